This is an optimization exercise on Yosys and OpenROAD, whose aim is small area and a short achievable clock period, not a production implementation.
RTL that was checked went through simulation tests only; none was proved equivalent to the original.
Order is by start time. A run may have started before the one above it ended, and the first run may already hold edits.
Some runs may be left out. An edit can pass the tests and still lose a function that they never use.
Function not checked in runs 3 to 5, 10 and 11: the RTL went through the layout flow alone.
Power is estimated from default activity; no workload was simulated.

## flow/run.sh

```bash
#!/bin/bash
# synth_recipe.tcl (not shown) runs the flow's synth.tcl, then flattens the netlist and writes it again
# the make line also repeats each setting of config.mk as NAME=value (left out here)
make -C /OpenROAD-flow-scripts/flow DESIGN_CONFIG=/design/flow/config.mk WORK_HOME=/design/flow/orfs CLKGATE_MAP_FILE= SYNTH_SCRIPT=/design/flow/synth_recipe.tcl finish
```

## flow/config.mk

```make
export PLATFORM = sky130hd
export DESIGN_NAME = MemorySystem
export DESIGN_NICKNAME = MemorySystem
export VERILOG_FILES = /design/flow/design.v
export SDC_FILE = /design/flow/constraint.sdc
export NUM_CORES = 4
export LEC_CHECK = 0
export CAP_MARGIN = 20
export CORE_MARGIN = 2
export CORE_UTILIZATION = 40
export PLACE_DENSITY = 0.6
export SLEW_MARGIN = 20
```

## flow/constraint.sdc

```tcl
create_clock -name core_clock -period 10.0 [get_ports {clk}]
set_input_delay 2.0000 -clock core_clock [delete_from_list [all_inputs] [get_ports {clk}]]
set_output_delay 2.0000 -clock core_clock [all_outputs]
set_load 0.01 [all_outputs]
```

## flow/design.v

```verilog
module RAM (ReadData, WriteData, Reset,readAddress,writeAddress, Clk, writeEn,readEn);
  output [7 : 0] ReadData;
  input [7 : 0] WriteData;
  input [5 : 0] readAddress,writeAddress;
  input Clk  ,writeEn , readEn , Reset;
  reg [7 : 0] Memory [0 : 63];
  integer i;
  assign ReadData =(readEn)? Memory[readAddress]:8'b00000000;
  always @(posedge Clk)
   if (Reset) begin
	for(i=0;i<64;i=i+1)
      Memory [i] <= 8'b00000000;		
    end else  if (writeEn)
      Memory [writeAddress] <= WriteData;
endmodule
module Cache (
	input [5:0] address,
	input [7:0] WriteData, MemoryToCache,
	input WriteEn,
	input reset,
	input clk,
	output hit, RAMWE,
	output [7:0] ReadData, 
	output [7:0] CacheToMemory,
	output [5:0] AddressToMemory
) ;
	reg [12:0] Way1 [7:0] ;
	reg [7:0] LRU ;				 
	reg [12:0] Way0 [7:0] ;
	wire hit1 ;
	wire hit0 ;
	assign hit1 = ( (Way1[address[2:0]][11]) && (address[5:3] == Way1[address[2:0]][10:8]) ) ;
	assign hit0 = ( (Way0[address[2:0]][11]) && (address[5:3] == Way0[address[2:0]][10:8]) ) ;
	assign hit = hit1 || hit0 ;
	assign ReadData = (hit1)? Way1[address[2:0]][7:0] : Way0[address[2:0]][7:0] ;
	assign RAMWE = (hit)? 1'b0 : ((LRU[address[2:0]]) && (Way1[address[2:0]][12])) 
							 || (!(LRU[address[2:0]]) && (Way0[address[2:0]][12])) ;
	assign CacheToMemory = (LRU[address[2:0]])? Way1[address[2:0]][7:0] : Way0[address[2:0]][7:0] ;
	assign AddressToMemory = (LRU[address[2:0]])? {Way1[address[2:0]][10:8], address[2:0]}
							 : {Way0[address[2:0]][10:8], address[2:0]} ;
	integer i ;
	always @(posedge clk)
		begin
			if(reset)
			begin
				LRU <= 8'd0 ;
				for (i = 0 ; i < 8 ; i = i + 1)
					begin
						Way1[i] <= 13'd0 ;
						Way0[i] <= 12'd0 ;	
					end
			end
			else
			begin
				if(WriteEn)								 
				begin
					if(hit)	
					begin
						if(hit0)
							begin
								Way0[address[2:0]][12] <= 1'b1 ;
								Way0[address[2:0]][7:0] <= WriteData ;	
							end
						else
							begin
								Way1[address[2:0]][12] <= 1'b1 ;
								Way1[address[2:0]][7:0] <= WriteData ;
							end
					end
					else if(!hit)						 
						if (LRU[address[2:0]])
							begin
								Way1[address[2:0]][11] <= 1'b1 ;
								Way1[address[2:0]][10:8] <= address[5:3] ; 
								Way1[address[2:0]][12] <= 1'b1 ;
								Way1[address[2:0]][7:0] <= WriteData ;
							end
						else
							begin
								Way0[address[2:0]][11] <= 1'b1 ;
								Way0[address[2:0]][10:8] <= address[5:3] ;
								Way0[address[2:0]][12] <= 1'b1 ;
								Way0[address[2:0]][7:0] <= WriteData ;
							end
				end
				else if(!hit)							 
					if (LRU[address[2:0]])
						begin
							Way1[address[2:0]][7:0] <= MemoryToCache ;
							Way1[address[2:0]][10:8] <= address[5:3] ;
							Way1[address[2:0]][11] <= 1'b1 ;	
							Way1[address[2:0]][12] <= 1'b0 ;
						end
					else
						begin
							Way0[address[2:0]][7:0] <= MemoryToCache ;
							Way0[address[2:0]][10:8] <= address[5:3] ;
							Way0[address[2:0]][11] <= 1'b1 ;	
							Way0[address[2:0]][12] <= 1'b0 ;	
						end
				if (hit)								 
					LRU[address[2:0]] <= hit0 ;
				else
					LRU[address[2:0]] <= !(LRU[address[2:0]]) ;
			end	
		end 
endmodule 
module MemorySystem	(
	input clk,
	input reset,
	input RWB,
	input [5:0] address,
	input [7:0] data,
	output hit,
	output [7:0] MemSysOut 
);
	wire [7:0] MemoryToCache, ReadDataCache, CacheToMemory ;
	wire [5:0] AddressToMemory ;
	wire RAMWE ;
	Cache cache1 (address,data,MemoryToCache,RWB,reset,clk,hit,RAMWE,ReadDataCache,CacheToMemory,AddressToMemory) ;
	RAM ram1 (MemoryToCache,CacheToMemory,reset,address,AddressToMemory,clk,RAMWE,(!hit)) ;
	assign MemSysOut = (RWB) ? 8'd0 : ((hit) ? ReadDataCache : MemoryToCache) ;
endmodule 
```

==> flow_summary.json, run 1 <==
{
  "status": "timing/DRC/antenna clean",
  "gp_congestion": 0.957,
  "timing.final.crit_share_pct": 82.0,
  "cp.arrival_ps": 6200,
  "dieWidth_um": 297,
  "cp-end-kind": "output pin",
  "syn-num-nets": 2757,
  "die-area_um2": 88200,
  "synthToLayoutAreaGrowth_pct": 10.3,
  "async_flop_share_pct": 0,
  "drv_slew": 0,
  "ant_nets": 0,
  "drc_errors": 0,
  "grt_pass1_vias": 24115,
  "cts_tree": "done",
  "yosysUniqueCellTypes": 84,
  "p_comb_share_pct": 12.3,
  "ys_warn_count": 2,
  "antenna_cells": 0,
  "wl_um": 114000,
  "power_per_cell_area_nw_per_um2": 193,
  "worstRegToRegCells": 9,
  "wl_per_cell_um": 29.8,
  "layout-drive-gt1-share_pct": 14.6,
  "top_layer_used": "met5",
  "stdcell_area_um2": 37900,
  "p_int_w": 0.00534,
  "placed_area_um2": 35300,
  "tightest_slew_ps": 1150,
  "place_ws_ps": 1930,
  "critPathLaunchType": "input port",
  "fin_tns_setup_ps": 0,
  "worstPathRequired_ps": 8000,
  "hold_buffers": 0,
  "syn_area_um2": 34300,
  "htree_levels": 3,
  "ir_worst_vdd_mv": 0.108,
  "global_route.usage.total_pct": 25.3,
  "ys_ff_latch": 728,
  "cap_viol_max_count": 0,
  "slowest_delay_ps": 730,
  "finalSetupViolations": 0,
  "clkTransAtPathRegs_ps": 60,
  "fin_nets": 2639,
  "p_seq_share_pct": 48.0,
  "min_path_type": "flop to flop",
  "route.met2.wl_um": 52100,
  "clock_latency_ps": 640,
  "cts_buffers": 77,
  "core-area_um2": 85100,
  "synth.avg_cell_area_um2": 12.5,
  "hold_viol": 0,
  "pwr-share-clk_pct": 39.6,
  "drtIter0Drc": 3789,
  "worst_slack_ps": 1800,
  "viasPerCell": 6.51,
  "crit_chain": "buf_8 > buf_4 > mux2_2 > a221oi_1 > o221ai_1 > o21ai_0 > o2bb2ai_1 > o311ai_0 > o31ai_1 > clkdlybuf4s50_1",
  "crit_type": "input port to output pin",
  "synth-edff-count": 704,
  "portBuffers": 25,
  "cp_max_fo": 85,
  "grt_setup_unrepaired": "no",
  "grt_pass1_wl_um": 167000,
  "wl_met3_um": 13300,
  "syn_inst": 2736,
  "synth_flop_cell": "edfxtp_1",
  "cts_setup_buffers": 0,
  "grt_overflow": 0,
  "drt-met1-wl_um": 43900,
  "antenna_found_initial": 1,
  "first_pass_iters": 8,
  "vias": 24889,
  "rows": 107,
  "slew_headroom_pct": 23.1,
  "ioPinCount": 26,
  "p_leak_nw": 12.3,
  "root_buffer": "clkbuf_16",
  "start_util_pct": 40.3,
  "min_path_cells": 2,
  "grt_start_max_net_pins": 86,
  "fillers": 7711,
  "p_total_w": 0.00729,
  "clock_path_buffers": 3,
  "swShare_pct": 26.7,
  "hpwl_um": 69600,
  "ys_seq_area_share_pct": 63.0,
  "fp.dieH_um": 297,
  "p_switching_w": 0.00195,
  "critPathSlowestCell": "buf_4",
  "fin_crit_ps": 8200,
  "post-route-util_pct": 44.5,
  "cts_resized": 0,
  "fmax_mhz": 122,
  "clock_skew_ps": 28.6,
  "cts_num_sinks": 728
}
critical path: cells and delay by family:
| kind | cells | cell delay (ps) |
|---|---|---|
| muxes | 1 | 430 |
| buffers and inverters | 3 | 1860 |
| AOI/OAI and AO/OA | 6 | 1740 |
logic make-up after synthesis:
| family | count (synthesis) | share of synthesized area, % |
|---|---|---|
| buffers and inverters | 336 | 4.50 |
| and+or+nand+nor | 953 | 13.4 |
| DFF | 728 | 63.0 |
| xor gates and xnor gates | 7 | 0.179 |
| AOI/OAI and AO/OA | 477 | 10.6 |
| muxes | 231 | 8.28 |
| adders and majority gates | 4 | 0.146 |
worst paths after layout:
check / endpoint / slack [ps] / startpoint
setup / recovery: MemSysOut[0] / 1800 / address[2]
hold reg to reg: cache1.Way0[0][11] / 460 / cache1.Way0[0][11]
hold / removal: cache1.Way0[0][11] / 460 / cache1.Way0[0][11]
setup reg to reg: ram1.Memory[10][4] / 5360 / cache1.Way0[7][9]
routing by layer:
metal  GRT usage [%]  vias to the layer above
met3            5.63                      294
met2            39.2                     1727
met5               0                        -
met4            10.1                        2
met1            34.5                    12552
li1                -                    10314
power groups by stage:
stage	clock network, W	registers [W]	logic [W]
CTS	0.00291	0.00350	0.000874
detailed placement	0	0.00357	0.000872
global placement	0	0.00356	0.000864
global route	0.00302	0.00351	0.000928
finish	0.00289	0.00350	0.000898
floorplan	0	0.00355	0.000554
cell type report:
type | instances | area (um^2) | share of cell area, %
clock buffer | 104 | 2190 | 5.79
clock inverter | 36 | 314 | 0.830
inverter | 26 | 97.6 | 0.258
multi-input combinational | 1672 | 11200 | 29.6
sequential | 728 | 21600 | 57.1
tap | 1144 | 1430 | 3.78
timing repair buffer | 113 | 976 | 2.58
Yosys cell counts (22+ instances only):
cell | count | share of area [%]
a21oi_1 | 50 | 0.73
a221o_1 | 32 | 0.93
a221oi_1 | 60 | 1.5
a22oi_1 | 58 | 1.3
buf_2 | 130 | 1.9
clkbuf_1 | 137 | 1.5
dfxtp_1 | 24 | 1.4
edfxtp_1 | 704 | 62
mux2_2 | 101 | 3.3
mux2i_1 | 97 | 2.8
mux4_2 | 32 | 2.1
nand2_1 | 93 | 1.0
nand2b_1 | 23 | 0.42
nand3_1 | 22 | 0.32
nor2_1 | 213 | 2.3
nor2b_1 | 22 | 0.40
nor3_1 | 533 | 7.8
o21ai_0 | 43 | 0.63
o21bai_1 | 65 | 1.4
o22ai_1 | 22 | 0.40
o2bb2ai_1 | 22 | 0.56
through the flow:
stage               std cells  hold slack [ps]
floorplan                2736              431
global placement         3683              441
detailed placement       3683              451
CTS                      3823              461
global route             3823              485
finish                   3823              462
state kept, by name, summed over array words and instances, names as in the netlist:
name         flops
cache1.LRU       8
ram1.Memory    512
cache1.Way0    104
cache1.Way1    104
placed cells by master (no fill, tap or decap), drive strengths merged, types with 7 or more instances in the layout:
master and count:
a211oi 7, a21o 18, a21oi 51, a221o 32
a221oi 60, a22oi 58, a31oi 8, buf 92
clkbuf 105, clkdlybuf4s50 20, clkinv 31, dfxtp 24
edfxtp 704, inv 24, mux2 102, mux2i 97
mux4 32, nand2 101, nand2b 23, nand3 22
nor2 215, nor2b 22, nor3 534, o211ai 12
o21ai 52, o21bai 65, o221ai 16, o22ai 22
o2bb2ai 22
==> run 2: changes to the inputs <==
==> flow/design.v (replaced) <==
module RAM (
	input        clk,
	input        reset,
	input        we,
	input  [5:0] address,
	input  [7:0] wdata,
	output [7:0] rdata
);
	reg [7:0] mem [0:63];
	wire [7:0] wd = reset ? 8'd0 : wdata;
	genvar g;
	generate
		for (g = 0; g < 64; g = g + 1) begin : byte_g
			always @(posedge clk)
				if (reset || (we && address == g))
					mem[g] <= wd;
		end
	endgenerate
	assign rdata = mem[address];
endmodule
module Cache (
	input        clk,
	input        reset,
	input  [5:0] address,
	output       hit
);
	reg [2:0] mru [0:7];
	reg [2:0] lru [0:7];
	reg [7:0] valid;
	wire [2:0] set = address[2:0];
	wire [2:0] tag = address[5:3];
	wire hit_m = valid[set] && (mru[set] == tag);
	wire hit_l = valid[set] && (lru[set] == tag);
	assign hit = hit_m || hit_l;
	genvar g;
	generate
		for (g = 0; g < 8; g = g + 1) begin : set_g
			wire sel = !reset && (set == g);
			always @(posedge clk) begin
				if (reset)
					valid[g] <= 1'b0;
				else if (sel)
					valid[g] <= 1'b1;
				if (sel)
					mru[g] <= tag;
				if (sel && !hit_m)
					lru[g] <= valid[g] ? mru[g] : tag;
			end
		end
	endgenerate
endmodule
module MemorySystem	(
	input clk,
	input reset,
	input RWB,
	input [5:0] address,
	input [7:0] data,
	output hit,
	output [7:0] MemSysOut
);
	wire [7:0] rdata ;
	Cache cache1 (.clk(clk), .reset(reset), .address(address), .hit(hit)) ;
	RAM ram1 (.clk(clk), .reset(reset), .we(RWB), .address(address), .wdata(data), .rdata(rdata)) ;
	assign MemSysOut = RWB ? 8'd0 : rdata ;
endmodule
==> flow_summary.json, run 2 <==
{
  "status": "timing/DRC/antenna clean",
  "cap_viol_max_count": 0,
  "ys_warn_count": 5,
  "fin_nets": 1484,
  "syn_area_um2": 22600,
  "synth_largest_area_cell": "edfxtp_1",
  "largest_reg_flops": 512,
  "synth_flop_cell": "edfxtp_1",
  "synth_top_family_by_area": "simple AND/OR/NAND/NOR gates",
  "hold_buffers": 0,
  "grt_setup_unrepaired": "no",
  "tightest_slew_ps": 1190,
  "synth_commonest_cells": "560 x edfxtp_1, 140 x nand2_1, 111 x a22oi_1, 60 x and3_1, 53 x a32oi_1",
  "vias": 14914,
  "ys_seq_area_share_pct": 75.0,
  "drv_slew": 0,
  "drtIter0Drc": 2627,
  "ioPinCount": 26,
  "die-area_um2": 58500,
  "grt_overflow": 0,
  "largest_register": "ram1.mem",
  "synthSimpleGateAreaFrac_pct": 11.1,
  "whs_ps": 560,
  "final_cell_mix": "560 x edfxtp_1, 140 x nand2_1, 111 x a22oi_1, 60 x and3_1, 56 x clkbuf_16",
  "cp.arrival_ps": 6930,
  "clock_skew_ps": 8.31,
  "hold_viol": 0,
  "yosysUniqueCellTypes": 62,
  "slowest_delay_ps": 1160,
  "yosysTopAreaCellShare_pct": 74.3,
  "synth-compound-area-share_pct": 10.2,
  "reg.largest.list": "ram1.mem (512), cache1.lru (24), cache1.mru (24)",
  "placed_area_um2": 23900,
  "fp.dieH_um": 242,
  "cts_buffers": 56,
  "critPathSlowestCell": "nor3_2",
  "grt_pass1_vias": 14211,
  "p_total_w": 0.00546,
  "cts_resized": 0,
  "antenna_found_initial": 1,
  "synth.avg_cell_area_um2": 16.1,
  "start_util_pct": 40.3,
  "synthAdderAreaFrac_pct": 0,
  "stdcell_area_um2": 25900,
  "antenna_cells": 0,
  "cts_setup_buffers": 0,
  "ant_nets": 0,
  "synthMuxAreaShare_pct": 1.49,
  "synth_xor_area_share_pct": 0.155,
  "fillers": 4919,
  "wl_per_cell_um": 36.4,
  "cts_num_sinks": 568,
  "ir_worst_vdd_mv": 0.150,
  "synthToLayoutAreaGrowth_pct": 14.2,
  "htree_levels": 2,
  "slew_headroom_pct": 20.4,
  "power_per_cell_area_nw_per_um2": 211,
  "worstPathRequired_ps": 8000,
  "viasPerCell": 6.57,
  "clkTransAtPathRegs_ps": 60,
  "syn-num-nets": 1426,
  "fin_tns_setup_ps": 0,
  "dieWidth_um": 242,
  "mostFrequentLayoutCell": "edfxtp_1",
  "yosys-top-cells-area": "edfxtp_1 74%, a22oi_1 3.7%, nand2_1 2.3%, a32oi_1 2.1%, nor3_2 1.7%",
  "wl_um": 82600,
  "cts_tree": "done",
  "cp_top_family": "simple AND/OR/NAND/NOR gates",
  "root_buffer": "clkbuf_16",
  "clock_latency_ps": 620,
  "ys_ff_latch": 568,
  "timing.final.crit_share_pct": 89.3,
  "fin_crit_ps": 8930,
  "multi_input_area_um2": 5320,
  "post-synth-top-count-cell": "edfxtp_1",
  "finalSetupViolations": 0,
  "portBuffers": 25,
  "synth-edff-count": 560,
  "gp_congestion": 1.02,
  "min_path_type": "flop to flop",
  "first_pass_iters": 5,
  "crit_chain": "buf_2 > nand2_1 > nor3_2 > a22oi_1 > nand4_1 > nor4_1 > a31oi_1 > clkdlybuf4s50_1",
  "seqCellArea_um2": 17000,
  "drc_errors": 0,
  "fmax_mhz": 112,
  "critPathLaunchType": "input port",
  "p_leak_nw": 8.74,
  "post-route-util_pct": 46.1,
  "rows": 87,
  "syn_inst": 1409,
  "async_flop_share_pct": 0,
  "cp_num_buf_inv": 2,
  "core-area_um2": 56200,
  "grt_start_max_net_pins": 73,
  "cp-end-kind": "output pin",
  "crit_type": "input port to output pin",
  "hpwl_um": 52800,
  "layout-drive-gt1-share_pct": 15.8,
  "global_route.usage.total_pct": 27.8,
  "cp_max_fo": 43,
  "grt_pass1_wl_um": 114000,
  "clock_path_buffers": 3
}
[run 2: changes by cell type in the layout (fill, tap and decap cells not counted), sizes merged, moves of 40 or more]
cell | previous run | this run
a22oi | 58 | 111
a32oi | 6 | 53
and3 | 3 | 60
clkbuf | 105 | 63
edfxtp | 704 | 560
mux2 | 102 | 18
mux2i | 97 | 9
nand2 | 101 | 141
nor2 | 215 | 35
nor3 | 534 | 63
o21ai | 52 | 9
o21bai | 65 | 7
[run 2: report_power, final]
group / internal, W / switching [W] / leakage [nW]
Combinational: 0.0000671 / 0.000248 / 2.35
Sequential: 0.00282 / 0.0000667 / 5.44
Clock: 0.00131 / 0.000942 / 0.952
[run 2: cell families after synthesis]
family          after synthesis
simple gates                425
flops                       568
buf+inv                      89
xor+xnor                      4
compound gates              294
mux                          29
[run 2: worst paths after layout]
check | from | endpoint | slack [ps] | depth (start not counted)
max | address[2] | MemSysOut[6] | 1070 | 8
max reg2reg | cache1.mru[4][2] | cache1.lru[6][0] | 7470 | 5
min reg2reg | cache1.mru[6][1] | cache1.lru[6][1] | 560 | 2
min | cache1.mru[6][1] | cache1.lru[6][1] | 560 | 2
[run 2: final cells by class]
type                       instances  area share, %
inverter                           8          0.116
sequential                       568           65.6
multi-input combinational        752           20.6
tap                              756           3.66
clock inverter                    42           1.91
clock buffer                      63           5.64
timing repair buffer              81           2.50
[run 2: per-stage QoR]
| stage | setup slack, ps | instances |
|---|---|---|
| 5_1_grt | 1150 | 2270 |
| 3_5_place_dp | 1560 | 2164 |
| 2_1_floorplan | 4300 | 1409 |
| 6_report | 1070 | 2270 |
| 3_3_place_gp | 1100 | 2163 |
| 4_1_cts | 1550 | 2269 |
[run 2: layer usage]
layer	wire (um)	share of wire, %	vias up	GRT usage [%]
li1	-	-	5893	-
met1	30000	36	7515	36.9
met2	36100	44	1255	41.3
met3	11000	13	251	7.64
met4	5490	6.6	0	15.8
met5	0	0	-	0
[run 2: worst register-to-register path, cell delays in order (launching register included)]
cell and delay (ps):
edfxtp_1 400, mux2_2 310, o32ai_1 340, a21boi_0 150
o2111a_1 440, nor3_1 520
==> run 3: changes to the inputs <==
--- a/flow/design.v
+++ b/flow/design.v
@@ -7,16 +7,59 @@
 	output [7:0] rdata
 );
 	reg [7:0] mem [0:63];
-	wire [7:0] wd = reset ? 8'd0 : wdata;
-	genvar g;
+	wire [7:0] lo = 8'd1 << address[2:0];
+	wire [7:0] hi = 8'd1 << address[5:3];
+	wire [7:0] wd  = reset ? 8'd0 : wdata;
+	wire [7:0] wlo = lo | {8{reset}};
+	wire [7:0] whi = (hi & {8{we}}) | {8{reset}};
+	genvar t, s, b;
 	generate
-		for (g = 0; g < 64; g = g + 1) begin : byte_g
-			always @(posedge clk)
-				if (reset || (we && address == g))
-					mem[g] <= wd;
+		for (t = 0; t < 8; t = t + 1) begin : row_g
+			for (s = 0; s < 8; s = s + 1) begin : col_g
+				always @(posedge clk)
+					if (wlo[s] && whi[t])
+						mem[t*8+s] <= wd;
+			end
 		end
 	endgenerate
-	assign rdata = mem[address];
+	wire [7:0] row [0:7];
+	generate
+		for (t = 0; t < 8; t = t + 1) begin : rrow_g
+			for (b = 0; b < 8; b = b + 1) begin : rbit_g
+				AndOr8 col_mux (
+					.sel(lo),
+					.d({mem[t*8+7][b], mem[t*8+6][b], mem[t*8+5][b], mem[t*8+4][b],
+					    mem[t*8+3][b], mem[t*8+2][b], mem[t*8+1][b], mem[t*8+0][b]}),
+					.y(row[t][b])
+				);
+			end
+		end
+		for (b = 0; b < 8; b = b + 1) begin : rout_g
+			AndOr8 row_mux (
+				.sel(hi),
+				.d({row[7][b], row[6][b], row[5][b], row[4][b],
+				    row[3][b], row[2][b], row[1][b], row[0][b]}),
+				.y(rdata[b])
+			);
+		end
+	endgenerate
+endmodule
+module AndOr8 (
+	input  [7:0] sel,
+	input  [7:0] d,
+	output       y
+);
+	wire n0, n1;
+	Aoi222 g0 (.a(sel[2:0]), .b(d[2:0]), .y(n0));
+	Aoi222 g1 (.a(sel[5:3]), .b(d[5:3]), .y(n1));
+	assign y = ~(n0 & n1) | (sel[6] & d[6]) | (sel[7] & d[7]);
+endmodule
+module Aoi222 (
+	input  [2:0] a,
+	input  [2:0] b,
+	output       y
+);
+	assign y = ~|(a & b);
 endmodule
 module Cache (
 	input        clk,
--- a/flow/config.mk
+++ b/flow/config.mk
@@ -9,4 +9,6 @@
 export CORE_MARGIN = 2
 export CORE_UTILIZATION = 40
 export PLACE_DENSITY = 0.6
+export SETUP_SLACK_MARGIN = 3.5
 export SLEW_MARGIN = 20
+export SYNTH_HIERARCHICAL = 1
==> flow_summary.json, run 3 <==
{
  "hold_buffers": 0,
  "cts_num_sinks": 568,
  "syn_area_um2": 21200,
  "min_path_type": "flop to flop",
  "hpwl_um": 31400,
  "use_met3_pct": 4.47,
  "grt_util_met2_pct": 33.6,
  "holdPathEnd": "cache1.valid[0]",
  "clock_skew_ps": 31.3,
  "p_total_w": 0.00540,
  "synth_flop_cell": "edfxtp_1",
  "cts_tree": "done",
  "cp-end-kind": "output pin",
  "synth-edff-count": 560,
  "yosys-top-cells-area": "edfxtp_1 79%, a222oi_1 6.8%, a22oi_1 2.6%, nand3_1 1.8%, mux2_2 1.3%",
  "p_seq_share_pct": 53.2,
  "grt_setup_unrepaired": "yes",
  "fin_tns_setup_ps": 0,
  "clock_latency_ps": 620,
  "ioPinCount": 26,
  "stdcell_area_um2": 25200,
  "antenna_found_initial": 1,
  "largest_register": "ram1.mem",
  "timing.final.crit_share_pct": 67.3,
  "fin_crit_ps": 6730,
  "status": "timing/DRC/antenna clean",
  "syn_inst": 1145,
  "fp.dieH_um": 234,
  "ir_worst_vdd_mv": 0.143,
  "drv_slew": 0,
  "async_flop_share_pct": 0,
  "post-synth-top-count-cell": "edfxtp_1",
  "tightest_slew_ps": 1070,
  "synth_largest_area_cell": "edfxtp_1",
  "ys_ff_latch": 568,
  "r2r-end": "cache1.lru[7][0]",
  "slew_headroom_pct": 28.4,
  "global_route.usage.total_pct": 21.2,
  "worstRegToRegCells": 6,
  "cts_buffers": 58,
  "grt_overflow": 0,
  "synth.avg_cell_area_um2": 18.5,
  "core-area_um2": 52400,
  "p_switching_w": 0.00123,
  "met1_usage_pct": 29.3,
  "p_leak_nw": 8.32,
  "ys_warn_count": 12,
  "seqCellArea_um2": 17000,
  "clkTransAtPathRegs_ps": 60,
  "wl_per_cell_um": 28.6,
  "yosysUniqueCellTypes": 49,
  "pwr-share-clk_pct": 39.4,
  "antenna_cells": 0,
  "fmax_mhz": 149,
  "layout-drive-gt1-share_pct": 19.4,
  "finalSetupViolations": 0,
  "start_util_pct": 40.3,
  "grt_start_max_net_pins": 65,
  "swShare_pct": 22.7,
  "min_path_cells": 2,
  "top_usage_layer": "met2",
  "rows": 84,
  "grt_pass1_vias": 12449,
  "reg.largest.list": "ram1.mem (512), cache1.lru (24), cache1.mru (24)",
  "timing.rr.start": "cache1.mru[1][1]",
  "crit_type": "input port to output pin",
  "mostFrequentLayoutCell": "edfxtp_1",
  "cp_max_fo": 12,
  "die-area_um2": 54800,
  "fin_nets": 1315,
  "synthToLayoutAreaGrowth_pct": 19.3,
  "synth_commonest_cells": "560 x edfxtp_1, 144 x a222oi_1, 76 x nand3_1, 73 x a22oi_1, 47 x o21ai_0",
  "critPathLaunchType": "input port",
  "cap_viol_max_count": 0,
  "worstPathRequired_ps": 8000,
  "multi_input_area_um2": 4120,
  "gp_congestion": 0.826,
  "largest_reg_flops": 512,
  "portBuffers": 25,
  "dieWidth_um": 234,
  "placed_area_um2": 22600,
  "ant_nets": 0,
  "final_cell_mix": "560 x edfxtp_1, 144 x a222oi_1, 76 x nand3_1, 72 x a22oi_1, 72 x buf_4",
  "syn-num-nets": 1162,
  "p_comb_share_pct": 7.3,
  "drtIter0Drc": 2342,
  "vias": 12731,
  "drc_errors": 0,
  "ff2ff_setup_slack_ps": 7740,
  "htree_levels": 2,
  "first_pass_iters": 7,
  "grt_pass1_wl_um": 84200,
  "startpoint": "address[1]",
  "hp-start": "cache1.valid[0]",
  "root_buffer": "clkbuf_16",
  "cp.arrival_ps": 4730,
  "wl_um": 58000,
  "yosysTopAreaCellShare_pct": 79.5,
  "viasPerCell": 6.27,
  "hold_viol": 0,
  "clock_path_buffers": 3,
  "p_int_w": 0.00418,
  "fillers": 4328,
  "power_per_cell_area_nw_per_um2": 214,
  "ys_seq_area_share_pct": 80.2
}
-- run 3: cell count changes after synthesis, moves of 17 or more --
cell	previous run	this run
a222oi_1	0	144
nand2_1	140	13
and3_1	60	3
a32oi_1	53	0
nand3_1	32	76
nor3_2	39	0
a22oi_1	111	73
o21ai_0	9	47
nand4_1	32	0
a221oi_1	21	0
clkbuf_1	32	11
a2111oi_0	17	0
-- run 3: power by group through the flow --
stage / sequential [W] / combinational, W / clock (W)
4_1_cts: 0.00288 / 0.000388 / 0.00215
2_1_floorplan: 0.00291 / 0.000195 / 0
6_report: 0.00288 / 0.000396 / 0.00213
3_3_place_gp: 0.00292 / 0.000352 / 0
5_1_grt: 0.00289 / 0.000417 / 0.00225
3_5_place_dp: 0.00293 / 0.000355 / 0
-- run 3: worst max-delay path: stages --
cell and delay (ps):
bufbuf_16 230, nand3b_1 220, bufinv_16 240, buf_12 150, buf_4 130, a222oi_1 360, nand3_1 190, a222oi_1 540
nand3_1 240, nor2b_2 230, buf_2 170
-- run 3: routing by layer --
layer | routed length (um) | up-vias
met4 | 1780 | 2
met1 | 23000 | 6451
met3 | 6020 | 113
met5 | 13 | -
met2 | 27200 | 789
li1 | - | 5376
-- run 3: cell families after synthesis --
logic type      after synthesis  share of synthesized area (%)
simple gates                174                           4.54
buf+inv                      48                           1.08
xor+xnor                      6                          0.248
compound gates              315                           12.0
flops                       568                           80.2
mux                          34                           1.87
-- run 3: final cells by class --
class | count | area share, %
flip-flops and latches | 568 | 67.2
multi-input cells | 531 | 16.3
clock buffers | 65 | 5.85
repair buffers | 117 | 4.78
well taps | 688 | 3.41
clock inverters | 40 | 1.60
inverters | 14 | 0.515
repair inverters | 8 | 0.278
-- run 3: how the worst max path moves through the flow --
| stage | cells after the start | slack [ps] | to |
|---|---|---|---|
| 2_1_floorplan | 9 | 3640 | MemSysOut[0] |
| 3_3_place_gp | 9 | 1750 | MemSysOut[7] |
| 3_5_place_dp | 10 | 1730 | MemSysOut[3] |
| 4_1_cts | 11 | 3390 | MemSysOut[6] |
| 5_1_grt | 12 | 3290 | MemSysOut[2] |
| 6_report | 11 | 3270 | MemSysOut[0] |
-- run 3: modules after synthesis (local to each module, per instance) --
| module | area, um^2 | times used | cells inside | flops+latches |
|---|---|---|---|---|
| MemorySystem | 50.0 | 1 | 8 | 0 |
| Cache | 2690 | 1 | 212 | 56 |
| Aoi222 | 10.0 | 144 | 1 | 0 |
| RAM | 16100 | 1 | 637 | 512 |
| AndOr8 | 12.5 | 72 | 2 | 0 |
-- run 3: what timing repair did --
action,CTS,global route
endpoints found under the setup margin,9,9
cloned,16,0
pin swaps,59,29
buffers inserted,23,4
resized for setup,112,17
-- run 3: stage by stage --
stage / hold slack (ps) / cells / setup slack [ps] / utilization (%)
2_1_floorplan: 475 / 1145 / 3640 / -
3_3_place_gp: 501 / 1883 / 1750 / 43.1
3_5_place_dp: 511 / 1883 / 1730 / 43.1
4_1_cts: 521 / 2027 / 3390 / 48.0
5_1_grt: 562 / 2031 / 3290 / 48.1
6_report: 517 / 2031 / 3270 / 48.1
==> run 4: changes to the inputs <==
--- a/flow/config.mk
+++ b/flow/config.mk
@@ -9,6 +9,6 @@
 export CORE_MARGIN = 2
 export CORE_UTILIZATION = 40
 export PLACE_DENSITY = 0.6
-export SETUP_SLACK_MARGIN = 3.5
+export SETUP_SLACK_MARGIN = 4.5
 export SLEW_MARGIN = 20
 export SYNTH_HIERARCHICAL = 1
==> flow_summary.json, run 4 <==
{
  "root_buffer": "clkbuf_16",
  "synth_largest_area_cell": "edfxtp_1",
  "syn_inst": 1145,
  "drtIter0Drc": 2189,
  "cts_buffers": 58,
  "place_ws_ps": 1690,
  "core-area_um2": 52400,
  "hpwl_um": 31300,
  "grt_overflow": 0,
  "status": "timing/DRC/antenna clean",
  "crit_type": "input port to output pin",
  "worstPathRequired_ps": 8000,
  "p_total_w": 0.00536,
  "post-synth-top-count-cell": "edfxtp_1",
  "largest_register": "ram1.mem",
  "min_path_type": "flop to flop",
  "grt_pass1_vias": 12693,
  "wl_per_cell_um": 28.5,
  "synthToLayoutAreaGrowth_pct": 20.5,
  "fp.dieH_um": 234,
  "wl_um": 58000,
  "clock_path_buffers": 3,
  "synth_flop_cell": "edfxtp_1",
  "drv_slew": 0,
  "ir_worst_vdd_mv": 0.157,
  "mostFrequentLayoutCell": "edfxtp_1",
  "cp_max_fo": 6,
  "synth.avg_cell_area_um2": 18.5,
  "fmax_mhz": 146,
  "ys_warn_count": 12,
  "dieWidth_um": 234,
  "fin_nets": 1323,
  "die-area_um2": 54800,
  "slew_headroom_pct": 25.8,
  "cts_num_sinks": 568,
  "gp_congestion": 0.876,
  "min_path_cells": 2,
  "syn_area_um2": 21200,
  "cts_tree": "done",
  "p_leak_nw": 8.37,
  "antenna_cells": 0,
  "finalSetupViolations": 0,
  "ant_nets": 0,
  "largest_reg_flops": 512,
  "rows": 84,
  "synth_commonest_cells": "560 x edfxtp_1, 144 x a222oi_1, 76 x nand3_1, 73 x a22oi_1, 47 x o21ai_0",
  "ys_ff_latch": 568,
  "first_pass_iters": 10,
  "worst_slack_ps": 3150,
  "post-route-util_pct": 48.6,
  "antenna_found_initial": 0,
  "cap_viol_max_count": 0,
  "timing.final.crit_share_pct": 68.5,
  "clock_skew_ps": 10.1,
  "viasPerCell": 6.29,
  "critPathLaunchType": "input port",
  "hold_buffers": 0,
  "hold_viol": 0,
  "drc_errors": 0,
  "grt_setup_unrepaired": "yes",
  "clock_latency_ps": 610,
  "startpoint": "address[1]",
  "yosysUniqueCellTypes": 49,
  "worstRegToRegCells": 7,
  "async_flop_share_pct": 0,
  "portBuffers": 25,
  "hp-start": "cache1.valid[0]",
  "synth-edff-count": 560,
  "clkTransAtPathRegs_ps": 60,
  "htree_levels": 2,
  "cp.arrival_ps": 4850,
  "start_util_pct": 40.3,
  "placed_area_um2": 22700,
  "tightest_slew_ps": 1110,
  "yosysTopAreaCellShare_pct": 79.5,
  "ioPinCount": 26,
  "final_cell_mix": "560 x edfxtp_1, 144 x a222oi_1, 76 x nand3_1, 75 x buf_4, 73 x a22oi_1",
  "timing.rr.start": "cache1.mru[7][0]",
  "vias": 12791,
  "grt_start_max_net_pins": 65,
  "stdcell_area_um2": 25500,
  "cp-end-kind": "output pin",
  "ys_seq_area_share_pct": 80.2,
  "power_per_cell_area_nw_per_um2": 210,
  "yosys-top-cells-area": "edfxtp_1 79%, a222oi_1 6.8%, a22oi_1 2.6%, nand3_1 1.8%, mux2_2 1.3%",
  "fin_tns_setup_ps": 0,
  "grt_pass1_wl_um": 85100,
  "reg.largest.list": "ram1.mem (512), cache1.lru (24), cache1.mru (24)",
  "layout-drive-gt1-share_pct": 20.8,
  "global_route.usage.total_pct": 21.3,
  "fin_crit_ps": 6850,
  "syn-num-nets": 1162
}
[run 4: area by class of cell]
cell class / instances / area (um^2)
flip-flops and latches: 568 / 17000
clock inverters: 29 / 302
multi-input cells: 529 / 4210
repair inverters: 2 / 16.3
inverters: 14 / 92.6
fillers: 4283 / 26900
repair buffers: 133 / 1540
clock buffers: 72 / 1500
well taps: 688 / 861
[run 4: logic make-up (layout without fill, tap and decap cells)]
logic type	Yosys count	count (layout)	share of synthesized area, %
XOR/XNOR	6	6	0.248
flip-flops	568	568	80.2
AND/OR/NAND/NOR	174	174	4.54
AO/OA/AOI/OAI	315	315	12.0
buffers and inverters	48	250	1.08
multiplexers	34	34	1.87
[run 4: worst paths after layout]
kind,endpoint,slack [ps]
max reg2reg,cache1.lru[3][2],7600
min reg2reg,cache1.valid[0],520
min,cache1.valid[0],520
max,MemSysOut[3],3150
[run 4: Yosys stat by module, one instance, submodules excluded]
module / flip-flops and latches / cells inside / times used
RAM: 512 / 637 / 1
Cache: 56 / 212 / 1
MemorySystem: 0 / 8 / 1
AndOr8: 0 / 2 / 72
Aoi222: 0 / 1 / 144
[run 4: worst max-delay path, stage by stage]
cell and delay [ps]:
buf_8 100, buf_12 130, or3b_4 250, clkinvlp_4 120, buf_6 140, buf_12 130
a222oi_1 620, nand3_1 140, a222oi_1 660, nand3_1 190, nor2b_4 170, buf_6 160
[run 4: what timing repair did]
item,CTS,global route
pin swaps,67,23
cloned,16,0
setup endpoints to repair,9,9
buffers inserted,27,4
gates resized for setup,140,17
[run 4: where the power goes]
part / switching, W / internal (W) / total [W]
clock: 0.000902 / 0.00117 / 0.00207
combinational: 0.000266 / 0.000143 / 0.000409
sequential: 0.0000535 / 0.00283 / 0.00288
[run 4: through the flow]
stage          hold slack (ps)  std cells
6_report                   523       2035
5_1_grt                    588       2035
4_1_cts                    528       2031
3_5_place_dp               526       1887
3_3_place_gp               505       1887
2_1_floorplan              475       1145
[run 4: metal layers]
metal,share of wire (%),wire (um),vias up,global-route usage [%]
li1,-,-,5374,-
met1,40,23400,6613,29.3
met2,47,27400,680,33.5
met3,9.2,5350,124,4.58
met4,3.2,1870,0,7.71
met5,0,0,-,0
==> run 5: changes to the inputs <==
==> flow/design.v (replaced) <==
module RAM (
	input        clk,
	input        reset,
	input        we,
	input  [7:0] col_oh,
	input  [7:0] row_oh,
	input  [7:0] wdata,
	output [7:0] rdata
);
	reg [7:0] mem [0:63];
	wire [7:0] wd  = reset ? 8'd0 : wdata;
	wire [7:0] wcol_n = ~(col_oh | {8{reset}});
	wire [7:0] wrow_n = ~((row_oh & {8{we}}) | {8{reset}});
	wire [7:0] rrow = row_oh & {8{!we}};
	genvar t, s, b;
	generate
		for (t = 0; t < 8; t = t + 1) begin : row_g
			for (s = 0; s < 8; s = s + 1) begin : col_g
				wire en;
				Nor2 en_g (.a(wcol_n[s]), .b(wrow_n[t]), .y(en));
				always @(posedge clk)
					if (en)
						mem[t*8+s] <= wd;
			end
		end
	endgenerate
	wire [7:0] row [0:7];
	generate
		for (t = 0; t < 8; t = t + 1) begin : rrow_g
			for (b = 0; b < 8; b = b + 1) begin : rbit_g
				AndOr8 col_mux (
					.sel(col_oh),
					.d({mem[t*8+7][b], mem[t*8+6][b], mem[t*8+5][b], mem[t*8+4][b],
					    mem[t*8+3][b], mem[t*8+2][b], mem[t*8+1][b], mem[t*8+0][b]}),
					.y(row[t][b])
				);
			end
		end
		for (b = 0; b < 8; b = b + 1) begin : rout_g
			AndOr8 row_mux (
				.sel(rrow),
				.d({row[7][b], row[6][b], row[5][b], row[4][b],
				    row[3][b], row[2][b], row[1][b], row[0][b]}),
				.y(rdata[b])
			);
		end
	endgenerate
endmodule
module AndOr8 (
	input  [7:0] sel,
	input  [7:0] d,
	output       y
);
	wire n0, n1;
	Aoi222 g0 (.a(sel[2:0]), .b(d[2:0]), .y(n0));
	Aoi222 g1 (.a(sel[5:3]), .b(d[5:3]), .y(n1));
	assign y = ~(n0 & n1) | (sel[6] & d[6]) | (sel[7] & d[7]);
endmodule
module Aoi222 (
	input  [2:0] a,
	input  [2:0] b,
	output       y
);
	assign y = ~|(a & b);
endmodule
module Nor2 (
	input  a,
	input  b,
	output y
);
	assign y = ~(a | b);
endmodule
module Cache (
	input        clk,
	input        reset,
	input  [7:0] set_oh,
	input  [2:0] tag,
	output       hit
);
	reg [2:0] mru [0:7];
	reg [2:0] lru [0:7];
	reg [7:0] valid;
	wire [2:0] mru_s, lru_s;
	wire       valid_s;
	genvar b, g;
	generate
		for (b = 0; b < 3; b = b + 1) begin : sel_g
			AndOr8 mru_mux (
				.sel(set_oh),
				.d({mru[7][b], mru[6][b], mru[5][b], mru[4][b],
				    mru[3][b], mru[2][b], mru[1][b], mru[0][b]}),
				.y(mru_s[b])
			);
			AndOr8 lru_mux (
				.sel(set_oh),
				.d({lru[7][b], lru[6][b], lru[5][b], lru[4][b],
				    lru[3][b], lru[2][b], lru[1][b], lru[0][b]}),
				.y(lru_s[b])
			);
		end
	endgenerate
	AndOr8 valid_mux (.sel(set_oh), .d(valid), .y(valid_s));
	wire hit_m = valid_s && (mru_s == tag);
	wire hit_l = valid_s && (lru_s == tag);
	assign hit = hit_m || hit_l;
	wire [2:0] lru_d = valid_s ? mru_s : tag;
	generate
		for (g = 0; g < 8; g = g + 1) begin : set_g
			always @(posedge clk) begin
				if (reset)
					valid[g] <= 1'b0;
				else if (set_oh[g])
					valid[g] <= 1'b1;
				if (set_oh[g])
					mru[g] <= tag;
				if (set_oh[g] && !hit_m)
					lru[g] <= lru_d;
			end
		end
	endgenerate
endmodule
module MemorySystem	(
	input clk,
	input reset,
	input RWB,
	input [5:0] address,
	input [7:0] data,
	output hit,
	output [7:0] MemSysOut
);
	wire [7:0] set_oh = 8'd1 << address[2:0];
	wire [7:0] tag_oh = 8'd1 << address[5:3];
	Cache cache1 (
		.clk(clk), .reset(reset), .set_oh(set_oh), .tag(address[5:3]), .hit(hit)
	) ;
	RAM ram1 (
		.clk(clk), .reset(reset), .we(RWB), .col_oh(set_oh), .row_oh(tag_oh),
		.wdata(data), .rdata(MemSysOut)
	) ;
endmodule
--- a/flow/config.mk
+++ b/flow/config.mk
@@ -8,7 +8,8 @@
 export CAP_MARGIN = 20
 export CORE_MARGIN = 2
 export CORE_UTILIZATION = 40
+export CTS_BUF_LIST = sky130_fd_sc_hd__clkbuf_4
 export PLACE_DENSITY = 0.6
-export SETUP_SLACK_MARGIN = 4.5
+export SETUP_SLACK_MARGIN = 4
 export SLEW_MARGIN = 20
 export SYNTH_HIERARCHICAL = 1
==> flow_summary.json, run 5 <==
{
  "status": "timing/DRC/antenna clean",
  "crit_type": "input port to output pin",
  "hold_viol": 0,
  "ys_warn_count": 12,
  "drtIter0Drc": 1837,
  "power_per_cell_area_nw_per_um2": 213,
  "largest_register": "ram1.mem",
  "yosys-top-cells-area": "edfxtp_1 83%, a222oi_1 7.8%, a22oi_1 2.9%, nand3_1 1.9%, nor2_1 1.6%",
  "ioPinCount": 26,
  "grt_overflow": 0,
  "ir_worst_vdd_mv": 0.113,
  "critPathSlowestCell": "a222oi_1",
  "yosysUniqueCellTypes": 24,
  "synth_flop_cell": "edfxtp_1",
  "clock_skew_ps": 40.3,
  "cp.arrival_ps": 4310,
  "synth.avg_cell_area_um2": 19.6,
  "holdPathEnd": "cache1.valid[6]",
  "ant_nets": 0,
  "ff2ff_setup_slack_ps": 7880,
  "place_ws_ps": 2360,
  "drv_slew": 0,
  "async_flop_share_pct": 0,
  "hpwl_um": 29000,
  "syn-num-nets": 1053,
  "fp.dieH_um": 230,
  "core-area_um2": 50200,
  "place_inst": 1756,
  "ys_seq_area_share_pct": 83.4,
  "gp_congestion": 0.807,
  "drc_errors": 0,
  "min_path_cells": 2,
  "worstPathRequired_ps": 8000,
  "timing.final.crit_share_pct": 63.1,
  "cts_buffers": 140,
  "cp-end-kind": "output pin",
  "synth_commonest_cells": "560 x edfxtp_1, 158 x a222oi_1, 88 x nor2_1, 79 x a22oi_1, 79 x nand3_1",
  "fin_crit_ps": 6310,
  "synthToLayoutAreaGrowth_pct": 19.2,
  "finalSetupViolations": 0,
  "htree_levels": 4,
  "reg.largest.list": "ram1.mem (512), cache1.lru (24), cache1.mru (24)",
  "fin_tns_setup_ps": 0,
  "largest_reg_flops": 512,
  "die-area_um2": 52700,
  "p_total_w": 0.00517,
  "syn_inst": 1036,
  "crit_chain": "buf_12 > nor3b_4 > buf_12 > buf_4 > a222oi_1 > nand3_1 > a222oi_1 > nand3_1 > buf_2",
  "root_buffer": "clkbuf_4",
  "hold_buffers": 0,
  "start_util_pct": 40.6,
  "syn_area_um2": 20300,
  "layout-drive-gt1-share_pct": 23.7,
  "cap_viol_max_count": 0,
  "critPathLaunchType": "input port",
  "rows": 82,
  "post-synth-top-count-cell": "edfxtp_1",
  "worstRegToRegCells": 7,
  "timing.rr.start": "cache1.mru[3][2]",
  "ys_ff_latch": 568,
  "final_cells": 2030,
  "slowest_delay_ps": 570,
  "fmax_mhz": 158,
  "cts_num_sinks": 568,
  "viasPerCell": 6.01,
  "fin_nets": 1284,
  "dieWidth_um": 230,
  "global_route.usage.total_pct": 21.0,
  "mostFrequentLayoutCell": "edfxtp_1",
  "clkTransAtPathRegs_ps": 70,
  "grt_pass1_vias": 12040,
  "grt_start_max_net_pins": 65,
  "grt_pass1_wl_um": 80300,
  "hp-start": "cache1.valid[6]",
  "first_pass_iters": 9,
  "yosysTopAreaCellShare_pct": 82.6,
  "clock_path_buffers": 3,
  "min_path_type": "flop to flop",
  "worst_slack_ps": 3690,
  "synth_largest_area_cell": "edfxtp_1",
  "r2r-end": "cache1.lru[7][2]",
  "wl_um": 55500,
  "final_cell_mix": "560 x edfxtp_1, 203 x clkbuf_4, 158 x a222oi_1, 88 x nor2_1",
  "synth-edff-count": 560,
  "grt_setup_unrepaired": "yes",
  "portBuffers": 25,
  "tightest_slew_ps": 1180,
  "slew_headroom_pct": 21.0,
  "cts_tree": "done",
  "vias": 12192,
  "wl_per_cell_um": 27.3,
  "cp_max_fo": 5,
  "clock_latency_ps": 830,
  "antenna_found_initial": 2,
  "p_leak_nw": 7.83
}
## run 5: cell types whose count changed after synthesis, sizes merged, moves of 9 or more
cell / previous run / this run
nor3: 11 / 2
inv: 13 / 0
clkbuf: 12 / 1
nor2: 19 / 88
nor2b: 19 / 10
o21ai: 54 / 0
buf: 22 / 3
mux2: 25 / 3
a21oi: 23 / 8
a222oi: 144 / 158
nand2: 13 / 1
## run 5: report_power, final
group	internal [W]	switching [W]
clock	0.00103	0.000870
combinational	0.000113	0.000268
sequential	0.00284	0.0000500
## run 5: metal layers
layer | global-route usage [%] | part of all wire (%)
met1 | 28.3 | 40
met2 | 32.8 | 48
met3 | 6.08 | 9.7
met4 | 7.31 | 2.7
met5 | 0 | 0.023
## run 5: what timing repair did
item                                    4_1_cts  5_1_grt
gates cloned                                 15        0
endpoints found under the setup margin        9        9
gates resized for setup                     109        7
buffers inserted                             23        3
pin swaps                                    62       25
## run 5: per-stage QoR
step | hold WS, ps | util, % | cell area (um^2)
2_1_floorplan | 439 | - | 20400
3_3_place_gp | 449 | 43.3 | 21700
3_5_place_dp | 462 | 43.3 | 21700
4_1_cts | 477 | 48.2 | 24200
5_1_grt | 491 | 48.3 | 24200
6_report | 473 | 48.3 | 24200
## run 5: final cells by class
class	instances	area (um^2)
Tap cell	672	841
Timing Repair Buffer	90	1190
Fill cell	4185	25900
Clock inverter	29	216
Multi-Input combinational cell	467	3500
Sequential cell	568	17000
Clock buffer	203	1520
Antenna cell	1	2.50
## run 5: cells by family after synthesis
family | synth area share (%)
xor gates and xnor gates | 0.258
muxes | 0.166
and+or+nand+nor | 5.09
DFF | 83.4
buffers and inverters | 0.148
AOI/OAI and AO/OA | 10.9
## run 5: Yosys stat by module (local to each module, per instance)
module | area (um^2) | flip-flops and latches | copies in the design
Aoi222 | 10.0 | 0 | 158
AndOr8 | 12.5 | 0 | 79
MemorySystem | 130 | 0 | 1
Cache | 1820 | 56 | 1
RAM | 15600 | 512 | 1
Nor2 | 3.75 | 0 | 64
## run 5: worst max-delay path, delay by kind of cell
kind / cells / cell delay [ps]
compound gates: 2 / 1060
buf+inv: 4 / 630
simple gates: 3 / 610
## run 5: how the worst max path moves through the flow
| stage | end | start | cells past startpoint |
|---|---|---|---|
| finish | MemSysOut[7] | address[1] | 9 |
| global placement | MemSysOut[3] | address[1] | 8 |
| detailed placement | MemSysOut[7] | address[1] | 9 |
| global route | MemSysOut[7] | address[1] | 9 |
| floorplan | hit | address[1] | 6 |
| CTS | MemSysOut[3] | address[1] | 8 |
==> run 6: changes to the inputs <==
--- a/flow/design.v
+++ b/flow/design.v
@@ -51,17 +51,7 @@
 	input  [7:0] d,
 	output       y
 );
-	wire n0, n1;
-	Aoi222 g0 (.a(sel[2:0]), .b(d[2:0]), .y(n0));
-	Aoi222 g1 (.a(sel[5:3]), .b(d[5:3]), .y(n1));
-	assign y = ~(n0 & n1) | (sel[6] & d[6]) | (sel[7] & d[7]);
-endmodule
-module Aoi222 (
-	input  [2:0] a,
-	input  [2:0] b,
-	output       y
-);
-	assign y = ~|(a & b);
+	assign y = |(sel & d);
 endmodule
 module Nor2 (
 	input  a,
==> flow_summary.json, run 6 <==
{
  "fp.dieH_um": 231,
  "htree_levels": 4,
  "synth.avg_cell_area_um2": 18.5,
  "p_total_w": 0.00523,
  "clkTransAtPathRegs_ps": 60,
  "rows": 83,
  "clock_latency_ps": 840,
  "drtIter0Drc": 1391,
  "antenna_found_initial": 5,
  "syn_inst": 1115,
  "place_inst": 1837,
  "drv_slew": 0,
  "wl_um": 53800,
  "fin_tns_setup_ps": 0,
  "final_cell_mix": "560 x edfxtp_1, 282 x a22oi_1, 218 x clkbuf_4, 88 x nor2_1, 80 x nand4_1",
  "status": "timing/DRC/antenna clean",
  "synth_flop_cell": "edfxtp_1",
  "p_int_w": 0.00403,
  "yosys-top-cells-area": "edfxtp_1 81%, a22oi_1 11%, nand4_1 2.4%, nor2_1 1.6%, dfxtp_1 0.78%",
  "synthToLayoutAreaGrowth_pct": 17.6,
  "vias": 12195,
  "largest_reg_flops": 512,
  "first_pass_iters": 5,
  "grt_setup_unrepaired": "yes",
  "reg.largest.list": "ram1.mem (512), cache1.lru (24), cache1.mru (24)",
  "ys_warn_count": 12,
  "cp-end-kind": "output pin",
  "min_path_cells": 2,
  "p_comb_share_pct": 6.8,
  "cp.arrival_ps": 3960,
  "hold_viol": 0,
  "p_leak_nw": 7.59,
  "layout-drive-gt1-share_pct": 23.8,
  "yosysTopAreaCellShare_pct": 81.5,
  "hold_buffers": 0,
  "synth_commonest_cells": "560 x edfxtp_1, 316 x a22oi_1, 88 x nor2_1, 80 x nand4_1, 10 x nor2b_1",
  "ioPinCount": 26,
  "core-area_um2": 51200,
  "dieWidth_um": 231,
  "cap_viol_max_count": 0,
  "swShare_pct": 22.9,
  "cts_buffers": 145,
  "ant_nets": 0,
  "fmax_mhz": 168,
  "grt_pass1_wl_um": 77500,
  "min_path_type": "flop to flop",
  "placed_area_um2": 22000,
  "cts_tree": "done",
  "clock_path_buffers": 3,
  "fin_crit_ps": 5960,
  "synth-edff-count": 560,
  "drc_errors": 0,
  "grt_start_max_net_pins": 78,
  "ir_worst_vdd_mv": 0.116,
  "mostFrequentLayoutCell": "edfxtp_1",
  "finalSetupViolations": 0,
  "grt_overflow": 0,
  "start_util_pct": 40.3,
  "p_switching_w": 0.00120,
  "cts_num_sinks": 568,
  "p_seq_share_pct": 55.4,
  "fin_nets": 1336,
  "global_route.usage.total_pct": 19.9,
  "worstPathRequired_ps": 8000,
  "root_buffer": "clkbuf_4",
  "cp_max_fo": 45,
  "power_per_cell_area_nw_per_um2": 215,
  "ff2ff_setup_slack_ps": 8280,
  "synth_largest_area_cell": "edfxtp_1",
  "stdcell_area_um2": 24300,
  "syn_area_um2": 20600,
  "whs_ps": 471,
  "async_flop_share_pct": 0,
  "hpwl_um": 28400,
  "ys_seq_area_share_pct": 82.2,
  "worstRegToRegCells": 6,
  "post-synth-top-count-cell": "edfxtp_1",
  "crit_type": "input port to output pin",
  "slew_headroom_pct": 22.9,
  "grt_pass1_vias": 12218,
  "viasPerCell": 5.81,
  "gp_congestion": 0.805,
  "largest_register": "ram1.mem",
  "portBuffers": 25,
  "critPathLaunchType": "input port",
  "pwr-share-clk_pct": 37.8,
  "ys_ff_latch": 568,
  "die-area_um2": 53400,
  "syn-num-nets": 1132,
  "timing.final.crit_share_pct": 59.6,
  "tightest_slew_ps": 1150,
  "clock_skew_ps": 24.8,
  "wl_per_cell_um": 25.7,
  "fillers": 4355,
  "yosysUniqueCellTypes": 22,
  "final_cells": 2098
}
run 6: cell types whose count changed after synthesis:
cell,previous run,this run
nand4_1,1,80
nand3_1,79,0
a222oi_1,158,0
a22oi_1,79,316
run 6: cell families after synthesis:
logic type,share of synthesized area [%]
DFF,82.2
AOI/OAI and AO/OA,11.7
and+or+nand+nor,5.50
xor gates and xnor gates,0.255
buffers and inverters,0.145
muxes,0.164
run 6: worst max-delay path: stages:
cell             delay [ps]
buf_8                   160
and3b_4                 250
buf_6                   230
a22oi_1                 290
nand4_1                 250
a22oi_2                 220
nand4_1                 220
clkdlybuf4s15_1         300
run 6: cell type report:
type                       count  area [um^2]  share of cell area, %
timing repair buffer          56          619                   2.55
sequential                   568        17000                   69.9
clock inverter                26          211                  0.871
multi-input combinational    548         3970                   16.4
tap                          680          851                   3.51
antenna                        2         5.00                 0.0206
clock buffer                 218         1640                   6.74
run 6: final timing paths:
kind	endpoint	startpoint
setup / recovery	MemSysOut[6]	address[1]
hold / removal	cache1.valid[7]	cache1.valid[7]
setup reg to reg	cache1.lru[3][1]	cache1.mru[3][2]
hold reg to reg	cache1.valid[7]	cache1.valid[7]
run 6: per-module statistics from Yosys (local to each module, per instance):
| module | cells inside | cell area (um^2) | copies in the design | flip-flops and latches |
|---|---|---|---|---|
| Cache | 93 | 1820 | 1 | 56 |
| Nor2 | 1 | 3.75 | 64 | 0 |
| AndOr8 | 5 | 36.3 | 79 | 0 |
| MemorySystem | 16 | 130 | 1 | 0 |
| RAM | 547 | 15600 | 1 | 512 |
run 6: timing repair:
item                                    in CTS  in global routing
resized for setup                           99                 34
setup buffers                                6                  2
gates cloned                                 5                  2
pin swaps                                    7                 18
endpoints found under the setup margin       9                  9
run 6: power by group through the flow:
stage / Sequential, W / Combinational, W / Clock, W
floorplan: 0.00293 / 0.000183 / 0
global placement: 0.00293 / 0.000326 / 0
global route: 0.00291 / 0.000378 / 0.00215
finish: 0.00290 / 0.000354 / 0.00198
CTS: 0.00289 / 0.000348 / 0.00203
detailed placement: 0.00294 / 0.000331 / 0
run 6: metal layers:
| layer | part of all wire (%) | track usage, % | wire length (um) | vias up |
|---|---|---|---|---|
| met4 | 2.6 | 7.48 | 1390 | 0 |
| li1 | - | - | - | 5339 |
| met3 | 8.2 | 5.50 | 4430 | 98 |
| met1 | 43 | 27.5 | 22900 | 6208 |
| met5 | 0 | 0 | 0 | - |
| met2 | 47 | 30.0 | 25100 | 550 |
run 6: per-stage QoR:
step	setup slack [ps]	utilization, %
after floorplan	3640	-
after global routing	3960	47.4
after detailed placement	2370	42.9
after CTS	3910	47.2
final	4040	47.4
after global placement	2400	42.9
==> run 7: changes to the inputs <==
--- a/flow/config.mk
+++ b/flow/config.mk
@@ -8,8 +8,10 @@
 export CAP_MARGIN = 20
 export CORE_MARGIN = 2
 export CORE_UTILIZATION = 40
-export CTS_BUF_LIST = sky130_fd_sc_hd__clkbuf_4
+export CTS_BUF_LIST = sky130_fd_sc_hd__clkbuf_16
+export CTS_CLUSTER_DIAMETER = 100
+export CTS_CLUSTER_SIZE = 30
 export PLACE_DENSITY = 0.6
-export SETUP_SLACK_MARGIN = 4
+export SETUP_SLACK_MARGIN = 5
 export SLEW_MARGIN = 20
 export SYNTH_HIERARCHICAL = 1
==> flow_summary.json, run 7 <==
{
  "cp-end-kind": "output pin",
  "drc_errors": 0,
  "synth_largest_area_cell": "edfxtp_1",
  "drv_slew": 0,
  "wl_um": 55800,
  "synth_flop_cell": "edfxtp_1",
  "fp.dieH_um": 231,
  "timing.final.crit_share_pct": 58.8,
  "yosysTopAreaCellShare_pct": 81.5,
  "fin_tns_setup_ps": 0,
  "drtIter0Drc": 1556,
  "dieWidth_um": 231,
  "min_path_type": "flop to flop",
  "rows": 83,
  "vias": 11734,
  "hold_buffers": 0,
  "mostFrequentLayoutCell": "edfxtp_1",
  "grt_setup_unrepaired": "yes",
  "clock_latency_ps": 570,
  "synth-edff-count": 560,
  "final_cell_mix": "560 x edfxtp_1, 221 x a22oi_1, 95 x a22oi_2, 88 x nor2_1, 80 x nand4_1",
  "crit_type": "input port to output pin",
  "hold_viol": 0,
  "largest_register": "ram1.mem",
  "die-area_um2": 53400,
  "clock_path_buffers": 3,
  "grt_pass1_wl_um": 77700,
  "slew_headroom_pct": 20.6,
  "cts_tree": "done",
  "syn-num-nets": 1132,
  "layout-drive-gt1-share_pct": 18.0,
  "cts_buffers": 22,
  "start_util_pct": 40.3,
  "cp_max_fo": 7,
  "finalSetupViolations": 0,
  "portBuffers": 25,
  "yosys-top-cells-area": "edfxtp_1 81%, a22oi_1 11%, nand4_1 2.4%, nor2_1 1.6%, dfxtp_1 0.78%",
  "gp_congestion": 0.805,
  "p_leak_nw": 7.07,
  "clock_skew_ps": 10.0,
  "grt_overflow": 0,
  "largest_reg_flops": 512,
  "met1_usage_pct": 28.9,
  "core-area_um2": 51200,
  "grt_util_met2_pct": 30.6,
  "ys_ff_latch": 568,
  "synthToLayoutAreaGrowth_pct": 15.9,
  "yosysUniqueCellTypes": 22,
  "cts_num_sinks": 568,
  "ir_worst_vdd_mv": 0.128,
  "fin_nets": 1234,
  "first_pass_iters": 5,
  "syn_inst": 1115,
  "cp.arrival_ps": 3880,
  "p_total_w": 0.00439,
  "fmax_mhz": 170,
  "global_route.usage.total_pct": 19.9,
  "worstPathRequired_ps": 8000,
  "grt_pass1_vias": 11244,
  "post-route-util_pct": 46.7,
  "status": "timing/DRC/antenna clean",
  "synth_commonest_cells": "560 x edfxtp_1, 316 x a22oi_1, 88 x nor2_1, 80 x nand4_1, 10 x nor2b_1",
  "async_flop_share_pct": 0,
  "tightest_slew_ps": 1190,
  "ant_nets": 0,
  "ys_seq_area_share_pct": 82.2,
  "reg.largest.list": "ram1.mem (512), cache1.lru (24), cache1.mru (24)",
  "clkTransAtPathRegs_ps": 110,
  "antenna_found_initial": 3,
  "synth.avg_cell_area_um2": 18.5,
  "wl_per_cell_um": 29.3,
  "htree_levels": 1,
  "antenna_cells": 0,
  "top_usage_layer": "met2",
  "syn_area_um2": 20600,
  "fin_crit_ps": 5880,
  "critPathLaunchType": "input port",
  "root_buffer": "clkbuf_16",
  "viasPerCell": 6.16,
  "power_per_cell_area_nw_per_um2": 183,
  "hpwl_um": 28400,
  "ioPinCount": 26,
  "use_met3_pct": 3.31,
  "post-synth-top-count-cell": "edfxtp_1",
  "grt_start_max_net_pins": 78,
  "cap_viol_max_count": 0,
  "ys_warn_count": 12
}
==> run 7: cell count changes in the layout (fill, tap and decap cells not counted), moves of 4 or more <==
cell / change
bufinv_16: -4
a22oi_2: +61
buf_2: +9
a22oi_1: -61
inv_2: -4
clkbuf_16: +31
clkbuf_4: -218
buf_12: +6
buf_16: +13
inv_1: +7
clkinv_1: -14
==> run 7: area by class of cell <==
class / instances / area [um^2]
clock inverters: 8 / 30.0
fillers: 4268 / 27300
flip-flops and latches: 568 / 17000
well taps: 680 / 851
repair buffers: 77 / 1200
multi-input cells: 548 / 4280
clock buffers: 23 / 576
==> run 7: repair_timing <==
item	CTS	global route
gates resized for setup	192	42
setup buffers	10	2
pin swaps	46	48
endpoints found under the setup margin	169	9
cloned	14	10
==> run 7: logic make-up (layout without fill, tap and decap cells) <==
logic type,after synthesis,count (layout),synth area share [%]
AND/OR/NAND/NOR,210,215,5.50
XOR/XNOR,6,6,0.255
buffers and inverters,4,108,0.145
multiplexers,3,3,0.164
AO/OA/AOI/OAI,324,324,11.7
flip-flops,568,568,82.2
==> run 7: power breakdown <==
part	total (W)	switching (W)	internal, W
Clock	0.00110	0.000676	0.000420
Sequential	0.00290	0.0000595	0.00284
Combinational	0.000394	0.000274	0.000120
Total	0.00439	0.00101	0.00338
==> run 7: path summary, 6_finish.rpt <==
kind	startpoint	to	slack (ps)	depth (start not counted)
setup / recovery	address[1]	MemSysOut[0]	4120	9
hold / removal	cache1.valid[7]	cache1.valid[7]	490	2
setup reg to reg	cache1.mru[3][1]	cache1.lru[1][2]	8240	6
hold reg to reg	cache1.valid[7]	cache1.valid[7]	490	2
==> run 7: metrics by stage <==
stage               instance area (um^2)  std cells  setup WS (ps)  hold WS [ps]
floorplan                          20700       1115           3640           441
global placement                   22000       1837           2400           450
detailed placement                 22000       1837           2370           459
CTS                                23400       1892           4250           486
global route                       23900       1904           4140           513
finish                             23900       1904           4120           486
==> run 7: critical path, stage by stage <==
cell and delay [ps]:
buf_16 120, nor3b_4 160, buf_12 160, buf_16 160, a22oi_2 180, nand4_1 230
a22oi_2 370, nand4_1 240, buf_2 220
==> run 7: Yosys stat by module (local to each module, per instance) <==
| module | cells | area (um^2) |
|---|---|---|
| RAM | 547 | 15600 |
| MemorySystem | 16 | 130 |
| Cache | 93 | 1820 |
| Nor2 | 1 | 3.75 |
| AndOr8 | 5 | 36.3 |
==> run 7: per-layer routing <==
layer,vias up,part of all wire [%]
met3,101,7.4
met2,548,46
met1,6107,43
met4,4,3.6
li1,4974,-
met5,-,0.041
==> run 8: changes to the inputs <==
==> flow/config.mk (replaced) <==
export PLATFORM = sky130hd
export DESIGN_NAME = MemorySystem
export DESIGN_NICKNAME = MemorySystem
export VERILOG_FILES = /design/flow/design.v
export SDC_FILE = /design/flow/constraint.sdc
export NUM_CORES = 4
export LEC_CHECK = 0
export CAP_MARGIN = 20
export CORE_MARGIN = 2
export CORE_UTILIZATION = 60
export CTS_BUF_LIST = sky130_fd_sc_hd__clkbuf_8
export CTS_CLUSTER_DIAMETER = 80
export CTS_CLUSTER_SIZE = 16
export PLACE_DENSITY = 0.75
export SETUP_SLACK_MARGIN = 5
export SLEW_MARGIN = 20
export SYNTH_HIERARCHICAL = 1
export TNS_END_PERCENT = 5
==> flow_summary.json, run 8 <==
{
  "synth-edff-count": 560,
  "synth_flop_cell": "edfxtp_1",
  "drtIter0Drc": 2158,
  "global_route.usage.total_pct": 30.5,
  "syn_inst": 1115,
  "dieWidth_um": 189,
  "timing.final.crit_share_pct": 58.5,
  "cap_viol_max_count": 0,
  "antenna_found_initial": 0,
  "fp.dieH_um": 189,
  "mostFrequentLayoutCell": "edfxtp_1",
  "slew_headroom_pct": 17.0,
  "largest_register": "ram1.mem",
  "final_cell_mix": "560 x edfxtp_1, 240 x a22oi_1, 88 x nor2_1, 80 x nand4_1, 76 x a22oi_2",
  "grt_setup_unrepaired": "yes",
  "yosysTopAreaCellShare_pct": 81.5,
  "gp_congestion": 0.889,
  "synthMuxAreaShare_pct": 0.164,
  "grt_pass1_wl_um": 78300,
  "post-synth-top-count-cell": "edfxtp_1",
  "ir_worst_vdd_mv": 0.170,
  "ys_ff_latch": 568,
  "rows": 67,
  "drc_errors": 0,
  "clkTransAtPathRegs_ps": 100,
  "p_leak_nw": 7.17,
  "crit_type": "input port to output pin",
  "fmax_mhz": 171,
  "hold_viol": 0,
  "synth_largest_area_cell": "edfxtp_1",
  "cts_tree": "done",
  "portBuffers": 25,
  "min_path_type": "flop to flop",
  "start_util_pct": 61.3,
  "status": "timing/DRC/antenna clean",
  "first_pass_iters": 5,
  "die-area_um2": 35900,
  "fin_crit_ps": 5850,
  "ys_seq_area_share_pct": 82.2,
  "core-area_um2": 33700,
  "synthSimpleGateAreaFrac_pct": 5.50,
  "cp.arrival_ps": 3850,
  "viasPerCell": 7.21,
  "wl_um": 54400,
  "hp-start": "cache1.valid[0]",
  "syn_area_um2": 20600,
  "synthToLayoutAreaGrowth_pct": 14.6,
  "ioPinCount": 26,
  "synth_top_family_by_area": "compound AO/OA/AOI/OAI gates",
  "cts_buffers": 41,
  "root_buffer": "clkbuf_8",
  "place_inst": 1603,
  "ys_warn_count": 12,
  "power_per_cell_area_nw_per_um2": 184,
  "synth_commonest_cells": "560 x edfxtp_1, 316 x a22oi_1, 88 x nor2_1, 80 x nand4_1, 10 x nor2b_1",
  "clock_skew_ps": 26.8,
  "critPathLaunchType": "input port",
  "grt_overflow": 0,
  "cts_num_sinks": 568,
  "grt_start_max_net_pins": 65,
  "finalSetupViolations": 0,
  "drv_slew": 0,
  "wl_per_cell_um": 32.0,
  "ant_nets": 0,
  "fin_tns_setup_ps": 0,
  "hpwl_um": 26900,
  "synth.avg_cell_area_um2": 18.5,
  "clock_latency_ps": 610,
  "yosys-top-cells-area": "edfxtp_1 81%, a22oi_1 11%, nand4_1 2.4%, nor2_1 1.6%, dfxtp_1 0.78%",
  "clock_path_buffers": 3,
  "synthAdderAreaFrac_pct": 0,
  "cp-end-kind": "output pin",
  "worstPathRequired_ps": 8000,
  "yosysUniqueCellTypes": 22,
  "largest_reg_flops": 512,
  "timing.rr.start": "cache1.mru[2][1]",
  "grt_pass1_vias": 11867,
  "synth-compound-area-share_pct": 11.7,
  "layout-drive-gt1-share_pct": 18.7,
  "tightest_slew_ps": 1240,
  "async_flop_share_pct": 0,
  "final_cells": 1701,
  "startpoint": "address[0]",
  "synth_xor_area_share_pct": 0.255,
  "cp_max_fo": 12,
  "vias": 12270,
  "fin_nets": 1260,
  "htree_levels": 2,
  "syn-num-nets": 1132,
  "reg.largest.list": "ram1.mem (512), cache1.lru (24), cache1.mru (24)",
  "post-route-util_pct": 70.2
}
run 8: cell counts after synthesis:
Identical to the previous run, type by type.
run 8: repair_timing:
item	4_1_cts	5_1_grt
buffers inserted	22	0
setup endpoints to repair	54	9
pin swaps	50	32
hold buffers	0	0
resized for setup	200	30
cloned	21	2
run 8: Yosys stat by module, one instance, submodules excluded:
| module | times used | cells | flip-flops and latches | area [um^2] |
|---|---|---|---|---|
| RAM | 1 | 547 | 512 | 15600 |
| Nor2 | 64 | 1 | 0 | 3.75 |
| MemorySystem | 1 | 16 | 0 | 130 |
| Cache | 1 | 93 | 56 | 1820 |
| AndOr8 | 79 | 5 | 0 | 36.3 |
run 8: critical path, cell delays in order:
cell	delay, ps
buf_12	130
and3b_4	280
buf_16	180
a22oi_2	170
nand4_1	230
a22oi_2	390
nand4_1	250
buf_2	210
run 8: metal layers:
layer,up-vias,global-route usage [%],wire [um]
li1,5025,-,-
met1,6080,42.6,19700
met2,988,47.4,25000
met3,177,7.45,7250
met4,0,11.7,2420
met5,-,0,0
run 8: final timing paths:
kind         cells past startpoint  slack (ps)                to
max                              8        4150      MemSysOut[7]
min                              2         490   cache1.valid[0]
max reg2reg                      6        8130  cache1.lru[0][2]
min reg2reg                      2         490   cache1.valid[0]
run 8: through the flow:
| stage | hold slack (ps) | instance area, um^2 | power [W] | setup slack [ps] |
|---|---|---|---|---|
| 5_1_grt | 524 | 23700 | 0.00447 | 4180 |
| 3_5_place_dp | 467 | 21700 | 0.00326 | 2450 |
| 3_3_place_gp | 450 | 21700 | 0.00325 | 2490 |
| 4_1_cts | 491 | 23500 | 0.00435 | 4230 |
| 2_1_floorplan | 441 | 20700 | 0.00311 | 3640 |
| 6_report | 488 | 23700 | 0.00436 | 4150 |
run 8: layout make-up:
class	instances	area [um^2]
clock buffers	41	564
fillers	2102	10000
clock inverters	11	60.1
repair buffers	85	1280
well taps	448	561
multi-input cells	547	4220
diodes	1	2.50
flip-flops and latches	568	17000
run 8: power by group:
group	total [W]	internal, W	leakage (nW)	switching [W]
Clock	0.00107	0.000380	0.346	0.000687
Sequential	0.00290	0.00284	5.06	0.0000598
Combinational	0.000393	0.000122	1.76	0.000271
run 8: kinds of logic after synthesis:
logic type | Yosys count
DFF | 568
AOI/OAI and AO/OA | 324
buffers and inverters | 4
muxes | 3
xor gates and xnor gates | 6
and+or+nand+nor | 210
==> run 9: changes to the inputs <==
--- a/flow/config.mk
+++ b/flow/config.mk
@@ -7,11 +7,11 @@
 export LEC_CHECK = 0
 export CAP_MARGIN = 20
 export CORE_MARGIN = 2
-export CORE_UTILIZATION = 60
+export CORE_UTILIZATION = 40
 export CTS_BUF_LIST = sky130_fd_sc_hd__clkbuf_8
 export CTS_CLUSTER_DIAMETER = 80
 export CTS_CLUSTER_SIZE = 16
-export PLACE_DENSITY = 0.75
+export PLACE_DENSITY = 0.6
 export SETUP_SLACK_MARGIN = 5
 export SLEW_MARGIN = 20
 export SYNTH_HIERARCHICAL = 1
==> flow_summary.json, run 9 <==
{
  "status": "timing/DRC/antenna clean",
  "wl_um": 57600,
  "p_leak_nw": 7.17,
  "placed_area_um2": 22000,
  "htree_levels": 2,
  "grt_pass1_wl_um": 80600,
  "timing.rr.start": "cache1.mru[3][1]",
  "grt_start_max_net_pins": 65,
  "yosys-top-cells-area": "edfxtp_1 81%, a22oi_1 11%, nand4_1 2.4%, nor2_1 1.6%, dfxtp_1 0.78%",
  "cts_buffers": 41,
  "drtIter0Drc": 1496,
  "top_layer_used": "met4",
  "cp-end-kind": "output pin",
  "swShare_pct": 23.8,
  "r2r-end": "cache1.lru[1][2]",
  "crit_type": "input port to output pin",
  "yosysTopAreaCellShare_pct": 81.5,
  "drc_errors": 0,
  "min_path_cells": 2,
  "pwr-share-clk_pct": 25.1,
  "global_route.usage.total_pct": 20.9,
  "ff2ff_setup_slack_ps": 8260,
  "clkTransAtPathRegs_ps": 100,
  "final_cell_mix": "560 x edfxtp_1, 237 x a22oi_1, 88 x nor2_1, 80 x nand4_1, 79 x a22oi_2",
  "wl_per_cell_um": 29.8,
  "cp_max_fo": 7,
  "slew_headroom_pct": 20.5,
  "critPathSlowestCell": "a22oi_2",
  "ys_warn_count": 12,
  "root_buffer": "clkbuf_8",
  "stdcell_area_um2": 24000,
  "cp_top_family": "simple AND/OR/NAND/NOR gates",
  "synth.avg_cell_area_um2": 18.5,
  "fin_tns_setup_ps": 0,
  "slowest_delay_ps": 340,
  "hold_buffers": 0,
  "cp_num_buf_inv": 4,
  "syn_area_um2": 20600,
  "tightest_slew_ps": 1190,
  "ys_ff_latch": 568,
  "vias": 11869,
  "async_flop_share_pct": 0,
  "syn-num-nets": 1132,
  "cap_viol_max_count": 0,
  "gp_congestion": 0.805,
  "syn_inst": 1115,
  "ant_nets": 0,
  "ioPinCount": 26,
  "p_seq_share_pct": 65.8,
  "largest_reg_flops": 512,
  "viasPerCell": 6.14,
  "p_comb_share_pct": 9.1,
  "p_int_w": 0.00335,
  "grt_overflow": 0,
  "worstPathRequired_ps": 8000,
  "ir_worst_vdd_mv": 0.0840,
  "seqCellArea_um2": 17000,
  "crit_chain": "clkbuf_16 > and3b_4 > buf_12 > buf_12 > a22oi_2 > nand4_1 > a22oi_2 > nand4_1 > buf_2",
  "reg.largest.list": "ram1.mem (512), cache1.lru (24), cache1.mru (24)",
  "fin_nets": 1263,
  "start_util_pct": 40.3,
  "mostFrequentLayoutCell": "edfxtp_1",
  "p_switching_w": 0.00105,
  "core-area_um2": 51200,
  "synth-edff-count": 560,
  "drt-met1-wl_um": 23200,
  "route.met2.wl_um": 26700,
  "synth_commonest_cells": "560 x edfxtp_1, 316 x a22oi_1, 88 x nor2_1, 80 x nand4_1, 10 x nor2b_1",
  "layout-drive-gt1-share_pct": 18.7,
  "drv_slew": 0,
  "hpwl_um": 28400,
  "cts_tree": "done",
  "fin_crit_ps": 5880,
  "synth_largest_area_cell": "edfxtp_1",
  "first_pass_iters": 5,
  "largest_register": "ram1.mem",
  "clock_skew_ps": 10.5,
  "wl_met3_um": 5290,
  "grt_pass1_vias": 11666,
  "die-area_um2": 53400,
  "p_total_w": 0.00440,
  "antenna_found_initial": 2,
  "timing.final.crit_share_pct": 58.8,
  "clock_path_buffers": 3,
  "fp.dieH_um": 231,
  "power_per_cell_area_nw_per_um2": 183,
  "min_path_type": "flop to flop",
  "post-synth-top-count-cell": "edfxtp_1",
  "portBuffers": 25,
  "multi_input_area_um2": 4210,
  "holdPathEnd": "cache1.valid[7]",
  "dieWidth_um": 231,
  "cp.arrival_ps": 3880,
  "critPathLaunchType": "input port",
  "grt_setup_unrepaired": "yes",
  "fmax_mhz": 170,
  "fillers": 4307,
  "ys_seq_area_share_pct": 82.2,
  "antenna_cells": 0,
  "synthToLayoutAreaGrowth_pct": 16.3,
  "worstRegToRegCells": 6,
  "synth_flop_cell": "edfxtp_1",
  "finalSetupViolations": 0,
  "yosysUniqueCellTypes": 22,
  "hp-start": "cache1.valid[7]",
  "rows": 83,
  "cts_num_sinks": 568,
  "clock_latency_ps": 630,
  "hold_viol": 0
}
## run 9: cell counts after synthesis
Identical to the previous run, type by type.
## run 9: how the worst max path moves through the flow
stage,cells after the start,end,startpoint
floorplan,6,hit,address[1]
global placement,9,hit,address[2]
detailed placement,9,hit,address[2]
CTS,10,MemSysOut[2],address[1]
global route,8,MemSysOut[2],address[1]
finish,9,MemSysOut[0],address[1]
## run 9: worst min-delay path: stages (launching register included)
cell     delay (ps)
dfxtp_1         340
nor2_1           50
nor2_1           70
## run 9: layout make-up
class	instances	share of cell area [%]
sequential	568	70.7
multi-input combinational	548	17.5
timing repair buffer	87	5.58
tap	680	3.54
clock buffer	43	2.47
clock inverter	8	0.162
## run 9: cells by family after synthesis
family / count (synthesis) / share of synthesized area, %
AOI/OAI and AO/OA: 324 / 11.7
and+or+nand+nor: 210 / 5.50
muxes: 3 / 0.164
xor gates and xnor gates: 6 / 0.255
buffers and inverters: 4 / 0.145
DFF: 568 / 82.2
## run 9: power groups by stage
stage / clock network (W) / registers (W) / logic (W)
finish: 0.00110 / 0.00290 / 0.000400
global placement: 0 / 0.00293 / 0.000326
floorplan: 0 / 0.00293 / 0.000183
detailed placement: 0 / 0.00294 / 0.000331
global route: 0.00120 / 0.00291 / 0.000422
CTS: 0.00112 / 0.00289 / 0.000381
## run 9: metrics by stage
stage / worst slack, ps / instances / hold slack (ps) / util (%)
2_1_floorplan: 3640 / 1115 / 441 / -
5_1_grt: 4120 / 1934 / 508 / 46.9
6_report: 4120 / 1934 / 482 / 46.9
3_5_place_dp: 2370 / 1837 / 459 / 42.9
3_3_place_gp: 2400 / 1837 / 450 / 42.9
4_1_cts: 4210 / 1917 / 484 / 46.1
## run 9: repair_timing
item                       4_1_cts  5_1_grt
setup endpoints to repair       65        9
buffers inserted                13        8
pin swaps                       58       12
cloned                          16        9
resized for setup              208       12
## run 9: metal layers
| metal | vias up | track usage (%) |
|---|---|---|
| met5 | - | 0 |
| met4 | 0 | 9.09 |
| met2 | 596 | 32.0 |
| met3 | 125 | 4.40 |
| met1 | 6118 | 29.1 |
| li1 | 5030 | - |
## run 9: per-module statistics from Yosys, one instance, submodules excluded
module,flip-flops and latches,copies in the design,cells,area [um^2]
AndOr8,0,79,5,36.3
Cache,56,1,93,1820
MemorySystem,0,1,16,130
Nor2,0,64,1,3.75
RAM,512,1,547,15600
==> run 10: changes to the inputs <==
--- a/flow/design.v
+++ b/flow/design.v
@@ -11,25 +11,24 @@
 	wire [7:0] wd  = reset ? 8'd0 : wdata;
 	wire [7:0] wcol_n = ~(col_oh | {8{reset}});
 	wire [7:0] wrow_n = ~((row_oh & {8{we}}) | {8{reset}});
-	wire [7:0] rrow = row_oh & {8{!we}};
+	wire [7:0] rcol_n = ~col_oh;
+	wire [7:0] rrow_n = ~(row_oh & {8{!we}});
+	wire [7:0] row [0:7];
 	genvar t, s, b;
 	generate
 		for (t = 0; t < 8; t = t + 1) begin : row_g
+			wire [7:0] rsel;
 			for (s = 0; s < 8; s = s + 1) begin : col_g
 				wire en;
 				Nor2 en_g (.a(wcol_n[s]), .b(wrow_n[t]), .y(en));
+				Nor2 rsel_g (.a(rcol_n[s]), .b(rrow_n[t]), .y(rsel[s]));
 				always @(posedge clk)
 					if (en)
 						mem[t*8+s] <= wd;
 			end
-		end
-	endgenerate
-	wire [7:0] row [0:7];
-	generate
-		for (t = 0; t < 8; t = t + 1) begin : rrow_g
 			for (b = 0; b < 8; b = b + 1) begin : rbit_g
 				AndOr8 col_mux (
-					.sel(col_oh),
+					.sel(rsel),
 					.d({mem[t*8+7][b], mem[t*8+6][b], mem[t*8+5][b], mem[t*8+4][b],
 					    mem[t*8+3][b], mem[t*8+2][b], mem[t*8+1][b], mem[t*8+0][b]}),
 					.y(row[t][b])
@@ -37,14 +36,19 @@
 			end
 		end
 		for (b = 0; b < 8; b = b + 1) begin : rout_g
-			AndOr8 row_mux (
-				.sel(rrow),
+			Or8 row_or (
 				.d({row[7][b], row[6][b], row[5][b], row[4][b],
 				    row[3][b], row[2][b], row[1][b], row[0][b]}),
 				.y(rdata[b])
 			);
 		end
 	endgenerate
+endmodule
+module Or8 (
+	input  [7:0] d,
+	output       y
+);
+	assign y = |d;
 endmodule
 module AndOr8 (
 	input  [7:0] sel,
--- a/flow/config.mk
+++ b/flow/config.mk
@@ -8,9 +8,9 @@
 export CAP_MARGIN = 20
 export CORE_MARGIN = 2
 export CORE_UTILIZATION = 40
-export CTS_BUF_LIST = sky130_fd_sc_hd__clkbuf_8
-export CTS_CLUSTER_DIAMETER = 80
-export CTS_CLUSTER_SIZE = 16
+export CTS_BUF_LIST = sky130_fd_sc_hd__clkbuf_16
+export CTS_CLUSTER_DIAMETER = 100
+export CTS_CLUSTER_SIZE = 30
 export PLACE_DENSITY = 0.6
 export SETUP_SLACK_MARGIN = 5
 export SLEW_MARGIN = 20
==> flow_summary.json, run 10 <==
{
  "timing.final.crit_share_pct": 59.6,
  "ff2ff_setup_slack_ps": 8230,
  "final_cell_mix": "560 x edfxtp_1, 223 x a22oi_1, 89 x nor2_1, 72 x nand4_1, 61 x a22oi_2",
  "ys_warn_count": 12,
  "rows": 83,
  "synth.avg_cell_area_um2": 17.7,
  "wl_um": 53300,
  "cap_viol_max_count": 0,
  "place_inst": 1887,
  "cts_tree": "done",
  "async_flop_share_pct": 0,
  "hold_viol": 0,
  "cts_buffers": 22,
  "largest_register": "ram1.mem",
  "cp.arrival_ps": 3960,
  "drc_errors": 0,
  "drtIter0Drc": 1322,
  "crit_type": "input port to output pin",
  "finalSetupViolations": 0,
  "synthToLayoutAreaGrowth_pct": 15.4,
  "place_ws_ps": 2490,
  "largest_reg_flops": 512,
  "grt_start_max_net_pins": 65,
  "htree_levels": 1,
  "cp-end-kind": "output pin",
  "yosysUniqueCellTypes": 22,
  "hold_buffers": 0,
  "ant_nets": 0,
  "hpwl_um": 32000,
  "grt_overflow": 0,
  "portBuffers": 25,
  "clock_latency_ps": 590,
  "endpoint": "MemSysOut[2]",
  "synth_xor_area_share_pct": 0.253,
  "synth_flop_cell": "edfxtp_1",
  "final_cells": 1952,
  "ys_ff_latch": 568,
  "fin_tns_setup_ps": 0,
  "clock_path_buffers": 3,
  "r2r-end": "cache1.lru[4][0]",
  "fp.dieH_um": 232,
  "first_pass_iters": 6,
  "fmax_mhz": 168,
  "grt_setup_unrepaired": "yes",
  "die-area_um2": 53700,
  "yosysTopAreaCellShare_pct": 81.1,
  "synth_largest_area_cell": "edfxtp_1",
  "synthMuxAreaShare_pct": 0.163,
  "worstRegToRegCells": 6,
  "syn-num-nets": 1188,
  "root_buffer": "clkbuf_16",
  "p_total_w": 0.00425,
  "worst_slack_ps": 4040,
  "worstPathRequired_ps": 8000,
  "post-synth-top-count-cell": "edfxtp_1",
  "ioPinCount": 26,
  "dieWidth_um": 232,
  "yosys-top-cells-area": "edfxtp_1 81%, a22oi_1 10%, nor2_1 2.8%, nand4_1 2.2%, dfxtp_1 0.77%",
  "startpoint": "address[5]",
  "ys_seq_area_share_pct": 81.9,
  "wl_per_cell_um": 27.3,
  "syn_inst": 1171,
  "syn_area_um2": 20700,
  "post-route-util_pct": 46.6,
  "viasPerCell": 6.00,
  "cp_max_fo": 8,
  "reg.largest.list": "ram1.mem (512), cache1.lru (24), cache1.mru (24)",
  "gp_congestion": 0.872,
  "vias": 11721,
  "antenna_cells": 0,
  "synthSimpleGateAreaFrac_pct": 6.98,
  "drv_slew": 0,
  "synth-edff-count": 560,
  "synth_commonest_cells": "560 x edfxtp_1, 284 x a22oi_1, 152 x nor2_1, 72 x nand4_1, 16 x nor4_1",
  "clkTransAtPathRegs_ps": 110,
  "layout-drive-gt1-share_pct": 20.9,
  "status": "timing/DRC/antenna clean",
  "min_path_type": "flop to flop",
  "fin_nets": 1280,
  "grt_pass1_wl_um": 77300,
  "timing.rr.start": "cache1.mru[5][0]",
  "global_route.usage.total_pct": 19.6,
  "p_leak_nw": 7.01,
  "ir_worst_vdd_mv": 0.140,
  "critPathLaunchType": "input port",
  "core-area_um2": 51300,
  "synth-compound-area-share_pct": 10.5,
  "antenna_found_initial": 1,
  "clock_skew_ps": 9.35,
  "mostFrequentLayoutCell": "edfxtp_1",
  "slew_headroom_pct": 20.8,
  "power_per_cell_area_nw_per_um2": 178,
  "grt_pass1_vias": 11171,
  "synth_top_family_by_area": "compound AO/OA/AOI/OAI gates",
  "synthAdderAreaFrac_pct": 0,
  "fin_crit_ps": 5960,
  "cts_num_sinks": 568,
  "tightest_slew_ps": 1190,
  "start_util_pct": 40.4
}
run 10: layout make-up:
class                   instances  area, um^2
clock inverters                11        53.8
well taps                     680         851
clock buffers                  22         551
repair buffers                 72         638
inverters                       8         108
fillers                      4353       27400
multi-input cells             591        4750
flip-flops and latches        568       17000
run 10: per-module statistics from Yosys, one instance, submodules excluded:
module / flip-flops and latches / area [um^2] / times used / cells inside
Nor2: 0 / 3.75 / 128 / 1
Cache: 56 / 1820 / 1 / 93
MemorySystem: 0 / 130 / 1 / 16
RAM: 512 / 15600 / 1 / 555
AndOr8: 0 / 36.3 / 71 / 5
Or8: 0 / 16.3 / 8 / 3
run 10: timing repair:
action	CTS	global route
buffers inserted	22	10
gates resized for setup	201	19
pin swaps	83	16
endpoints found under the setup margin	9	9
run 10: kinds of logic after synthesis:
kind of cell | after synthesis
DFF | 568
AOI/OAI and AO/OA | 292
and+or+nand+nor | 290
buffers and inverters | 12
xor gates and xnor gates | 6
muxes | 3
run 10: layer usage:
| metal | vias up | share of wire [%] | global-route usage, % |
|---|---|---|---|
| met2 | 493 | 48 | 31.7 |
| met4 | 2 | 3.6 | 6.39 |
| met3 | 103 | 6.7 | 2.65 |
| met1 | 6058 | 42 | 27.4 |
| li1 | 5065 | - | - |
| met5 | - | 0.019 | 0 |
run 10: per-stage QoR:
stage	area (um^2)	hold slack, ps
floorplan	21200	441
global placement	22400	449
detailed placement	22400	465
CTS	23700	491
global route	23900	506
finish	23900	487
run 10: power breakdown:
| part | leakage (nW) | total, W | switching [W] | internal (W) |
|---|---|---|---|---|
| clock | 0.328 | 0.00108 | 0.000671 | 0.000407 |
| combinational | 1.62 | 0.000270 | 0.000203 | 0.0000669 |
| sequential | 5.06 | 0.00290 | 0.0000633 | 0.00284 |
run 10: worst min path at each step:
stage,start,end,slack (ps),cells past startpoint
floorplan,cache1.valid[0],cache1.valid[0],440,2
global placement,cache1.valid[4],cache1.valid[4],450,2
detailed placement,cache1.valid[6],cache1.valid[6],460,2
CTS,cache1.valid[6],cache1.valid[6],490,2
global route,cache1.valid[7],cache1.valid[7],510,2
finish,cache1.valid[5],cache1.valid[5],490,2
run 10: critical path, stage by stage:
cell and delay, ps:
buf_12 110, and3_2 230, nand2b_4 170, nor2_4 100, a22oi_1 310, nand4_1 310, nor4_4 400, nand2_1 140
buf_2 170
==> run 11: changes to the inputs <==
--- a/flow/config.mk
+++ b/flow/config.mk
@@ -7,11 +7,11 @@
 export LEC_CHECK = 0
 export CAP_MARGIN = 20
 export CORE_MARGIN = 2
-export CORE_UTILIZATION = 40
+export CORE_UTILIZATION = 60
 export CTS_BUF_LIST = sky130_fd_sc_hd__clkbuf_16
 export CTS_CLUSTER_DIAMETER = 100
 export CTS_CLUSTER_SIZE = 30
-export PLACE_DENSITY = 0.6
+export PLACE_DENSITY = 0.75
 export SETUP_SLACK_MARGIN = 5
 export SLEW_MARGIN = 20
 export SYNTH_HIERARCHICAL = 1
==> flow_summary.json, run 11 <==
{
  "status": "timing/DRC/antenna clean",
  "synth_flop_cell": "edfxtp_1",
  "async_flop_share_pct": 0,
  "crit_chain": "buf_2 > buf_12 > nand2b_4 > buf_4 > nor2_4 > a22oi_1 > nand4_1 > nor4_4 > nand2_1 > buf_2",
  "hpwl_um": 30800,
  "final_cells": 1744,
  "largest_reg_flops": 512,
  "grt_start_max_net_pins": 65,
  "fmax_mhz": 167,
  "drtIter0Drc": 1877,
  "cp_top_family": "simple AND/OR/NAND/NOR gates",
  "dieWidth_um": 190,
  "grt_pass1_wl_um": 74800,
  "cp_max_fo": 8,
  "synth-edff-count": 560,
  "finalSetupViolations": 0,
  "fin_tns_setup_ps": 0,
  "drv_slew": 0,
  "vias": 12164,
  "fin_crit_ps": 5980,
  "worstRegToRegCells": 6,
  "syn-num-nets": 1188,
  "die-area_um2": 36100,
  "ioPinCount": 26,
  "cap_viol_max_count": 0,
  "cts_num_sinks": 568,
  "ys_seq_area_share_pct": 81.9,
  "ant_nets": 0,
  "timing.final.crit_share_pct": 59.8,
  "cp.arrival_ps": 3980,
  "antenna_cells": 0,
  "r2r-end": "cache1.lru[6][2]",
  "cts_tree": "done",
  "slowest_delay_ps": 480,
  "critPathLaunchType": "input port",
  "stdcell_area_um2": 23900,
  "min_path_cells": 2,
  "p_total_w": 0.00424,
  "power_per_cell_area_nw_per_um2": 178,
  "synthToLayoutAreaGrowth_pct": 15.1,
  "cp.depth": 10,
  "clock_latency_ps": 560,
  "yosysTopAreaCellShare_pct": 81.1,
  "grt_pass1_vias": 11727,
  "gp_congestion": 0.894,
  "min_path_type": "flop to flop",
  "grt_setup_unrepaired": "yes",
  "synth_largest_area_cell": "edfxtp_1",
  "layout-drive-gt1-share_pct": 22.2,
  "p_leak_nw": 7.13,
  "critPathSlowestCell": "nor4_4",
  "cts_buffers": 22,
  "rows": 68,
  "global_route.usage.total_pct": 28.5,
  "wl_per_cell_um": 29.5,
  "reg.largest.list": "ram1.mem (512), cache1.lru (24), cache1.mru (24)",
  "ys_warn_count": 12,
  "place_ws_ps": 2430,
  "hp-start": "cache1.valid[1]",
  "wl_um": 51500,
  "fp.dieH_um": 190,
  "antenna_found_initial": 0,
  "post-synth-top-count-cell": "edfxtp_1",
  "syn_area_um2": 20700,
  "clock_path_buffers": 3,
  "timing.rr.start": "cache1.mru[5][1]",
  "slew_headroom_pct": 44.4,
  "holdPathEnd": "cache1.valid[1]",
  "worst_slack_ps": 4020,
  "yosysUniqueCellTypes": 22,
  "start_util_pct": 60.5,
  "placed_area_um2": 22100,
  "ir_worst_vdd_mv": 0.156,
  "final_cell_mix": "560 x edfxtp_1, 218 x a22oi_1, 88 x nor2_1, 72 x nand4_1, 66 x a22oi_2",
  "fin_nets": 1298,
  "htree_levels": 1,
  "ff2ff_setup_slack_ps": 8160,
  "yosys-top-cells-area": "edfxtp_1 81%, a22oi_1 10%, nor2_1 2.8%, nand4_1 2.2%, dfxtp_1 0.77%",
  "clkTransAtPathRegs_ps": 110,
  "first_pass_iters": 6,
  "fillers": 2074,
  "cp_num_buf_inv": 4,
  "largest_register": "ram1.mem",
  "grt_overflow": 0,
  "ys_ff_latch": 568,
  "tightest_slew_ps": 834,
  "cpMostUsedCell": "buf_2",
  "synth_commonest_cells": "560 x edfxtp_1, 284 x a22oi_1, 152 x nor2_1, 72 x nand4_1, 16 x nor4_1",
  "clock_skew_ps": 6.69,
  "core-area_um2": 34300,
  "synth.avg_cell_area_um2": 17.7,
  "hold_viol": 0,
  "place_inst": 1665,
  "crit_type": "input port to output pin",
  "portBuffers": 25,
  "root_buffer": "clkbuf_16",
  "drc_errors": 0,
  "mostFrequentLayoutCell": "edfxtp_1",
  "viasPerCell": 6.97,
  "worstPathRequired_ps": 8000,
  "cp-end-kind": "output pin",
  "syn_inst": 1171
}
## run 11: layer usage
metal	track usage, %	wire length (um)	up-vias
li1	-	-	5103
met1	38.1	18600	6200
met2	48.4	25900	722
met3	4.11	4700	139
met4	10.6	2210	0
met5	0	0	-
## run 11: worst max-delay path by stage
stage / from / slack [ps] / to
6_report: RWB / 4020 / MemSysOut[5]
5_1_grt: address[5] / 3990 / MemSysOut[0]
4_1_cts: address[5] / 4090 / MemSysOut[1]
3_5_place_dp: address[4] / 2430 / MemSysOut[7]
3_3_place_gp: address[4] / 2410 / MemSysOut[7]
2_1_floorplan: address[0] / 4830 / MemSysOut[1]
## run 11: tightest hold or removal path: stages, from the launching register on
cell     delay (ps)
dfxtp_1         340
nor2_1           50
nor2_1           70
## run 11: through the flow
step	hold WS [ps]	utilization, %
3_5_place_dp	461	64.6
2_1_floorplan	441	-
3_3_place_gp	449	64.6
5_1_grt	521	69.6
4_1_cts	485	69.0
6_report	486	69.6
## run 11: cell families (layout without fill, tap and decap cells)
| family | after synthesis | after routing | share of synthesized area, % |
|---|---|---|---|
| AO/OA/AOI/OAI | 292 | 292 | 10.5 |
| XOR/XNOR | 6 | 6 | 0.253 |
| buffers and inverters | 12 | 129 | 0.271 |
| flip-flops | 568 | 568 | 81.9 |
| multiplexers | 3 | 3 | 0.163 |
| AND/OR/NAND/NOR | 290 | 291 | 6.98 |
## run 11: per-module statistics from Yosys, one instance, submodules excluded
module | times used | cells inside
RAM | 1 | 555
AndOr8 | 71 | 5
Cache | 1 | 93
MemorySystem | 1 | 16
Nor2 | 128 | 1
Or8 | 8 | 3
## run 11: where the power goes
| group | internal (W) | total [W] | switching (W) |
|---|---|---|---|
| combinational | 0.0000733 | 0.000275 | 0.000202 |
| clock | 0.000419 | 0.00106 | 0.000645 |
| sequential | 0.00284 | 0.00290 | 0.0000651 |
## run 11: area by class of cell
type                       count  area [um^2]  share of cell area, %
multi-input combinational    592         4790                   20.1
tap                          455          569                   2.38
clock inverter                 9         33.8                  0.142
clock buffer                  23          576                   2.41
sequential                   568        17000                   71.1
timing repair buffer          89          837                   3.51
inverter                       8         92.6                  0.388
## run 11: what timing repair did
item	CTS	global route
buffers inserted	36	9
resized for setup	198	27
hold buffers	0	0
cloned	2	0
pin swaps	68	24
setup endpoints to repair	9	9
==> run 12: changes to the inputs <==
--- a/flow/design.v
+++ b/flow/design.v
@@ -11,24 +11,25 @@
 	wire [7:0] wd  = reset ? 8'd0 : wdata;
 	wire [7:0] wcol_n = ~(col_oh | {8{reset}});
 	wire [7:0] wrow_n = ~((row_oh & {8{we}}) | {8{reset}});
-	wire [7:0] rcol_n = ~col_oh;
-	wire [7:0] rrow_n = ~(row_oh & {8{!we}});
-	wire [7:0] row [0:7];
+	wire [7:0] rrow = row_oh & {8{!we}};
 	genvar t, s, b;
 	generate
 		for (t = 0; t < 8; t = t + 1) begin : row_g
-			wire [7:0] rsel;
 			for (s = 0; s < 8; s = s + 1) begin : col_g
 				wire en;
 				Nor2 en_g (.a(wcol_n[s]), .b(wrow_n[t]), .y(en));
-				Nor2 rsel_g (.a(rcol_n[s]), .b(rrow_n[t]), .y(rsel[s]));
 				always @(posedge clk)
 					if (en)
 						mem[t*8+s] <= wd;
 			end
+		end
+	endgenerate
+	wire [7:0] row [0:7];
+	generate
+		for (t = 0; t < 8; t = t + 1) begin : rrow_g
 			for (b = 0; b < 8; b = b + 1) begin : rbit_g
 				AndOr8 col_mux (
-					.sel(rsel),
+					.sel(col_oh),
 					.d({mem[t*8+7][b], mem[t*8+6][b], mem[t*8+5][b], mem[t*8+4][b],
 					    mem[t*8+3][b], mem[t*8+2][b], mem[t*8+1][b], mem[t*8+0][b]}),
 					.y(row[t][b])
@@ -36,19 +37,14 @@
 			end
 		end
 		for (b = 0; b < 8; b = b + 1) begin : rout_g
-			Or8 row_or (
+			AndOr8 row_mux (
+				.sel(rrow),
 				.d({row[7][b], row[6][b], row[5][b], row[4][b],
 				    row[3][b], row[2][b], row[1][b], row[0][b]}),
 				.y(rdata[b])
 			);
 		end
 	endgenerate
-endmodule
-module Or8 (
-	input  [7:0] d,
-	output       y
-);
-	assign y = |d;
 endmodule
 module AndOr8 (
 	input  [7:0] sel,
--- a/flow/config.mk
+++ b/flow/config.mk
@@ -7,11 +7,11 @@
 export LEC_CHECK = 0
 export CAP_MARGIN = 20
 export CORE_MARGIN = 2
-export CORE_UTILIZATION = 60
+export CORE_UTILIZATION = 40
 export CTS_BUF_LIST = sky130_fd_sc_hd__clkbuf_16
 export CTS_CLUSTER_DIAMETER = 100
 export CTS_CLUSTER_SIZE = 30
-export PLACE_DENSITY = 0.75
+export PLACE_DENSITY = 0.6
 export SETUP_SLACK_MARGIN = 5
 export SLEW_MARGIN = 20
 export SYNTH_HIERARCHICAL = 1
==> flow_summary.json, run 12 <==
{
  "synth-edff-count": 560,
  "htree_levels": 1,
  "power_per_cell_area_nw_per_um2": 184,
  "wl_per_cell_um": 28.9,
  "cts_buffers": 22,
  "yosysTopAreaCellShare_pct": 81.5,
  "grt_setup_unrepaired": "yes",
  "antenna_found_initial": 3,
  "root_buffer": "clkbuf_16",
  "p_comb_share_pct": 8.8,
  "mostFrequentLayoutCell": "edfxtp_1",
  "cap_viol_max_count": 0,
  "cp_top_family": "buffers and inverters",
  "finalSetupViolations": 0,
  "ant_nets": 0,
  "fin_crit_ps": 5850,
  "hpwl_um": 28400,
  "yosys-top-cells-area": "edfxtp_1 81%, a22oi_1 11%, nand4_1 2.4%, nor2_1 1.6%, dfxtp_1 0.78%",
  "synth_commonest_cells": "560 x edfxtp_1, 316 x a22oi_1, 88 x nor2_1, 80 x nand4_1, 10 x nor2b_1",
  "p_total_w": 0.00437,
  "critPathSlowestCell": "a22oi_2",
  "cts_num_sinks": 568,
  "start_util_pct": 40.3,
  "worstPathRequired_ps": 8000,
  "whs_ps": 483,
  "cp_max_fo": 10,
  "syn_area_um2": 20600,
  "reg.largest.list": "ram1.mem (512), cache1.lru (24), cache1.mru (24)",
  "synthToLayoutAreaGrowth_pct": 14.8,
  "gp_congestion": 0.805,
  "die-area_um2": 53400,
  "crit_chain": "buf_16 > nor3b_4 > buf_12 > buf_16 > a22oi_2 > nand4_1 > a22oi_2 > nand4_1 > buf_2",
  "drtIter0Drc": 1575,
  "synth_largest_area_cell": "edfxtp_1",
  "clkTransAtPathRegs_ps": 110,
  "rows": 83,
  "fmax_mhz": 171,
  "portBuffers": 25,
  "crit_type": "input port to output pin",
  "vias": 11685,
  "viasPerCell": 6.15,
  "fp.dieH_um": 231,
  "ioPinCount": 26,
  "clock_latency_ps": 570,
  "cp_num_buf_inv": 4,
  "post-synth-top-count-cell": "edfxtp_1",
  "p_int_w": 0.00337,
  "syn-num-nets": 1132,
  "p_leak_nw": 7.02,
  "p_seq_share_pct": 66.3,
  "slowest_delay_ps": 350,
  "p_switching_w": 0.000996,
  "global_route.usage.total_pct": 19.9,
  "first_pass_iters": 5,
  "swShare_pct": 22.8,
  "layout-drive-gt1-share_pct": 15.8,
  "slew_headroom_pct": 22.5,
  "hold_buffers": 0,
  "clock_skew_ps": 11.5,
  "cts_tree": "done",
  "ys_seq_area_share_pct": 82.2,
  "cp.arrival_ps": 3850,
  "drv_slew": 0,
  "async_flop_share_pct": 0,
  "grt_pass1_wl_um": 77700,
  "dieWidth_um": 231,
  "wl_um": 54900,
  "fin_tns_setup_ps": 0,
  "grt_overflow": 0,
  "ys_warn_count": 12,
  "fin_nets": 1229,
  "cp-end-kind": "output pin",
  "pwr-share-clk_pct": 24.9,
  "ir_worst_vdd_mv": 0.126,
  "synth_flop_cell": "edfxtp_1",
  "largest_register": "ram1.mem",
  "grt_pass1_vias": 11252,
  "syn_inst": 1115,
  "grt_start_max_net_pins": 78,
  "stdcell_area_um2": 23700,
  "hold_viol": 0,
  "ys_ff_latch": 568,
  "min_path_type": "flop to flop",
  "largest_reg_flops": 512,
  "status": "timing/DRC/antenna clean",
  "placed_area_um2": 22000,
  "yosysUniqueCellTypes": 22,
  "drc_errors": 0,
  "timing.final.crit_share_pct": 58.5,
  "critPathLaunchType": "input port",
  "final_cell_mix": "560 x edfxtp_1, 242 x a22oi_1, 88 x nor2_1, 80 x nand4_1, 74 x a22oi_2",
  "tightest_slew_ps": 1160,
  "synth.avg_cell_area_um2": 18.5,
  "clock_path_buffers": 3,
  "core-area_um2": 51200
}
[run 12: cell types whose count changed after synthesis, moves of 6 or more]
cell      before  now
and2b_1        0    6
nand2b_1       8    0
a22oi_1      284  316
nand4_1       72   80
inv_1          8    0
nor4_1        16    0
nor2_1       152   88
nand2_1        9    1
[run 12: worst paths after layout]
| path | from | endpoint | slack (ps) | cells past startpoint |
|---|---|---|---|---|
| max | address[1] | MemSysOut[0] | 4150 | 9 |
| min | cache1.valid[7] | cache1.valid[7] | 480 | 2 |
| max reg2reg | cache1.mru[3][1] | cache1.lru[1][2] | 8240 | 6 |
| min reg2reg | cache1.valid[7] | cache1.valid[7] | 480 | 2 |
[run 12: modules after synthesis (local to each module, per instance)]
module        cell area (um^2)  times used
Cache                     1820           1
AndOr8                    36.3          79
Nor2                      3.75          64
MemorySystem               130           1
RAM                      15600           1
[run 12: per-stage QoR]
stage | cells | worst slack (ps) | utilization (%)
6_report | 1900 | 4150 | 46.3
3_3_place_gp | 1837 | 2400 | 42.9
4_1_cts | 1892 | 4250 | 45.8
3_5_place_dp | 1837 | 2370 | 42.9
2_1_floorplan | 1115 | 3640 | -
5_1_grt | 1899 | 4130 | 46.3
[run 12: what timing repair did]
| item | CTS | global route |
|---|---|---|
| pin swaps | 46 | 18 |
| setup endpoints to repair | 169 | 9 |
| gates resized for setup | 191 | 19 |
| setup buffers | 10 | 1 |
| endpoints found under the hold margin | 0 | 0 |
| cloned | 14 | 6 |
[run 12: kinds of logic after synthesis]
kind of cell,after synthesis,synth area share [%]
flops,568,82.2
compound gates,324,11.7
simple gates,210,5.50
xor+xnor,6,0.255
buf+inv,4,0.145
mux,3,0.164
[run 12: layout make-up]
type,instances,area (um^2)
well taps,680,851
diodes,1,2.50
multi-input cells,548,4180
clock buffers,23,576
clock inverters,8,30.0
repair buffers,72,1090
flip-flops and latches,568,17000
fillers,4290,27500
[run 12: tightest hold or removal path, stage by stage, from the launching register on]
cell and delay [ps]:
dfxtp_1 340, nor2_1 50, nor2_1 70
[run 12: power by group through the flow]
stage	Sequential, W	Clock, W	Combinational (W)
6_report	0.00290	0.00109	0.000385
3_5_place_dp	0.00294	0	0.000331
3_3_place_gp	0.00293	0	0.000326
5_1_grt	0.00291	0.00117	0.000408
2_1_floorplan	0.00293	0	0.000183
4_1_cts	0.00289	0.00111	0.000372
[run 12: layer usage]
metal	track usage (%)	up-vias	part of all wire [%]
met1	28.9	6027	42
met4	6.59	2	3.5
met3	3.31	91	8.2
met2	30.6	597	46
met5	0	-	0.022
li1	-	4968	-
==> run 13: changes to the inputs <==
--- a/flow/config.mk
+++ b/flow/config.mk
@@ -7,12 +7,12 @@
 export LEC_CHECK = 0
 export CAP_MARGIN = 20
 export CORE_MARGIN = 2
-export CORE_UTILIZATION = 40
+export CORE_UTILIZATION = 60
 export CTS_BUF_LIST = sky130_fd_sc_hd__clkbuf_16
 export CTS_CLUSTER_DIAMETER = 100
 export CTS_CLUSTER_SIZE = 30
-export PLACE_DENSITY = 0.6
-export SETUP_SLACK_MARGIN = 5
+export PLACE_DENSITY = 0.75
+export SETUP_SLACK_MARGIN = 4.4
 export SLEW_MARGIN = 20
 export SYNTH_HIERARCHICAL = 1
 export TNS_END_PERCENT = 5
==> flow_summary.json, run 13 <==
{
  "status": "timing/DRC/antenna clean",
  "cts_num_sinks": 568,
  "p_switching_w": 0.000988,
  "p_seq_share_pct": 66.4,
  "power_per_cell_area_nw_per_um2": 185,
  "gp_congestion": 0.889,
  "drtIter0Drc": 2165,
  "ioPinCount": 26,
  "die-area_um2": 35900,
  "finalSetupViolations": 0,
  "grt_overflow": 0,
  "synth-edff-count": 560,
  "core-area_um2": 33700,
  "grt_start_max_net_pins": 65,
  "start_util_pct": 61.3,
  "p_leak_nw": 7.12,
  "holdPathEnd": "cache1.valid[5]",
  "first_pass_iters": 6,
  "grt_pass1_vias": 11519,
  "viasPerCell": 7.28,
  "portBuffers": 25,
  "vias": 12232,
  "syn_inst": 1115,
  "fillers": 2092,
  "hpwl_um": 26900,
  "root_buffer": "clkbuf_16",
  "yosys-top-cells-area": "edfxtp_1 81%, a22oi_1 11%, nand4_1 2.4%, nor2_1 1.6%, dfxtp_1 0.78%",
  "global_route.usage.total_pct": 29.6,
  "grt_setup_unrepaired": "yes",
  "clkTransAtPathRegs_ps": 110,
  "r2r-end": "cache1.lru[0][0]",
  "mostFrequentLayoutCell": "edfxtp_1",
  "p_int_w": 0.00338,
  "critPathSlowestCell": "a22oi_2",
  "cts_tree": "done",
  "wl_per_cell_um": 31.8,
  "antenna_cells": 0,
  "layout-drive-gt1-share_pct": 17.1,
  "syn_area_um2": 20600,
  "clock_latency_ps": 580,
  "worst_slack_ps": 4170,
  "synthToLayoutAreaGrowth_pct": 14.3,
  "hp-start": "cache1.valid[5]",
  "slowest_delay_ps": 370,
  "fin_nets": 1241,
  "fmax_mhz": 171,
  "hold_viol": 0,
  "ys_seq_area_share_pct": 82.2,
  "stdcell_area_um2": 23600,
  "yosysTopAreaCellShare_pct": 81.5,
  "timing.final.crit_share_pct": 58.3,
  "grt_pass1_wl_um": 76500,
  "largest_register": "ram1.mem",
  "place_ws_ps": 2450,
  "critPathLaunchType": "input port",
  "wl_um": 53500,
  "ant_nets": 0,
  "pwr-share-clk_pct": 24.7,
  "place_inst": 1603,
  "worstRegToRegCells": 6,
  "final_cell_mix": "560 x edfxtp_1, 241 x a22oi_1, 88 x nor2_1, 80 x nand4_1, 75 x a22oi_2",
  "fin_tns_setup_ps": 0,
  "synth_flop_cell": "edfxtp_1",
  "cp.arrival_ps": 3830,
  "min_path_type": "flop to flop",
  "reg.largest.list": "ram1.mem (512), cache1.lru (24), cache1.mru (24)",
  "timing.rr.start": "cache1.mru[0][1]",
  "swShare_pct": 22.6,
  "final_cells": 1681,
  "rows": 67,
  "tightest_slew_ps": 1210,
  "cp-end-kind": "output pin",
  "min_path_cells": 2,
  "yosysUniqueCellTypes": 22,
  "placed_area_um2": 21700,
  "drc_errors": 0,
  "worstPathRequired_ps": 8000,
  "crit_chain": "buf_12 > nor3b_4 > buf_8 > buf_12 > buf_16 > a22oi_2 > nand4_1 > a22oi_2 > nand4_1 > buf_2",
  "syn-num-nets": 1132,
  "dieWidth_um": 189,
  "ff2ff_setup_slack_ps": 8090,
  "synth_largest_area_cell": "edfxtp_1",
  "post-synth-top-count-cell": "edfxtp_1",
  "slew_headroom_pct": 18.8,
  "hold_buffers": 0,
  "htree_levels": 1,
  "synth_commonest_cells": "560 x edfxtp_1, 316 x a22oi_1, 88 x nor2_1, 80 x nand4_1, 10 x nor2b_1",
  "drv_slew": 0,
  "cap_viol_max_count": 0,
  "clock_skew_ps": 21.7,
  "cts_buffers": 22,
  "largest_reg_flops": 512,
  "synth.avg_cell_area_um2": 18.5,
  "async_flop_share_pct": 0,
  "clock_path_buffers": 3,
  "ir_worst_vdd_mv": 0.150,
  "cp_max_fo": 10,
  "antenna_found_initial": 0,
  "p_comb_share_pct": 8.9,
  "ys_ff_latch": 568,
  "ys_warn_count": 12,
  "fp.dieH_um": 189,
  "crit_type": "input port to output pin",
  "fin_crit_ps": 5830
}
## run 13: cell count changes in the layout (fill, tap and decap cells not counted), moves of 3 or more
cell       before  now
buf_4          14   24
clkbuf_16      29   25
and3b_2         6    3
and3b_4         3    6
buf_16         12   15
xnor2_1         6    3
xnor2_2         0    3
## run 13: repair_timing
action                     4_1_cts  5_1_grt
pin swaps                       57       24
gates resized for setup        210       19
setup buffers                   22        1
setup endpoints to repair        9        9
cloned                          19        2
## run 13: logic make-up after synthesis
logic type             count (synthesis)  synth area share (%)
flip-flops                           568                  82.2
AO/OA/AOI/OAI                        324                  11.7
AND/OR/NAND/NOR                      210                  5.50
XOR/XNOR                               6                 0.255
buffers and inverters                  4                 0.145
multiplexers                           3                 0.164
## run 13: worst max-delay path, delay by kind of cell
family / cells / cell delay [ps]
AND/OR/NAND/NOR: 3 / 570
buffers and inverters: 5 / 730
AO/OA/AOI/OAI: 2 / 520
## run 13: how the worst max path moves through the flow
stage	start	to	slack, ps	depth (start not counted)
final	address[0]	MemSysOut[3]	4170	10
after global routing	address[2]	MemSysOut[2]	4190	8
after CTS	address[1]	MemSysOut[7]	4260	9
after detailed placement	address[0]	hit	2450	9
after global placement	address[0]	hit	2490	8
after floorplan	address[1]	hit	3640	6
## run 13: area by class of cell
class,count,area [um^2],area share [%]
timing repair buffer,85,1220,5.19
clock inverter,10,37.5,0.159
tap,448,561,2.38
multi-input combinational,547,4220,17.9
sequential,568,17000,71.9
clock buffer,23,576,2.44
## run 13: per-module statistics from Yosys, one instance, submodules excluded
module | area (um^2) | flops+latches
RAM | 15600 | 512
Cache | 1820 | 56
MemorySystem | 130 | 0
AndOr8 | 36.3 | 0
Nor2 | 3.75 | 0
## run 13: metrics by stage
stage               power [W]  util (%)  hold slack [ps]
detailed placement    0.00326      64.3              467
global route          0.00447      70.0              518
global placement      0.00325      64.3              450
finish                0.00437      70.0              489
floorplan             0.00311         -              441
CTS                   0.00434      69.7              497
## run 13: power by group through the flow
stage | clock [W] | sequential (W) | combinational, W
2_1_floorplan | 0 | 0.00293 | 0.000183
3_3_place_gp | 0 | 0.00293 | 0.000312
3_5_place_dp | 0 | 0.00294 | 0.000319
4_1_cts | 0.00107 | 0.00289 | 0.000377
5_1_grt | 0.00115 | 0.00291 | 0.000407
6_report | 0.00108 | 0.00290 | 0.000391
## run 13: routing by layer
metal	part of all wire, %	global-route usage, %	vias up
met1	36	43.7	6098
met4	3.6	8.88	0
met5	0	0	-
met3	13	4.30	142
met2	47	46.8	991
li1	-	-	5001
==> run 14: changes to the inputs <==
--- a/flow/config.mk
+++ b/flow/config.mk
@@ -7,12 +7,12 @@
 export LEC_CHECK = 0
 export CAP_MARGIN = 20
 export CORE_MARGIN = 2
-export CORE_UTILIZATION = 60
+export CORE_UTILIZATION = 70
 export CTS_BUF_LIST = sky130_fd_sc_hd__clkbuf_16
 export CTS_CLUSTER_DIAMETER = 100
 export CTS_CLUSTER_SIZE = 30
-export PLACE_DENSITY = 0.75
-export SETUP_SLACK_MARGIN = 4.4
+export PLACE_DENSITY = 0.82
+export SETUP_SLACK_MARGIN = 5
 export SLEW_MARGIN = 20
 export SYNTH_HIERARCHICAL = 1
 export TNS_END_PERCENT = 5
==> flow_summary.json, run 14 <==
{
  "async_flop_share_pct": 0,
  "viasPerCell": 7.94,
  "timing.final.crit_share_pct": 58.9,
  "fp.dieH_um": 176,
  "slew_headroom_pct": 19.6,
  "drv_slew": 0,
  "mostFrequentLayoutCell": "edfxtp_1",
  "fin_tns_setup_ps": 0,
  "cap_viol_max_count": 0,
  "start_util_pct": 71.5,
  "largest_register": "ram1.mem",
  "p_leak_nw": 7.13,
  "drtIter0Drc": 2485,
  "clock_latency_ps": 580,
  "critPathLaunchType": "input port",
  "root_buffer": "clkbuf_16",
  "fillers": 1296,
  "yosys-top-cells-area": "edfxtp_1 81%, a22oi_1 11%, nand4_1 2.4%, nor2_1 1.6%, dfxtp_1 0.78%",
  "yosysTopAreaCellShare_pct": 81.5,
  "clock_skew_ps": 15.3,
  "startpoint": "address[0]",
  "grt_pass1_vias": 11951,
  "grt_setup_unrepaired": "yes",
  "crit_type": "input port to output pin",
  "clock_path_buffers": 3,
  "fin_crit_ps": 5890,
  "yosysUniqueCellTypes": 22,
  "worstPathRequired_ps": 8000,
  "htree_levels": 1,
  "cts_buffers": 22,
  "tightest_slew_ps": 1200,
  "ant_nets": 0,
  "cp_max_fo": 12,
  "gp_congestion": 0.849,
  "ys_seq_area_share_pct": 82.2,
  "core-area_um2": 28900,
  "final_cell_mix": "560 x edfxtp_1, 239 x a22oi_1, 85 x nor2_1, 80 x nand4_1, 77 x a22oi_2",
  "hold_viol": 0,
  "cts_num_sinks": 568,
  "wl_um": 57600,
  "cp-end-kind": "output pin",
  "power_per_cell_area_nw_per_um2": 187,
  "finalSetupViolations": 0,
  "antenna_found_initial": 0,
  "vias": 12905,
  "cpMostUsedCell": "nand4_1",
  "hold_buffers": 0,
  "first_pass_iters": 9,
  "cp.arrival_ps": 3890,
  "clkTransAtPathRegs_ps": 110,
  "antenna_cells": 0,
  "global_route.usage.total_pct": 34.9,
  "fin_nets": 1251,
  "reg.largest.list": "ram1.mem (512), cache1.lru (24), cache1.mru (24)",
  "synth_flop_cell": "edfxtp_1",
  "wl_per_cell_um": 35.5,
  "syn-num-nets": 1132,
  "layout-drive-gt1-share_pct": 18.4,
  "stdcell_area_um2": 23500,
  "synth-edff-count": 560,
  "cts_tree": "done",
  "syn_area_um2": 20600,
  "die-area_um2": 30900,
  "post-synth-top-count-cell": "edfxtp_1",
  "whs_ps": 507,
  "drc_errors": 0,
  "largest_reg_flops": 512,
  "ys_warn_count": 12,
  "crit_chain": "buf_12 > and3b_4 > buf_4 > a22oi_1 > nand4_1 > a22oi_2 > nand4_1 > buf_2",
  "slowest_delay_ps": 380,
  "dieWidth_um": 176,
  "min_path_type": "flop to flop",
  "hpwl_um": 27100,
  "fmax_mhz": 170,
  "synth_commonest_cells": "560 x edfxtp_1, 316 x a22oi_1, 88 x nor2_1, 80 x nand4_1, 10 x nor2b_1",
  "syn_inst": 1115,
  "ys_ff_latch": 568,
  "synth_largest_area_cell": "edfxtp_1",
  "synthToLayoutAreaGrowth_pct": 14.1,
  "placed_area_um2": 21600,
  "grt_pass1_wl_um": 77500,
  "portBuffers": 25,
  "rows": 62,
  "hp-start": "cache1.valid[7]",
  "status": "timing/DRC/antenna clean",
  "ir_worst_vdd_mv": 0.144,
  "critPathSlowestCell": "nand4_1",
  "grt_overflow": 0,
  "timing.rr.start": "cache1.mru[0][0]",
  "ioPinCount": 26,
  "synth.avg_cell_area_um2": 18.5,
  "grt_start_max_net_pins": 78
}
## run 14: cell counts after synthesis
Identical to the previous run, type by type.
## run 14: power by group
part           switching [W]  leakage [nW]  internal [W]
Combinational       0.000281          1.75      0.000121
Clock               0.000660         0.322      0.000419
Sequential         0.0000701          5.06       0.00284
## run 14: cell families after synthesis
logic type,synth area share [%]
DFF,82.2
and+or+nand+nor,5.50
muxes,0.164
buffers and inverters,0.145
xor gates and xnor gates,0.255
AOI/OAI and AO/OA,11.7
## run 14: per-module statistics from Yosys, one instance, submodules excluded
module,flops+latches,copies in the design,cells inside
RAM,512,1,547
Cache,56,1,93
MemorySystem,0,1,16
AndOr8,0,79,5
Nor2,0,64,1
## run 14: repair_timing
item / 4_1_cts / 5_1_grt
gates resized for setup: 174 / 50
gates cloned: 12 / 9
setup endpoints to repair: 73 / 9
hold endpoints to repair: 0 / 0
setup buffers: 15 / 21
pin swaps: 55 / 33
## run 14: path summary, 6_finish.rpt
| path | end | slack (ps) | depth (start not counted) |
|---|---|---|---|
| worst max register to register | cache1.lru[0][2] | 8100 | 6 |
| worst min register to register | cache1.valid[7] | 510 | 2 |
| worst min-delay path | cache1.valid[7] | 510 | 2 |
| worst max-delay path | MemSysOut[1] | 4110 | 8 |
## run 14: area by class of cell
cell class | instances | area [um^2] | share of cell area (%)
Clock buffer | 23 | 576 | 2.44
Clock inverter | 8 | 30.0 | 0.128
Multi-Input combinational cell | 547 | 4240 | 18.0
Sequential cell | 568 | 17000 | 72.1
Tap cell | 384 | 480 | 2.04
Timing Repair Buffer | 95 | 1240 | 5.28
## run 14: routing by layer
| metal | part of all wire (%) | vias to the layer above | GRT usage [%] |
|---|---|---|---|
| li1 | - | 5011 | - |
| met1 | 33 | 6291 | 49.4 |
| met5 | 0 | - | 0 |
| met3 | 16 | 260 | 8.55 |
| met2 | 46 | 1343 | 53.9 |
| met4 | 5.5 | 0 | 13.8 |
## run 14: per-stage QoR
stage / power (W) / utilization [%] / instances / setup slack (ps)
2_1_floorplan: 0.00311 / - / 1115 / 3640
3_3_place_gp: 0.00324 / 74.7 / 1537 / 2550
3_5_place_dp: 0.00327 / 74.7 / 1537 / 2520
4_1_cts: 0.00431 / 79.5 / 1595 / 4260
5_1_grt: 0.00448 / 81.6 / 1625 / 4090
6_report: 0.00439 / 81.6 / 1625 / 4110
## run 14: worst max-delay path: cells and delay by family
kind	cells	cell delay (ps)
buffers and inverters	3	490
AO/OA/AOI/OAI	2	590
AND/OR/NAND/NOR	3	780
==> run 15: changes to the inputs <==
==> flow/config.mk (replaced) <==
export PLATFORM = sky130hd
export DESIGN_NAME = MemorySystem
export DESIGN_NICKNAME = MemorySystem
export VERILOG_FILES = /design/flow/design.v
export SDC_FILE = /design/flow/constraint.sdc
export NUM_CORES = 4
export LEC_CHECK = 0
export CAP_MARGIN = 5
export CORE_MARGIN = 2
export CORE_UTILIZATION = 40
export CTS_BUF_LIST = sky130_fd_sc_hd__clkbuf_16
export CTS_CLUSTER_DIAMETER = 100
export CTS_CLUSTER_SIZE = 30
export PLACE_DENSITY = 0.6
export SETUP_SLACK_MARGIN = 5
export SLEW_MARGIN = 5
export SYNTH_HIERARCHICAL = 1
export TNS_END_PERCENT = 5
==> flow_summary.json, run 15 <==
{
  "synthSimpleGateAreaFrac_pct": 5.50,
  "mostFrequentLayoutCell": "edfxtp_1",
  "critPathSlowestCell": "a22oi_2",
  "global_route.usage.total_pct": 19.9,
  "worstPathRequired_ps": 8000,
  "clkTransAtPathRegs_ps": 110,
  "status": "timing/DRC/antenna clean",
  "hpwl_um": 28400,
  "grt_start_max_net_pins": 78,
  "post-synth-top-count-cell": "edfxtp_1",
  "syn_inst": 1115,
  "tightest_slew_ps": 1160,
  "synthMuxAreaShare_pct": 0.164,
  "critPathLaunchType": "input port",
  "syn-num-nets": 1132,
  "grt_setup_unrepaired": "yes",
  "drtIter0Drc": 1575,
  "cp_num_buf_inv": 4,
  "worst_slack_ps": 4150,
  "synth_largest_area_cell": "edfxtp_1",
  "placed_area_um2": 22000,
  "yosysUniqueCellTypes": 22,
  "cp_top_family": "buffers and inverters",
  "min_path_type": "flop to flop",
  "core-area_um2": 51200,
  "drc_errors": 0,
  "power_per_cell_area_nw_per_um2": 184,
  "slowest_delay_ps": 350,
  "synth-compound-area-share_pct": 11.7,
  "cp.arrival_ps": 3850,
  "cp-end-kind": "output pin",
  "synth_commonest_cells": "560 x edfxtp_1, 316 x a22oi_1, 88 x nor2_1, 80 x nand4_1, 10 x nor2b_1",
  "crit_chain": "buf_16 > nor3b_4 > buf_12 > buf_16 > a22oi_2 > nand4_1 > a22oi_2 > nand4_1 > buf_2",
  "root_buffer": "clkbuf_16",
  "die-area_um2": 53400,
  "grt_overflow": 0,
  "synth_xor_area_share_pct": 0.255,
  "r2r-end": "cache1.lru[1][2]",
  "fillers": 4290,
  "layout-drive-gt1-share_pct": 15.8,
  "cp.depth": 9,
  "fin_tns_setup_ps": 0,
  "htree_levels": 1,
  "vias": 11685,
  "ys_warn_count": 12,
  "grt_pass1_wl_um": 77700,
  "timing.rr.start": "cache1.mru[3][1]",
  "startpoint": "address[1]",
  "fmax_mhz": 171,
  "cap_viol_max_count": 0,
  "grt_pass1_vias": 11252,
  "place_ws_ps": 2370,
  "rows": 83,
  "cts_num_sinks": 568,
  "synth.avg_cell_area_um2": 18.5,
  "largest_register": "ram1.mem",
  "synth_flop_cell": "edfxtp_1",
  "synthAdderAreaFrac_pct": 0,
  "ioPinCount": 26,
  "hold_viol": 0,
  "gp_congestion": 0.805,
  "ant_nets": 0,
  "cts_buffers": 22,
  "fin_crit_ps": 5850,
  "largest_reg_flops": 512,
  "fin_nets": 1229,
  "yosysTopAreaCellShare_pct": 81.5,
  "viasPerCell": 6.15,
  "wl_per_cell_um": 28.9,
  "hold_buffers": 0,
  "final_cell_mix": "560 x edfxtp_1, 242 x a22oi_1, 88 x nor2_1, 80 x nand4_1, 74 x a22oi_2",
  "wl_um": 54900,
  "ff2ff_setup_slack_ps": 8240,
  "slew_headroom_pct": 22.5,
  "syn_area_um2": 20600,
  "synth_top_family_by_area": "compound AO/OA/AOI/OAI gates",
  "async_flop_share_pct": 0,
  "clock_path_buffers": 3,
  "synthToLayoutAreaGrowth_pct": 14.8,
  "clock_latency_ps": 570,
  "timing.final.crit_share_pct": 58.5,
  "portBuffers": 25,
  "ys_seq_area_share_pct": 82.2,
  "ys_ff_latch": 568,
  "start_util_pct": 40.3,
  "cts_tree": "done",
  "reg.largest.list": "ram1.mem (512), cache1.lru (24), cache1.mru (24)",
  "fp.dieH_um": 231,
  "dieWidth_um": 231,
  "finalSetupViolations": 0,
  "synth-edff-count": 560,
  "crit_type": "input port to output pin",
  "p_leak_nw": 7.02,
  "ir_worst_vdd_mv": 0.126,
  "stdcell_area_um2": 23700,
  "drv_slew": 0,
  "antenna_found_initial": 3,
  "yosys-top-cells-area": "edfxtp_1 81%, a22oi_1 11%, nand4_1 2.4%, nor2_1 1.6%, dfxtp_1 0.78%",
  "endpoint": "MemSysOut[0]",
  "clock_skew_ps": 11.5,
  "cp_max_fo": 10,
  "first_pass_iters": 5,
  "worstRegToRegCells": 6
}
==> run 15: worst min-delay path by stage <==
stage / cells past startpoint / slack (ps) / startpoint / end
6_report: 2 / 480 / cache1.valid[7] / cache1.valid[7]
5_1_grt: 2 / 510 / cache1.valid[5] / cache1.valid[5]
4_1_cts: 2 / 490 / cache1.valid[7] / cache1.valid[7]
3_5_place_dp: 2 / 460 / cache1.valid[7] / cache1.valid[7]
3_3_place_gp: 2 / 450 / cache1.valid[1] / cache1.valid[1]
2_1_floorplan: 2 / 440 / cache1.valid[0] / cache1.valid[0]
==> run 15: power by group <==
part           switching [W]  leakage, nW  internal (W)  total, W
clock               0.000669        0.322      0.000420   0.00109
combinational       0.000270         1.64      0.000114  0.000385
sequential         0.0000568         5.06       0.00284   0.00290
total               0.000996         7.02       0.00337   0.00437
==> run 15: final cells by class <==
cell class                 count  area [um^2]  share of cell area (%)
multi-input combinational    548         4180                    17.6
clock inverter                 8         30.0                   0.127
clock buffer                  23          576                    2.43
tap                          680          851                    3.59
timing repair buffer          72         1090                    4.58
antenna                        1         2.50                  0.0106
sequential                   568        17000                    71.6
==> run 15: worst register-to-register path, cell delays in order (launching register included) <==
cell and delay [ps]:
edfxtp_1 380, a22oi_1 230, nand4_1 170, xnor2_1 230, nand4_2 130, buf_4 180
and2_1 200
==> run 15: cells by family after synthesis <==
kind of cell / Yosys count
and+or+nand+nor: 210
AOI/OAI and AO/OA: 324
buffers and inverters: 4
muxes: 3
xor gates and xnor gates: 6
DFF: 568
==> run 15: per-stage QoR <==
step / hold slack (ps) / cells / power (W) / util (%)
5_1_grt: 513 / 1899 / 0.00449 / 46.3
3_3_place_gp: 450 / 1837 / 0.00326 / 42.9
2_1_floorplan: 441 / 1115 / 0.00311 / -
6_report: 483 / 1900 / 0.00437 / 46.3
3_5_place_dp: 459 / 1837 / 0.00328 / 42.9
4_1_cts: 486 / 1892 / 0.00437 / 45.8
==> run 15: timing repair <==
item	in CTS	in global routing
setup buffers	10	1
pin swaps	46	18
endpoints found under the hold margin	0	0
endpoints found under the setup margin	169	9
resized for setup	191	19
gates cloned	14	6
==> run 15: Yosys stat by module, one instance, submodules excluded <==
module	cells	flip-flops and latches	copies in the design	cell area, um^2
RAM	547	512	1	15600
Cache	93	56	1	1820
MemorySystem	16	0	1	130
AndOr8	5	0	79	36.3
Nor2	1	0	64	3.75
==> run 15: per-layer routing <==
metal  wire, um  part of all wire [%]  up-vias  global-route usage (%)
li1           -                     -     4968                       -
met1      23000                    42     6027                    28.9
met2      25500                    46      597                    30.6
met3       4470                   8.2       91                    3.31
met4       1920                   3.5        2                    6.59
met5         12                 0.022        -                       0
==> run 16: changes to the inputs <==
==> flow/config.mk (replaced) <==
export PLATFORM = sky130hd
export DESIGN_NAME = MemorySystem
export DESIGN_NICKNAME = MemorySystem
export VERILOG_FILES = /design/flow/design.v
export SDC_FILE = /design/flow/constraint.sdc
export NUM_CORES = 4
export LEC_CHECK = 0
export CAP_MARGIN = 20
export CORE_MARGIN = 2
export CORE_UTILIZATION = 50
export CTS_BUF_LIST = sky130_fd_sc_hd__clkbuf_16
export CTS_CLUSTER_DIAMETER = 100
export CTS_CLUSTER_SIZE = 30
export PLACE_DENSITY = 0.65
export SETUP_SLACK_MARGIN = 5
export SLEW_MARGIN = 20
export SYNTH_HIERARCHICAL = 1
export TNS_END_PERCENT = 5
==> flow_summary.json, run 16 <==
{
  "ant_nets": 0,
  "fin_crit_ps": 5800,
  "clock_skew_ps": 7.30,
  "cap_viol_max_count": 0,
  "drtIter0Drc": 1391,
  "grt_pass1_vias": 11408,
  "syn_area_um2": 20600,
  "yosys-top-cells-area": "edfxtp_1 81%, a22oi_1 11%, nand4_1 2.4%, nor2_1 1.6%, dfxtp_1 0.78%",
  "synth.avg_cell_area_um2": 18.5,
  "hpwl_um": 28100,
  "layout-drive-gt1-share_pct": 17.6,
  "critPathSlowestCell": "a22oi_1",
  "syn_inst": 1115,
  "power_per_cell_area_nw_per_um2": 184,
  "synth_flop_cell": "edfxtp_1",
  "critPathLaunchType": "input port",
  "drv_slew": 0,
  "first_pass_iters": 5,
  "grt_overflow": 0,
  "clock_latency_ps": 570,
  "cp.arrival_ps": 3800,
  "p_switching_w": 0.000989,
  "place_ws_ps": 2400,
  "synth_largest_area_cell": "edfxtp_1",
  "p_seq_share_pct": 66.5,
  "ff2ff_setup_slack_ps": 8130,
  "yosysTopAreaCellShare_pct": 81.5,
  "timing.rr.start": "cache1.mru[3][2]",
  "die-area_um2": 42900,
  "placed_area_um2": 21800,
  "timing.final.crit_share_pct": 58.0,
  "rows": 74,
  "cts_num_sinks": 568,
  "stdcell_area_um2": 23700,
  "grt_start_max_net_pins": 65,
  "gp_congestion": 0.818,
  "cts_buffers": 22,
  "hold_buffers": 0,
  "portBuffers": 25,
  "antenna_found_initial": 3,
  "finalSetupViolations": 0,
  "slew_headroom_pct": 18.5,
  "worstPathRequired_ps": 8000,
  "p_comb_share_pct": 8.9,
  "clkTransAtPathRegs_ps": 110,
  "synth_commonest_cells": "560 x edfxtp_1, 316 x a22oi_1, 88 x nor2_1, 80 x nand4_1, 10 x nor2b_1",
  "largest_register": "ram1.mem",
  "worst_slack_ps": 4200,
  "cp-end-kind": "output pin",
  "cp_max_fo": 17,
  "core-area_um2": 40800,
  "htree_levels": 1,
  "r2r-end": "cache1.lru[2][1]",
  "swShare_pct": 22.7,
  "wl_per_cell_um": 30.5,
  "synth-edff-count": 560,
  "syn-num-nets": 1132,
  "ir_worst_vdd_mv": 0.135,
  "drc_errors": 0,
  "tightest_slew_ps": 1220,
  "p_leak_nw": 7.11,
  "endpoint": "MemSysOut[0]",
  "status": "timing/DRC/antenna clean",
  "ys_ff_latch": 568,
  "crit_chain": "buf_16 > buf_4 > and3b_2 > a22oi_1 > nand4_1 > a22oi_1 > nand4_1 > buf_2",
  "fin_nets": 1248,
  "wl_um": 54100,
  "ys_seq_area_share_pct": 82.2,
  "slowest_delay_ps": 440,
  "vias": 11736,
  "min_path_cells": 2,
  "grt_setup_unrepaired": "yes",
  "synthToLayoutAreaGrowth_pct": 14.8,
  "post-synth-top-count-cell": "edfxtp_1",
  "ys_warn_count": 12,
  "crit_type": "input port to output pin",
  "mostFrequentLayoutCell": "edfxtp_1",
  "min_path_type": "flop to flop",
  "viasPerCell": 6.62,
  "fillers": 3028,
  "pwr-share-clk_pct": 24.6,
  "grt_pass1_wl_um": 77300,
  "whs_ps": 489,
  "clock_path_buffers": 3,
  "root_buffer": "clkbuf_16",
  "fmax_mhz": 172,
  "reg.largest.list": "ram1.mem (512), cache1.lru (24), cache1.mru (24)",
  "worstRegToRegCells": 6,
  "fin_tns_setup_ps": 0,
  "largest_reg_flops": 512,
  "start_util_pct": 50.6,
  "p_int_w": 0.00336,
  "global_route.usage.total_pct": 24.6,
  "cts_tree": "done",
  "startpoint": "address[0]",
  "dieWidth_um": 207,
  "hold_viol": 0,
  "fp.dieH_um": 207,
  "async_flop_share_pct": 0,
  "final_cell_mix": "560 x edfxtp_1, 239 x a22oi_1, 88 x nor2_1, 80 x nand4_1, 77 x a22oi_2",
  "ioPinCount": 26,
  "yosysUniqueCellTypes": 22
}
==> run 16: timing repair <==
item                                    4_1_cts  5_1_grt
buffers inserted                             26        6
cloned                                       13        3
pin swaps                                    60       16
endpoints found under the setup margin       73        9
resized for setup                           212        8
==> run 16: worst min-delay path by stage <==
stage | from | end
3_5_place_dp | cache1.valid[6] | cache1.valid[6]
5_1_grt | cache1.valid[7] | cache1.valid[7]
3_3_place_gp | cache1.valid[6] | cache1.valid[6]
6_report | cache1.valid[7] | cache1.valid[7]
2_1_floorplan | cache1.valid[0] | cache1.valid[0]
4_1_cts | cache1.valid[6] | cache1.valid[6]
==> run 16: per-module statistics from Yosys, one instance, submodules excluded <==
module / cell area, um^2 / flip-flops and latches / times used / cells
RAM: 15600 / 512 / 1 / 547
AndOr8: 36.3 / 0 / 79 / 5
Nor2: 3.75 / 0 / 64 / 1
MemorySystem: 130 / 0 / 1 / 16
Cache: 1820 / 56 / 1 / 93
==> run 16: cells by family after synthesis <==
family                    synth area share (%)
muxes                                    0.164
AOI/OAI and AO/OA                         11.7
and+or+nand+nor                           5.50
DFF                                       82.2
xor gates and xnor gates                 0.255
buffers and inverters                    0.145
==> run 16: routing by layer <==
metal  share of wire, %  up-vias  global-route usage, %
met5              0.024        -                      0
li1                   -     5007                      -
met4                2.8        2                   7.19
met3                9.7       86                   5.59
met1                 39     6064                   34.1
met2                 48      577                   39.4
==> run 16: critical path, delay by kind of cell <==
kind	cells	cell delay, ps
buffers and inverters	3	460
AND/OR/NAND/NOR	3	670
AO/OA/AOI/OAI	2	660
==> run 16: layout make-up <==
| cell class | instances | area, um^2 | area share, % |
|---|---|---|---|
| flip-flops and latches | 568 | 17000 | 71.6 |
| multi-input cells | 548 | 4220 | 17.8 |
| repair buffers | 91 | 1240 | 5.23 |
| well taps | 532 | 666 | 2.81 |
| clock buffers | 22 | 551 | 2.32 |
| clock inverters | 9 | 46.3 | 0.195 |
| diodes | 3 | 7.51 | 0.0317 |
==> run 16: per-stage QoR <==
step / power [W] / cells / utilization, %
final: 0.00435 / 1773 / 58.1
after CTS: 0.00435 / 1761 / 57.6
after floorplan: 0.00311 / 1115 / -
after global placement: 0.00325 / 1691 / 53.4
after detailed placement: 0.00327 / 1691 / 53.4
after global routing: 0.00448 / 1771 / 58.1
==> run 16: power groups by stage <==
stage                     Clock, W  Sequential [W]  Combinational (W)
final                      0.00107         0.00290           0.000387
after global routing       0.00115         0.00291           0.000410
after CTS                  0.00108         0.00289           0.000378
after detailed placement         0         0.00294           0.000327
after global placement           0         0.00293           0.000321
after floorplan                  0         0.00293           0.000183

-- separate check: timing with driven ports --
In the flow no input, the clock included, has a driving cell. The finished layouts below were timed again as built, in two steps.
Step 1 (the two cells are an assumption about what drives the block):
set clk [get_ports {clk}]
set_driving_cell -lib_cell sky130_fd_sc_hd__clkbuf_16 $clk
set_driving_cell -lib_cell sky130_fd_sc_hd__buf_2 [delete_from_list [all_inputs] $clk]
Step 2 moves the port delays by t, midway between the first and last clock arrival at a register: inputs arrive t later, outputs are due t later. That takes back most of the time a late clock gives input paths.
Three values: no drivers, after step 1, after step 2; two values: the first two.
run	t (ns)	slack for setup (ns)	worst hold slack (ns)	worst setup path at the end	slew at the worst register clock pin (ns)
run 1	0.695	1.799 / 1.745 / 1.745	0.462 / 0.462 / 0.462	input to output	0.07 / 0.07
run 2	0.686	1.067 / 1.043 / 1.043	0.560 / 0.560 / 0.560	input to output	0.07 / 0.07
run 3	0.670	3.272 / 3.136 / 3.136	0.517 / 0.517 / 0.517	input to output	0.06 / 0.06
run 4	0.676	3.151 / 3.112 / 3.112	0.523 / 0.523 / 0.523	input to output	0.07 / 0.07
run 5	0.866	3.685 / 3.592 / 3.592	0.473 / 0.473 / 0.473	input to output	0.08 / 0.08
run 6	0.889	4.044 / 3.991 / 3.991	0.471 / 0.471 / 0.471	input to output	0.07 / 0.07
run 7	0.625	4.122 / 3.964 / 3.964	0.486 / 0.486 / 0.486	input to output	0.12 / 0.12
run 8	0.652	4.152 / 4.018 / 4.018	0.488 / 0.488 / 0.488	input to output	0.11 / 0.11
run 9	0.692	4.123 / 3.942 / 3.942	0.482 / 0.482 / 0.482	input to output	0.11 / 0.11
run 10	0.629	4.045 / 3.988 / 3.988	0.487 / 0.487 / 0.487	input to output	0.12 / 0.12
run 11	0.605	4.018 / 3.971 / 3.971	0.486 / 0.486 / 0.486	input to output	0.11 / 0.11
run 12	0.623	4.150 / 4.022 / 4.022	0.483 / 0.483 / 0.483	input to output	0.12 / 0.12
run 13	0.615	4.165 / 4.046 / 4.046	0.489 / 0.489 / 0.489	input to output	0.12 / 0.12
run 14	0.619	4.114 / 3.985 / 3.985	0.507 / 0.507 / 0.507	input to output	0.12 / 0.12
run 15	0.623	4.150 / 4.022 / 4.022	0.483 / 0.483 / 0.483	input to output	0.12 / 0.12
run 16	0.628	4.199 / 4.108 / 4.108	0.489 / 0.489 / 0.489	input to output	0.11 / 0.11
After both steps every run listed still meets setup and hold. For run 9, which loses most, drivers alone change the setup slack by -0.181 ns; drivers and shift together by -0.181 ns.
